Context: an optimization exercise on an open-source flow, tuned for small area. The choices shown serve that exercise and are no tape-out recipe. Where RTL was checked, it was by simulation tests only, not by an equivalence proof against the original. The runs stand in the order in which they began. Some may have run side by side, so a run need not build on the results above it, and the first need not be the original design. Not every run is shown, and edits may drop behaviour that the tests do not exercise. Function not checked in run 2: the RTL went through the layout flow alone. The clock port is modelled as an ideal driver; clocking choices that lean on that would not hold on a real chip. No activity file was given, so power comes from the tool's default toggle rates.

**flow/config.mk**
```make
export PLATFORM = sky130hd
export DESIGN_NAME = Topmodule
export DESIGN_NICKNAME = Topmodule
export VERILOG_FILES = /design/flow/design.v
export SDC_FILE = /design/flow/constraint.sdc
export NUM_CORES = 4
export LEC_CHECK = 0
export CAP_MARGIN = 20
export CORE_MARGIN = 2
export CORE_UTILIZATION = 40
export SLEW_MARGIN = 20
```
**flow/constraint.sdc**
```tcl
create_clock -name core_clock -period 10.0 [get_ports {clk}]
set_input_delay 2.0000 -clock core_clock [delete_from_list [all_inputs] [get_ports {clk}]]
set_output_delay 2.0000 -clock core_clock [all_outputs]
set_load 0.01 [all_outputs]
```
**flow/design.v**
```verilog
module clock_divider #(parameter DIVISOR = 500_000_000)(
    input clk,
    input reset,
    output reg clk_out,
    output tick              
);
    reg [31:0] count;
    assign tick = (count == DIVISOR - 1) && !clk_out;
    always @(posedge clk or posedge reset) begin
        if (reset) begin
            count <= 0;
            clk_out <= 0;
        end else begin
            if (count == DIVISOR - 1) begin
                count <= 0;
                clk_out <= ~clk_out;
            end else begin
                count <= count + 1;
            end
        end
    end
endmodule
module time_counter (
    input clk,
    input tick_1Hz,     
    input reset,
    output reg [5:0] seconds,
    output reg [5:0] minutes,
    output reg [4:0] hours
);
    always @(posedge clk or posedge reset) begin
        if (reset) begin
            seconds <= 0;
            minutes <= 0;
            hours <= 0;
        end else if (tick_1Hz) begin
            if (seconds == 59) begin
                seconds <= 0;
                if (minutes == 59) begin
                    minutes <= 0;
                    if (hours == 23)
                        hours <= 0;
                    else
                        hours <= hours + 1;
                end else begin
                    minutes <= minutes + 1;
                end
            end else begin
                seconds <= seconds + 1;
            end
        end
    end
endmodule
module debounce (
    input clk,
    input tick,             
    input reset,
    input noisy_btn,
    output reg clean_btn
);
    reg [2:0] shift_reg;
    always @(posedge clk or posedge reset) begin
        if (reset) begin
            shift_reg <= 3'b000;
            clean_btn <= 0;
        end else if (tick) begin
            shift_reg <= {shift_reg[1:0], noisy_btn};
            if (shift_reg == 3'b111)
                clean_btn <= 1;
            else if (shift_reg == 3'b000)
                clean_btn <= 0;
        end
    end
endmodule
module alarm_fsm (
    input clk,
    input tick,              
    input reset,
    input btn_set,
    input btn_mode,
    input [4:0] curr_hour,
    input [5:0] curr_min,
    output reg [4:0] alarm_hour,
    output reg [5:0] alarm_min,
    output reg alarm_on
);
    parameter IDLE = 2'b00,
              SET_HOUR = 2'b01,
              SET_MIN = 2'b10;
    reg [1:0] state;
    always @(posedge clk or posedge reset) begin
        if (reset) begin
            state <= IDLE;
            alarm_hour <= 0;
            alarm_min <= 0;
            alarm_on <= 0;
        end else if (tick) begin
            case (state)
                IDLE: begin
                    if (btn_mode)
                        state <= SET_HOUR;
                    if (curr_hour == alarm_hour && curr_min == alarm_min)
                        alarm_on <= 1;
                    else
                        alarm_on <= 0;
                end
                SET_HOUR: begin
                    if (btn_set) begin
                        if (alarm_hour == 23)
                            alarm_hour <= 0;
                        else
                            alarm_hour <= alarm_hour + 1;
                    end
                    if (btn_mode)
                        state <= SET_MIN;
                end
                SET_MIN: begin
                    if (btn_set) begin
                        if (alarm_min == 59)
                            alarm_min <= 0;
                        else
                            alarm_min <= alarm_min + 1;
                    end
                    if (btn_mode)
                        state <= IDLE;
                end
            endcase
        end
    end
endmodule
module display_controller (
    input clk,
    input tick,              
    input reset,
    input [4:0] hours,
    input [5:0] minutes,
    output reg [6:0] seg,    
    output reg [3:0] an      
);
    reg [3:0] digit;
    reg [1:0] mux_index;
    wire [3:0] bcd_digits[3:0];
    assign bcd_digits[3] = hours / 10;   
    assign bcd_digits[2] = hours % 10;   
    assign bcd_digits[1] = minutes / 10;   
    assign bcd_digits[0] = minutes % 10;   
    always @(*) begin
        case (digit)
            4'd0: seg = 7'b1000000;
            4'd1: seg = 7'b1111001;
            4'd2: seg = 7'b0100100;
            4'd3: seg = 7'b0110000;
            4'd4: seg = 7'b0011001;
            4'd5: seg = 7'b0010010;
            4'd6: seg = 7'b0000010;
            4'd7: seg = 7'b1111000;
            4'd8: seg = 7'b0000000;
            4'd9: seg = 7'b0010000;
            default: seg = 7'b1111111;
        endcase
    end
    always @(posedge clk or posedge reset) begin
        if (reset) begin
            mux_index <= 0;
            an <= 4'b1111;
            digit <= 0;
        end else if (tick) begin
            mux_index <= mux_index + 1;
            case (mux_index)
                2'd0: begin
                    an <= 4'b1110;
                    digit <= bcd_digits[0];  
                end
                2'd1: begin
                    an <= 4'b1101;
                    digit <= bcd_digits[1];  
                end
                2'd2: begin
                    an <= 4'b1011;
                    digit <= bcd_digits[2];  
                end
                2'd3: begin
                    an <= 4'b0111;
                    digit <= bcd_digits[3];  
                end
            endcase
        end
    end
endmodule
module Topmodule (
    input clk,               
    input reset,
    input btn_set,
    input btn_mode,
    output [6:0] seg,
    output [3:0] an,
    output alarm_led         
);
    wire clk_1Hz, clk_1kHz;
    wire tick_1Hz, tick_1kHz;
    clock_divider #(25) clk_div_1Hz (
        .clk(clk),
        .reset(reset),
        .clk_out(clk_1Hz),
        .tick(tick_1Hz)
    );
    clock_divider #(5) clk_div_1kHz (
        .clk(clk),
        .reset(reset),
        .clk_out(clk_1kHz),
        .tick(tick_1kHz)
    );
    wire [5:0] seconds, minutes;
    wire [4:0] hours;
    time_counter time_cnt (
        .clk(clk),
        .tick_1Hz(tick_1Hz),
        .reset(reset),
        .seconds(seconds),
        .minutes(minutes),
        .hours(hours)
    );
    wire btn_set_clean, btn_mode_clean;
    debounce db_set (
        .clk(clk),
        .tick(tick_1kHz),
        .reset(reset),
        .noisy_btn(btn_set),
        .clean_btn(btn_set_clean)
    );
    debounce db_mode (
        .clk(clk),
        .tick(tick_1kHz),
        .reset(reset),
        .noisy_btn(btn_mode),
        .clean_btn(btn_mode_clean)
    );
    wire [5:0] alarm_min;
    wire [4:0] alarm_hour;
    wire alarm_active;
    alarm_fsm alarm (
        .clk(clk),
        .tick(tick_1Hz),
        .reset(reset),
        .btn_set(btn_set_clean),
        .btn_mode(btn_mode_clean),
        .curr_hour(hours),
        .curr_min(minutes),
        .alarm_hour(alarm_hour),
        .alarm_min(alarm_min),
        .alarm_on(alarm_active)
    );
    display_controller display (
        .clk(clk),
        .tick(tick_1kHz),
        .reset(reset),
        .hours(hours),
        .minutes(minutes),
        .seg(seg),
        .an(an)
    );
    assign alarm_led = alarm_active;
endmodule
```
**flow/run.sh**
```bash
#!/bin/bash
# synth_recipe.tcl (not shown) runs the flow's synth.tcl, then flattens the netlist and writes it again
# the make line also repeats each setting of config.mk as NAME=value (left out here)
make -C /OpenROAD-flow-scripts/flow DESIGN_CONFIG=/design/flow/config.mk WORK_HOME=/design/flow/orfs CLKGATE_MAP_FILE= SYNTH_SCRIPT=/design/flow/synth_recipe.tcl finish
```
==> results.yml, run 1 <==
logic_synthesis:
  synth_top_area_share_pct: 44.1
  ys_warn_count: 6
  netlist_instances: 638
  ys_seq_area_share_pct: 45.8
  synth.largest_area_cell: "dfrtp_1"
  yosys-top-cells-area: "dfrtp_1 (44%), xnor2_1 (8.6%), ha_1 (5.2%), nand2_1 (4.7%), nand3_1 (3.1%)"
  ys_ff_latch: 115
  netlist_area_mm2: 0.00630
  synth.net_count: 668
  synth-edff-count: 0
  synth.distinct_cells: 60
  syn_avg_cell_area_um2: 9.87
  synth_ff_type: "dfrtp_1"
  async_flop_share_pct: 100
hold_path:
  min_path_type: "reg2reg"
  worstHoldPathCells: 1
sta:
  rsz0062_at_grt: "no"
  fmax_ghz: 0.237
  min_period_over_period_pct: 42.2
  tightest_slew_ns: 0.901
  finalClockSkew_ns: 0.00761
  min_period_ns: 4.22
  setup_tns_ns: 0
  drv_slew: 0
  setup_viol: 0
  hold_viol: 0
  slew_headroom_pct: 39.9
  hold-worst-slack_ns: 0.472
placement:
  dp_hpwl_um: 8680
  gp_congestion: 0.817
  dp.cells: 844
  port_buffers: 15
final_layout:
  layout.nets: 682
  final.fill_count: 1454
  top_regs: "clk_div_1Hz.count: 32 flops, clk_div_1kHz.count: 32 flops"
  n_antenna_cell: 0
  synthToLayoutAreaGrowth_pct: 14.7
  layoutNonFillerInstCount: 876
  layout_common_cells: "dfrtp_1 (111), nand2_1 (79), xnor2_1 (62), nor2_1 (40), nand3_1 (39)"
  layout_commonest_cell: "dfrtp_1"
  drive_gt1_share_pct: 9.17
global_route:
  antenna_found_initial: 0
  grt_pass1_vias: 4715
  gr-total-overflow: 0
  grt_start_max_net_pins: 74
  grt_util_all_layers_pct: 16.5
  grt_pass1_wl_um: 22100
setup_path:
  ff2ff_path_depth: 10
  worstPathArrival_ns: 2.22
  critPathKind: "reg2out"
  crit_path_start_kind: "flip-flop"
  cpPeakStageDelay_ns: 0.49
  slowest_stage: "clkdlybuf4s50_1"
  cp-end-kind: "output pin"
  crit_required_ns: 8.00
  crit_chain: "inv_1, ha_1, or2_2, a21oi_1, a31oi_1, clkdlybuf4s50_1"
  crit_fanout: 6
  reg2reg_setup_slack_ns: 6.94
die:
  core_mm2: 0.0153
  dieArea_mm2: 0.0168
  die_x_um: 129
  chipHeight_um: 129
  ioPinCount: 16
  initial_utilization_pct: 41.1
  row_count: 45
detailed_routing:
  routed_wl_um: 12500
  drtIter0Drc: 216
  num_vias: 4639
  vias_per_cell: 5.30
  ant_nets: 0
  route.detailed.drc: 0
  wl_per_cell_um: 14.3
  firstDrtPassIters: 4
pwr:
  power_frac_clock_pct: 56.2
  power.density_mw_per_mm2: 152
  switching_share_pct: 19.8
  p_sw_w: 0.000217
  power_frac_seq_pct: 42.8
  leakage_nw: 3.11
  combPwrFrac_pct: 1.1
  peakVddDrop_mv: 0.106
  p_total_w: 0.00110
  p_int_w: 0.000879
cts:
  htree_num_levels: 4
  clkTransAtPathRegs_ns: 0.05
  cts_made_buffers: 17
  cts_root_buffer: "clkbuf_16"
  clk_latency_ns: 0.41
  cts_tree: "built"
  cts.sinks: 115
  clockBufferDepth: 2
  cts.repair.resized: 0
  cts_hold_buf: 0
  cts_setup_buffers: 0
status:
  status: "timing/DRC/antenna clean"
flow_run:
  maxCapViolations: 0
layout make-up:
type | instances | area, um^2 | share of cell area [%]
Clock buffer | 23 | 478 | 6.62
Clock inverter | 9 | 128 | 1.77
Inverter | 23 | 88.8 | 1.23
Multi-Input combinational cell | 479 | 3220 | 44.6
Sequential cell | 115 | 2880 | 39.9
Tap cell | 211 | 264 | 3.66
Timing Repair Buffer | 16 | 158 | 2.18
power by group through the flow:
stage | sequential [W] | combinational (W) | clock (W)
after floorplan | 0.000476 | 0.00000791 | 0
after global placement | 0.000476 | 0.0000120 | 0
after detailed placement | 0.000476 | 0.0000125 | 0
after CTS | 0.000468 | 0.0000125 | 0.000629
after global routing | 0.000468 | 0.0000141 | 0.000653
final | 0.000468 | 0.0000116 | 0.000616
kinds of logic (layout without fill, tap and decap cells):
group / count (synthesis) / in the layout / share of synthesized area [%]
simple gates: 264 / 264 / 22.1
xor+xnor: 76 / 76 / 10.6
compound gates: 87 / 87 / 8.88
mux: 26 / 26 / 4.47
buf+inv: 44 / 71 / 3.04
flops: 115 / 115 / 45.8
fa+ha+maj: 26 / 26 / 5.17
through the flow:
stage	cell area [um^2]	utilization [%]	setup WS, ns
finish	7220	47.2	5.78
CTS	7220	47.2	5.77
global placement	6620	43.2	6.21
global route	7220	47.2	5.61
floorplan	6300	-	4.96
detailed placement	6620	43.2	6.16
synth_stat cells (3+ instances only):
cell / n
clkbuf_1: 14
nand2b_1: 3
xor2_1: 14
nor4_1: 16
nor2_1: 40
nor2b_1: 8
a21oi_1: 6
ha_1: 26
dfrtp_1: 111
o41ai_1: 4
mux2_2: 11
and4_1: 10
nor3_1: 13
inv_1: 22
and2_1: 5
dfstp_2: 4
nand4_1: 17
o211ai_1: 5
o21ai_0: 32
and3_1: 14
buf_2: 3
xnor2_1: 62
a31oi_1: 11
nand2_1: 79
mux2i_1: 12
o31ai_1: 14
nand3_1: 39
final timing paths:
check / start / to
max in group asynchronous: reset / clk_div_1kHz.count[31]$_DFF_PP0_
max: display.digit[1]$_DFFE_PP0P_ / seg[3]
min: clk_div_1Hz.count[31]$_DFF_PP0_ / clk_div_1Hz.count[31]$_DFF_PP0_
min in group asynchronous: reset / clk_div_1kHz.count[29]$_DFF_PP0_
max reg2reg: display.mux_index[0]$_DFFE_PP0P_ / display.digit[3]$_DFFE_PP0P_
min reg2reg: clk_div_1Hz.count[31]$_DFF_PP0_ / clk_div_1Hz.count[31]$_DFF_PP0_
routing by layer:
layer	GRT usage, %	vias up	wire length, um
li1	-	2299	-
met4	7.27	0	229
met5	0	-	0
met3	3.51	18	304
met2	27.0	65	6010
met1	21.1	2257	5940
worst max-delay path, delay by kind of cell (launching register included):
kind / cells / cell delay [ns]
buf+inv: 2 / 0.63
flops: 1 / 0.41
compound gates: 2 / 0.30
simple gates: 1 / 0.27
fa+ha+maj: 1 / 0.20
==> run 2: changes to the inputs <==
==> flow/design.v (replaced) <==
module clock_divider (
    input clk,
    input reset,
    output tick,             
    output tick_sec,         
    output tick_upd,         
    output started           
);
    reg [3:0] cnt;
    reg [2:0] seq;
    assign tick     = cnt[3] & cnt[0];           
    assign tick_sec = tick & ~seq[2] & seq[1];   
    assign tick_upd = tick & seq[2] & seq[0];    
    assign started  = seq[2] | seq[0];
    always @(posedge clk or posedge reset) begin
        if (reset) begin
            cnt <= 4'd5;
            seq <= 3'b000;
        end else begin
            cnt <= tick ? 4'd0 : cnt + 4'd1;
            if (tick)
                seq <= {seq[1:0], ~(seq[2] & seq[1])};
        end
    end
endmodule
module time_counter (
    input clk,
    input reset,
    input tick_upd,
    input [1:0] dsel,
    output reg [3:0] min_o,
    output reg [2:0] min_t,
    output reg [3:0] hr_o,
    output reg [1:0] hr_t
);
    reg [3:0] s15;
    wire min_end = (dsel == 2'b11) && (s15 == 4'b1000);
    wire mo9 = min_o[3] & min_o[0];
    wire mt5 = min_t[2] & min_t[0];
    wire hr23 = hr_t[1] & hr_o[1] & hr_o[0];
    wire ho9 = hr_o[3] & hr_o[0];
    always @(posedge clk or posedge reset) begin
        if (reset) begin
            s15 <= 4'd0;
            min_o <= 4'd0;
            min_t <= 3'd0;
            hr_o <= 4'd0;
            hr_t <= 2'd0;
        end else if (tick_upd) begin
            s15 <= {s15[2:0], ~(s15[3] ^ s15[2])};
            if (min_end) begin
                min_o <= mo9 ? 4'd0 : min_o + 4'd1;
                if (mo9) begin
                    min_t <= mt5 ? 3'd0 : min_t + 3'd1;
                    if (mt5) begin
                        if (hr23) begin
                            hr_o <= 4'd0;
                            hr_t <= 2'd0;
                        end else if (ho9) begin
                            hr_o <= 4'd0;
                            hr_t <= hr_t + 2'd1;
                        end else
                            hr_o <= hr_o + 4'd1;
                    end
                end
            end
        end
    end
endmodule
module debounce (
    input clk,
    input tick,
    input reset,
    input noisy_btn,
    output reg clean_btn
);
    reg [2:0] shift_reg;
    always @(posedge clk or posedge reset) begin
        if (reset) begin
            shift_reg <= 3'b000;
            clean_btn <= 1'b0;
        end else if (tick) begin
            shift_reg <= {shift_reg[1:0], noisy_btn};
            if (shift_reg == 3'b111)
                clean_btn <= 1'b1;
            else if (shift_reg == 3'b000)
                clean_btn <= 1'b0;
        end
    end
endmodule
module alarm_fsm (
    input clk,
    input tick,              
    input reset,
    input btn_set,
    input btn_mode,
    input [3:0] min_o,
    input [2:0] min_t,
    input [3:0] hr_o,
    input [1:0] hr_t,
    output reg alarm_on
);
    localparam IDLE = 2'b00, SET_HOUR = 2'b01, SET_MIN = 2'b10;
    reg [1:0] state;
    reg [3:0] a_mo;
    reg [2:0] a_mt;
    reg [3:0] a_ho;
    reg [1:0] a_ht;
    wire match = (min_o == a_mo) && (min_t == a_mt) && (hr_o == a_ho) && (hr_t == a_ht);
    always @(posedge clk or posedge reset) begin
        if (reset) begin
            state <= IDLE;
            a_mo <= 4'd0;
            a_mt <= 3'd0;
            a_ho <= 4'd0;
            a_ht <= 2'd0;
            alarm_on <= 1'b0;
        end else if (tick) begin
            case (state)
                IDLE: begin
                    if (btn_mode) state <= SET_HOUR;
                    alarm_on <= match;
                end
                SET_HOUR: begin
                    if (btn_set) begin
                        if (a_ht[1] & a_ho[1] & a_ho[0]) begin
                            a_ho <= 4'd0;
                            a_ht <= 2'd0;
                        end else if (a_ho[3] & a_ho[0]) begin
                            a_ho <= 4'd0;
                            a_ht <= a_ht + 2'd1;
                        end else
                            a_ho <= a_ho + 4'd1;
                    end
                    if (btn_mode) state <= SET_MIN;
                end
                default: begin
                    if (btn_set) begin
                        if (a_mo[3] & a_mo[0]) begin
                            a_mo <= 4'd0;
                            a_mt <= (a_mt[2] & a_mt[0]) ? 3'd0 : a_mt + 3'd1;
                        end else
                            a_mo <= a_mo + 4'd1;
                    end
                    if (btn_mode) state <= IDLE;
                end
            endcase
        end
    end
endmodule
module display_controller (
    input clk,
    input tick,
    input reset,
    input started,
    input [3:0] min_o,
    input [2:0] min_t,
    input [3:0] hr_o,
    input [1:0] hr_t,
    output [1:0] dsel,
    output reg [6:0] seg,
    output [3:0] an
);
    reg [1:0] q;
    assign dsel = q;
    always @(posedge clk or posedge reset) begin
        if (reset)
            q <= 2'b00;
        else if (tick)
            q <= {q[0], ~q[1]};
    end
    assign an[0] = ~(started & (q == 2'b01));
    assign an[1] = ~(started & (q == 2'b11));
    assign an[2] = ~(started & (q == 2'b10));
    assign an[3] = ~(started & (q == 2'b00));
    reg [3:0] digit;
    always @(*) begin
        case (q)
            2'b01: digit = min_o;
            2'b11: digit = {1'b0, min_t};
            2'b10: digit = hr_o;
            default: digit = {2'b00, hr_t};
        endcase
    end
    always @(*) begin
        case (digit)
            4'd0: seg = 7'b1000000;
            4'd1: seg = 7'b1111001;
            4'd2: seg = 7'b0100100;
            4'd3: seg = 7'b0110000;
            4'd4: seg = 7'b0011001;
            4'd5: seg = 7'b0010010;
            4'd6: seg = 7'b0000010;
            4'd7: seg = 7'b1111000;
            4'd8: seg = 7'b0000000;
            default: seg = 7'b0010000;
        endcase
    end
endmodule
module Topmodule (
    input clk,               
    input reset,
    input btn_set,
    input btn_mode,
    output [6:0] seg,
    output [3:0] an,
    output alarm_led         
);
    wire tick, tick_sec, tick_upd, started;
    wire [1:0] dsel;
    clock_divider clk_div (
        .clk(clk),
        .reset(reset),
        .tick(tick),
        .tick_sec(tick_sec),
        .tick_upd(tick_upd),
        .started(started)
    );
    wire [3:0] min_o, hr_o;
    wire [2:0] min_t;
    wire [1:0] hr_t;
    time_counter time_cnt (
        .clk(clk),
        .reset(reset),
        .tick_upd(tick_upd),
        .dsel(dsel),
        .min_o(min_o),
        .min_t(min_t),
        .hr_o(hr_o),
        .hr_t(hr_t)
    );
    wire btn_set_clean, btn_mode_clean;
    debounce db_set (
        .clk(clk),
        .tick(tick),
        .reset(reset),
        .noisy_btn(btn_set),
        .clean_btn(btn_set_clean)
    );
    debounce db_mode (
        .clk(clk),
        .tick(tick),
        .reset(reset),
        .noisy_btn(btn_mode),
        .clean_btn(btn_mode_clean)
    );
    alarm_fsm alarm (
        .clk(clk),
        .tick(tick_sec),
        .reset(reset),
        .btn_set(btn_set_clean),
        .btn_mode(btn_mode_clean),
        .min_o(min_o),
        .min_t(min_t),
        .hr_o(hr_o),
        .hr_t(hr_t),
        .alarm_on(alarm_led)
    );
    display_controller display (
        .clk(clk),
        .tick(tick),
        .reset(reset),
        .started(started),
        .min_o(min_o),
        .min_t(min_t),
        .hr_o(hr_o),
        .hr_t(hr_t),
        .dsel(dsel),
        .seg(seg),
        .an(an)
    );
endmodule
==> run 2 against run 1 <==
Non-clock buffer count fell by 1. Flip-flop and latch count fell by 65. Final cell count fell by 57%. Sequential share of layout area is 1.3 points higher. Worst hold slack better by 0.022 ns. Critical path depth unchanged. Global-route usage shrank 1.5 points. Sequential power decreased by 56%. Die area shrank 55%. Setup slack worse by 0.73 ns. Core utilization fell by 2.2 points. Largest cell class unchanged. Largest power group is now sequential cells.
==> results.yml, run 2 <==
logic_synthesis:
  synth_top_area_share_pct: 43.4
  synthMostInstantiatedCell: "nand2_1"
  synth.net_count: 309
  async_flop_share_pct: 100
  synthTopCellsByCount: "nand2_1 (58), dfrtp_1 (48), clkbuf_1 (16), o21ai_0 (16)"
  netlist_area_mm2: 0.00277
  yosys-top-cells-area: "dfrtp_1 (43%), nand2_1 (7.9%), ha_1 (5.9%), xnor2_1 (4.1%), mux2_2 (3.7%)"
  ys_ff_latch: 50
  synth.distinct_cells: 45
  synth-edff-count: 0
  ys_warn_count: 5
  synth_ff_type: "dfrtp_1"
  ys_seq_area_share_pct: 45.3
  syn_avg_cell_area_um2: 9.48
  netlist_instances: 292
  synth.largest_area_cell: "dfrtp_1"
sta:
  worst_slack_ns: 5.05
  hold-worst-slack_ns: 0.495
  rsz0062_at_grt: "no"
  hold_viol: 0
  finalClockSkew_ns: 0.0118
  slew_headroom_pct: 41.3
  fmax_ghz: 0.202
  drv_slew: 0
  tightest_slew_ns: 0.879
  min_period_ns: 4.95
  setup_tns_ns: 0
  min_period_over_period_pct: 49.5
  setup_viol: 0
global_route:
  grt_util_all_layers_pct: 14.9
  grt_start_max_net_pins: 51
  grt_pass1_wl_um: 8970
  gr-total-overflow: 0
  antenna_found_initial: 0
  grt_pass1_vias: 1827
setup_path:
  slowest_stage: "dfrtp_1"
  path_buf_inv: 2
  crit_path_start_kind: "flip-flop"
  critPathKind: "reg2out"
  cpPeakStageDelay_ns: 0.67
  cp-end-kind: "output pin"
  worstPathArrival_ns: 2.95
  crit_chain: "mux4_2, inv_1, ha_1, or2_2, a21oi_1, clkdlybuf4s50_1"
  crit_family: "buffers and inverters"
  crit_fanout: 16
  crit_required_ns: 8.00
detailed_routing:
  vias_per_cell: 5.28
  firstDrtPassIters: 4
  drtIter0Drc: 131
  wl_met3_um: 152
  wl_per_cell_um: 13.5
  ant_nets: 0
  wl_met2_um: 2290
  routed_wl_um: 5110
  highest_layer: "met4"
  route.detailed.drc: 0
  num_vias: 1997
  wl_met1_um: 2620
cts:
  cts_hold_buf: 0
  clk_latency_ns: 0.31
  cts.repair.resized: 0
  cts_made_buffers: 5
  cts_root_buffer: "clkbuf_8"
  clockBufferDepth: 2
  cts_tree: "built"
  clkTransAtPathRegs_ns: 0.10
  cts.sinks: 50
  cts_setup_buffers: 0
  htree_num_levels: 2
die:
  die_x_um: 87.2
  core_mm2: 0.00676
  ioPinCount: 16
  initial_utilization_pct: 41.0
  dieArea_mm2: 0.00760
  row_count: 30
  chipHeight_um: 87.2
final_layout:
  layout.nets: 314
  synthToLayoutAreaGrowth_pct: 9.86
  layout_common_cells: "nand2_1 (58), dfrtp_1 (48), o21ai_0 (16), clkdlybuf4s50_1 (15)"
  drive_gt1_share_pct: 8.72
  final.fill_count: 641
  layout_commonest_cell: "nand2_1"
  n_antenna_cell: 0
  layoutNonFillerInstCount: 378
placement:
  port_buffers: 15
  gp_congestion: 0.780
  dp.cells: 370
  post-place-ws_ns: 5.40
  dp_hpwl_um: 3590
pwr:
  power.density_mw_per_mm2: 109
  leakage_nw: 1.39
  peakVddDrop_mv: 0.0659
status:
  status: "timing/DRC/antenna clean"
flow_run:
  maxCapViolations: 0
hold_path:
  min_path_type: "reg2reg"
## run 2: cell count changes in the layout (fill, tap and decap cells not counted), sizes merged, moves of 14 or more
cell and delta:
dfrtp -63, xnor2 -49, nand3 -31, nor2 -28, nand2 -21, clkbuf -17
inv -14, nor3 -14, o21ai -14
## run 2: worst paths after layout
path                       slack (ns)                     start  depth (start not counted)                      endpoint
max in group asynchronous        7.32                     reset                          2  time_cnt.hr_t[1]$_DFFE_PP0P_
min reg2reg                      0.49  clk_div.cnt[0]$_DFF_PP1_                          1      clk_div.cnt[0]$_DFF_PP1_
min                              0.49  clk_div.cnt[0]$_DFF_PP1_                          1      clk_div.cnt[0]$_DFF_PP1_
min in group asynchronous        2.17                     reset                          2    clk_div.seq[0]$_DFFE_PP0N_
max                              5.05  display.q[1]$_DFFE_PP0N_                          6                        seg[3]
max reg2reg                      7.73  display.q[0]$_DFFE_PP0N_                          4  time_cnt.hr_t[1]$_DFFE_PP0P_
## run 2: kinds of logic (layout without fill, tap and decap cells)
kind of cell | count (synthesis) | after routing | synth area share, %
mux | 14 | 14 | 6.83
flops | 50 | 50 | 45.3
fa+ha+maj | 13 | 13 | 5.88
buf+inv | 26 | 32 | 3.57
compound gates | 51 | 51 | 11.4
xor+xnor | 21 | 21 | 6.65
simple gates | 117 | 117 | 20.4
## run 2: stage by stage
step                      instance area, um^2  util, %  power, W
after floorplan                          2770        -  0.000213
after global placement                   2950     43.7  0.000215
after detailed placement                 2950     43.7  0.000216
after CTS                                3040     45.0  0.000334
after global routing                     3040     45.0  0.000346
final                                    3040     45.0  0.000330
## run 2: layout make-up
class,instances,area [um^2],share of cell area [%]
well taps,80,100,3.29
multi-input cells,216,1420,46.5
clock buffers,6,72.6,2.39
inverters,9,35.0,1.15
flip-flops and latches,50,1250,41.2
clock inverters,2,13.8,0.453
repair buffers,15,150,4.94
## run 2: power by group
| part | leakage, nW | internal [W] | total (W) | switching [W] |
|---|---|---|---|---|
| combinational | 0.687 | 0.00000197 | 0.00000691 | 0.00000494 |
| clock | 0.0452 | 0.0000496 | 0.000119 | 0.0000695 |
| sequential | 0.653 | 0.000203 | 0.000204 | 0.000000988 |
## run 2: layer usage
layer	GRT usage (%)	vias to the layer above
li1	-	1026
met1	21.9	933
met2	22.4	34
met3	3.70	4
met4	3.36	0
met5	0	-
==> run 3: changes to the inputs <==
==> flow/design.v (replaced) <==
module clock_divider (
    input clk,
    input reset,
    output tick,             
    output tick_sec,         
    output tick_upd,         
    output started           
);
    reg [3:0] cnt;
    reg [2:0] seq;
    assign tick     = cnt[3] & cnt[1] & cnt[0];
    assign tick_sec = tick & ~seq[2] & seq[1];   
    assign tick_upd = tick & seq[2] & seq[0];    
    assign started  = seq[2] | seq[0];
    always @(posedge clk or posedge reset) begin
        if (reset) begin
            cnt <= 4'd0;
            seq <= 3'b000;
        end else begin
            cnt <= {cnt[2:0], ~(cnt[3] ^ (~cnt[0] & cnt[2]))};
            if (tick)
                seq <= {seq[1:0], ~(seq[2] & seq[1])};
        end
    end
endmodule
module time_counter (
    input clk,
    input reset,
    input tick_upd,
    input [1:0] dsel,
    output reg [3:0] min_o,
    output reg [2:0] min_t,
    output reg [3:0] hr_o,
    output reg [1:0] hr_t,
    output min_inc,
    output hr_inc
);
    reg [3:0] s15;
    wire e1 = tick_upd & dsel[1] & dsel[0] & s15[3] & ~s15[2] & ~s15[1] & ~s15[0];
    wire e2 = e1 & min_o[3] & min_o[0];          
    wire e3 = e2 & min_t[2] & min_t[0];          
    assign min_inc = e1;
    assign hr_inc = e3;
    wire h23 = hr_t[1] & hr_o[1] & hr_o[0];
    wire ho9 = hr_o[3] & hr_o[0];
    wire [3:0] t_mo;
    assign t_mo[0] = e1;
    assign t_mo[1] = e1 & min_o[0] & ~min_o[3];
    assign t_mo[2] = e1 & min_o[0] & min_o[1];
    assign t_mo[3] = e1 & min_o[0] & (min_o[3] | (min_o[1] & min_o[2]));
    wire [2:0] t_mt;
    assign t_mt[0] = e2;
    assign t_mt[1] = e2 & min_t[0] & ~min_t[2];
    assign t_mt[2] = e2 & min_t[0] & (min_t[1] | min_t[2]);
    wire [3:0] t_ho;
    assign t_ho[0] = e3;
    assign t_ho[1] = e3 & hr_o[0] & ~hr_o[3];
    assign t_ho[2] = e3 & hr_o[0] & hr_o[1] & ~hr_t[1];
    assign t_ho[3] = e3 & hr_o[0] & (hr_o[3] | (hr_o[1] & hr_o[2]));
    wire [1:0] t_ht;
    assign t_ht[0] = e3 & ho9;
    assign t_ht[1] = e3 & ((ho9 & hr_t[0]) | h23);
    always @(posedge clk or posedge reset) begin
        if (reset) begin
            s15 <= 4'd0;
            min_o <= 4'd0;
            min_t <= 3'd0;
            hr_o <= 4'd0;
            hr_t <= 2'd0;
        end else begin
            if (tick_upd)
                s15 <= {s15[2:0], ~(s15[3] ^ s15[2])};
            min_o <= min_o ^ t_mo;
            min_t <= min_t ^ t_mt;
            hr_o <= hr_o ^ t_ho;
            hr_t <= hr_t ^ t_ht;
        end
    end
endmodule
module debounce (
    input clk,
    input tick,
    input reset,
    input noisy_btn,
    output reg clean_btn
);
    reg s0;
    reg [1:0] s21;
    wire all1 = s21[1] & s21[0] & s0;
    wire all0 = ~(s21[1] | s21[0] | s0);
    always @(posedge clk) begin
        if (tick)
            s21 <= {s21[0], s0};
    end
    always @(posedge clk or posedge reset) begin
        if (reset) begin
            s0 <= 1'b0;
            clean_btn <= 1'b0;
        end else if (tick) begin
            s0 <= noisy_btn;
            clean_btn <= all1 | (clean_btn & ~all0);
        end
    end
endmodule
module alarm_fsm (
    input clk,
    input tick,              
    input reset,
    input btn_set,
    input btn_mode,
    input min_inc,
    input hr_inc,
    output reg alarm_on
);
    reg [1:0] state;
    reg [4:0] dh;
    reg [5:0] dm;
    wire idle = ~state[1] & ~state[0];
    wire match = ~|dh & ~|dm;
    wire hu = tick & state[0] & btn_set;         
    wire mu = tick & state[1] & btn_set;         
    wire hd = hr_inc;
    wire md = min_inc;
    wire [4:0] th;
    assign th[0] = hu | hd;
    assign th[1] = (hu & dh[0]) | (hd & ~dh[0]);
    assign th[2] = (hu & dh[0] & dh[1]) | (hd & ~dh[0] & ~dh[1]);
    assign th[3] = ((hu & dh[0] & dh[1] & dh[2]) & ~dh[4]) | ((hd & ~dh[0] & ~dh[1] & ~dh[2]) & (dh[3] | dh[4]));
    assign th[4] = (hu & dh[0] & dh[1] & dh[2] & (dh[3] | dh[4])) | (hd & ~dh[0] & ~dh[1] & ~dh[2] & ~dh[3]);
    wire m59 = dm[5] & dm[4] & dm[3] & dm[1] & dm[0];
    wire mz = ~(dm[5] | dm[4] | dm[3] | dm[2] | dm[1] | dm[0]);
    wire [5:0] tm;
    assign tm[0] = mu | md;
    assign tm[1] = (mu & dm[0]) | (md & ~dm[0]);
    assign tm[2] = (mu & dm[0] & dm[1] & ~m59) | (md & ~dm[0] & ~dm[1] & ~mz);
    assign tm[3] = (mu & ((dm[0] & dm[1] & dm[2]) | m59)) | (md & ~dm[0] & ~dm[1] & ~dm[2]);
    assign tm[4] = (mu & ((dm[0] & dm[1] & dm[2] & dm[3]) | m59)) | (md & ~dm[0] & ~dm[1] & ~dm[2] & ~dm[3]);
    assign tm[5] = (mu & ((dm[0] & dm[1] & dm[2] & dm[3] & dm[4]) | m59)) | (md & ~dm[0] & ~dm[1] & ~dm[2] & ~dm[3] & ~dm[4]);
    always @(posedge clk or posedge reset) begin
        if (reset) begin
            state <= 2'b00;
            dh <= 5'd0;
            dm <= 6'd0;
            alarm_on <= 1'b0;
        end else begin
            if (tick & btn_mode)
                state <= {state[0], idle};
            if (tick & idle)
                alarm_on <= match;
            dh <= dh ^ th;
            dm <= dm ^ tm;
        end
    end
endmodule
module display_controller (
    input clk,
    input tick,
    input reset,
    input started,
    input [3:0] min_o,
    input [2:0] min_t,
    input [3:0] hr_o,
    input [1:0] hr_t,
    output [1:0] dsel,
    output [6:0] seg,
    output [3:0] an
);
    reg [1:0] q;
    assign dsel = q;
    always @(posedge clk or posedge reset) begin
        if (reset)
            q <= 2'b00;
        else if (tick)
            q <= {q[0], ~q[1]};
    end
    assign an[0] = ~(started & ~q[1] & q[0]);
    assign an[1] = ~(started & q[1] & q[0]);
    assign an[2] = ~(started & q[1] & ~q[0]);
    assign an[3] = ~(started & ~q[1] & ~q[0]);
    wire [3:0] d;
    assign d[0] = q[0] ? (q[1] ? min_t[0] : min_o[0]) : (q[1] ? hr_o[0] : hr_t[0]);
    assign d[1] = q[0] ? (q[1] ? min_t[1] : min_o[1]) : (q[1] ? hr_o[1] : hr_t[1]);
    assign d[2] = q[0] ? (q[1] ? min_t[2] : min_o[2]) : (q[1] & hr_o[2]);
    assign d[3] = (q[0] ^ q[1]) & (q[0] ? min_o[3] : hr_o[3]);
    assign seg[0] = (d[2] & ~d[1] & ~d[0]) | (~d[3] & ~d[2] & ~d[1] & d[0]);
    assign seg[1] = d[2] & (d[1] ^ d[0]);
    assign seg[2] = ~d[2] & d[1] & ~d[0];
    assign seg[3] = (d[2] & ~d[1] & ~d[0]) | (d[2] & d[1] & d[0]) | (~d[3] & ~d[2] & ~d[1] & d[0]);
    assign seg[4] = d[0] | (d[2] & ~d[1]);
    assign seg[5] = (~d[2] & d[1]) | (d[1] & d[0]) | (~d[3] & ~d[2] & d[0]);
    assign seg[6] = (d[2] & d[1] & d[0]) | (~d[3] & ~d[2] & ~d[1]);
endmodule
module Topmodule (
    input clk,               
    input reset,
    input btn_set,
    input btn_mode,
    output [6:0] seg,
    output [3:0] an,
    output alarm_led         
);
    wire tick, tick_sec, tick_upd, started;
    wire [1:0] dsel;
    clock_divider clk_div (
        .clk(clk),
        .reset(reset),
        .tick(tick),
        .tick_sec(tick_sec),
        .tick_upd(tick_upd),
        .started(started)
    );
    wire [3:0] min_o, hr_o;
    wire [2:0] min_t;
    wire [1:0] hr_t;
    wire min_inc, hr_inc;
    time_counter time_cnt (
        .clk(clk),
        .reset(reset),
        .tick_upd(tick_upd),
        .dsel(dsel),
        .min_o(min_o),
        .min_t(min_t),
        .hr_o(hr_o),
        .hr_t(hr_t),
        .min_inc(min_inc),
        .hr_inc(hr_inc)
    );
    wire btn_set_clean, btn_mode_clean;
    debounce db_set (
        .clk(clk),
        .tick(tick),
        .reset(reset),
        .noisy_btn(btn_set),
        .clean_btn(btn_set_clean)
    );
    debounce db_mode (
        .clk(clk),
        .tick(tick),
        .reset(reset),
        .noisy_btn(btn_mode),
        .clean_btn(btn_mode_clean)
    );
    alarm_fsm alarm (
        .clk(clk),
        .tick(tick_sec),
        .reset(reset),
        .btn_set(btn_set_clean),
        .btn_mode(btn_mode_clean),
        .min_inc(min_inc),
        .hr_inc(hr_inc),
        .alarm_on(alarm_led)
    );
    display_controller display (
        .clk(clk),
        .tick(tick),
        .reset(reset),
        .started(started),
        .min_o(min_o),
        .min_t(min_t),
        .hr_o(hr_o),
        .hr_t(hr_t),
        .dsel(dsel),
        .seg(seg),
        .an(an)
    );
endmodule
==> flow/flow/run.sh (new file) <==
#!/bin/bash
# Layout flow: the standard flow (standard.sh), with two changes:
#  - synthesis is ORFS's synthesis script run unchanged except that ABC maps
#    the logic with an area-oriented script (flow/abc_area.script); the
#    registers come out of the same Yosys passes as in the standard synthesis,
#    and this script checks that they match it (names and cell types) and
#    falls back to the standard netlist if they do not;
#  - the port buffers are sky130_fd_sc_hd__buf_1.
set -uo pipefail
W=$PWD
F=$W/flow
R=$W/orfs/results/$FLOW_PLATFORM/Topmodule/base
mkdir -p logs_flow

# 1. the standard synthesis, kept for reference
bash standard.sh synth > logs_flow/1_standard_synth.log 2>&1 || exit 1
cp $R/1_2_yosys.v $W/std_1_2_yosys.v

# 2. the same synthesis with the area-oriented ABC script
sed "s#source \$::env(SCRIPTS_DIR)/synth.tcl#source $F/synth_core.tcl#" synth_recipe.tcl > $F/my_synth.tcl
awk -v s="$F/abc_area.script" '{print} /source \$::env\(SCRIPTS_DIR\)\/synth_preamble.tcl/ {print "set abc_args [lreplace $abc_args 1 1 " s "]"}' \
    $FLOW_HOME/scripts/synth.tcl > $F/synth_core.tcl
grep -q "lreplace" $F/synth_core.tcl || echo "abc script not injected" >> logs_flow/notes.txt
rm -f $R/1_2_yosys.v $R/1_synth.odb $R/1_synth.sdc
bash standard.sh SYNTH_SCRIPT=$F/my_synth.tcl synth > logs_flow/2_area_synth.log 2>&1
ok=0
if [[ -f $R/1_2_yosys.v ]]; then
  regs() { grep -oE '^\s*sky130_fd_sc_hd__(df|edf|sdf|dl)[a-z0-9]*_[0-9]+ [^ ]+' "$1" | sed -E 's/_[0-9]+ / /' | sort; }
  if diff <(regs $W/std_1_2_yosys.v) <(regs $R/1_2_yosys.v) > logs_flow/reg_diff.txt; then ok=1; fi
fi
if [[ $ok != 1 ]]; then
  echo "falling back to the standard synthesis" >> logs_flow/notes.txt
  rm -f $R/1_synth.odb $R/1_synth.sdc
  cp $W/std_1_2_yosys.v $R/1_2_yosys.v
  touch $R/1_2_yosys.v
fi

# 3. the rest of the standard flow
EXTRA=()
[[ -f $F/params.sh ]] && source $F/params.sh
bash standard.sh BUFFER_PORTS_ARGS="-buffer_cell sky130_fd_sc_hd__buf_1" "${EXTRA[@]}" finish > logs_flow/3_finish.log 2>&1
==> flow/flow/abc_area.script (new file) <==
strash
 dch -f
 amap
 topo
 dnsize -c
==> flow/flow/params.sh (new file) <==
EXTRA=(CTS_ARGS="-sink_clustering_enable -repair_clock_nets -dont_use_dummy_load")
==> flow/standard.sh (new file) <==
#!/bin/bash
# synth_recipe.tcl (not shown) runs the flow's synth.tcl, then flattens the netlist and writes it again
# the make line also repeats each setting of config.mk as NAME=value (left out here)
make -C /OpenROAD-flow-scripts/flow DESIGN_CONFIG=/design/flow/config.mk WORK_HOME=/design/flow/orfs CLKGATE_MAP_FILE= SYNTH_SCRIPT=/design/flow/synth_recipe.tcl "${@:-finish}"
removed: flow/run.sh
==> run 3 against run 2 <==
Still clean on timing, DRC and antenna. Register-to-register slack worse by 0.90 ns. Setup slack better by 0.65 ns. Power is 7.2% lower. First-iteration DRC count is 41% lower. Largest cell class is now flip-flops and latches.
==> results.yml, run 3 <==
status:
  status: "timing/DRC/antenna clean"
logic_synthesis:
  synth_ff_type: "dfrtp_1"
  netlist_area_mm2: 0.00219
  synth.net_count: 246
  synth-compound-area-share_pct: 17.2
  synth_fa_ha_area_share_pct: 2.28
  netlist_instances: 238
  yosys-top-cells-area: "dfrtp_1 (50%), clkinv_1 (6.2%), edfxtp_1 (5.5%), o21ai_0 (5.0%), o22ai_1 (4.9%)"
  synth-simple-area-share_pct: 17.8
  ys_ff_latch: 48
  async_flop_share_pct: 91.7
  ys_seq_area_share_pct: 55.7
  synth-edff-count: 4
  synthMuxAreaShare_pct: 0
  ys_warn_count: 5
  synthMostInstantiatedCell: "dfrtp_1"
  synth_top_area_share_pct: 50.3
  synthTopCellsByCount: "dfrtp_1 (44), clkinv_1 (36), nor2_1 (24), nand2_1 (22), o21ai_0 (22)"
  synth.distinct_cells: 25
  synthXorXnorAreaFrac_pct: 0.800
  synth_top_family_by_area: "simple AND/OR/NAND/NOR gates"
  synth.largest_area_cell: "dfrtp_1"
  syn_avg_cell_area_um2: 9.21
global_route:
  grt_util_all_layers_pct: 14.8
  grt_start_max_net_pins: 45
  grt_pass1_vias: 1552
  grt_pass1_wl_um: 7060
  gr-total-overflow: 0
  antenna_found_initial: 0
die:
  ioPinCount: 16
  chipHeight_um: 78.0
  core_mm2: 0.00520
  initial_utilization_pct: 42.1
  dieArea_mm2: 0.00608
  row_count: 26
  die_x_um: 78.0
cts:
  cts_setup_buffers: 0
  cts_tree: "built"
  cts_root_buffer: "clkbuf_8"
  cts.sinks: 48
  cts_hold_buf: 0
  clockBufferDepth: 2
  htree_num_levels: 2
  cts_made_buffers: 5
  clk_latency_ns: 0.30
  cts.repair.resized: 0
  clkTransAtPathRegs_ns: 0.09
setup_path:
  path_buf_inv: 2
  slowest_stage: "dfrtp_1"
  crit_path_start_kind: "flip-flop"
  crit_required_ns: 8.00
  critPathKind: "reg2out"
  worstPathArrival_ns: 2.29
  crit_fanout: 12
  crit_chain: "clkinv_1, a22oi_1, o22ai_1, a31oi_1, o21ai_0, nor2_1, o21a_1, or2_0, buf_1"
  cpPeakStageDelay_ns: 0.54
  cp-end-kind: "output pin"
  crit_family: "compound AO/OA/AOI/OAI gates"
sta:
  setup_viol: 0
  min_period_ns: 4.29
  finalClockSkew_ns: 0.0157
  fmax_ghz: 0.233
  setup_tns_ns: 0
  hold-worst-slack_ns: 0.380
  rsz0062_at_grt: "no"
  tightest_slew_ns: 0.552
  worst_slack_ns: 5.71
  hold_viol: 0
  min_period_over_period_pct: 42.9
  slew_headroom_pct: 63.2
  drv_slew: 0
placement:
  gp_congestion: 0.754
  dp_hpwl_um: 2870
  post-place-ws_ns: 6.04
  port_buffers: 15
detailed_routing:
  ant_nets: 0
  route.detailed.drc: 0
  firstDrtPassIters: 6
  num_vias: 1691
  vias_per_cell: 5.14
  drtIter0Drc: 77
  routed_wl_um: 3930
  wl_per_cell_um: 11.9
final_layout:
  layout.nets: 269
  n_antenna_cell: 0
  synthToLayoutAreaGrowth_pct: 10.1
  largest_register_ffs: 6
  drive_gt1_share_pct: 2.32
  layout_commonest_cell: "dfrtp_1"
  top_register: "alarm.dm"
  final.fill_count: 519
  layout_common_cells: "dfrtp_1 (44), clkinv_1 (36), nor2_1 (24), nand2_1 (22), o21ai_0 (22)"
  top_regs: "alarm.dm: 6 flops, alarm.dh: 5 flops"
flow_run:
  maxCapViolations: 0
pwr:
  leakage_nw: 0.993
  power.density_mw_per_mm2: 127
  peakVddDrop_mv: 0.0699
hold_path:
  min_path_type: "reg2reg"
==> run 3: final timing paths <==
kind                                          start                         end  slack (ns)  cells past startpoint
hold / removal             clk_div.cnt[1]$_DFF_PP0_    clk_div.cnt[2]$_DFF_PP0_        0.38                      0
max in group asynchronous                     reset       alarm.dh[0]$_DFF_PP0_        7.81                      3
hold reg to reg            clk_div.cnt[1]$_DFF_PP0_    clk_div.cnt[2]$_DFF_PP0_        0.38                      0
setup reg to reg           clk_div.cnt[0]$_DFF_PP0_  time_cnt.hr_o[2]$_DFF_PP0_        6.83                     12
min in group asynchronous                     reset      db_mode.s0$_DFFE_PP0N_        1.80                      3
setup / recovery           display.q[1]$_DFFE_PP0N_                      seg[3]        5.71                      9
==> run 3: kinds of logic (layout without fill, tap and decap cells) <==
logic type               after synthesis  in the layout
AO/OA/AOI/OAI                         64             64
XOR/XNOR                               2              2
adder cells (fa/ha/maj)                4              4
buffers and inverters                 36             57
flip-flops                            48             48
AND/OR/NAND/NOR                       84             84
==> run 3: per-layer routing <==
metal,vias to the layer above,global-route usage (%),wire (um)
met4,0,5.79,65
met1,786,20.9,1930
met3,6,3.49,121
met5,-,0,0
met2,18,22.2,1820
li1,881,-,-
==> run 3: where the power goes <==
| part | total, W | internal (W) | switching [W] |
|---|---|---|---|
| Sequential | 0.000198 | 0.000197 | 0.000000570 |
| Clock | 0.000104 | 0.0000452 | 0.0000586 |
| Combinational | 0.00000535 | 0.00000116 | 0.00000418 |
| Total | 0.000307 | 0.000243 | 0.0000633 |
==> run 3: per-stage QoR <==
stage               total power, W  util, %  cells  cell area, um^2
global route              0.000321     46.3    329             2410
detailed placement        0.000207     45.0    324             2340
CTS                       0.000311     46.3    329             2410
floorplan                 0.000205        -    238             2190
finish                    0.000307     46.3    329             2410
global placement          0.000207     45.0    324             2340
==> run 3: worst reg2reg max path, stage by stage, from the launching register on <==
cell	delay, ns
dfrtp_1	0.37
nand3_1	0.38
nor3_1	0.51
clkinv_1	0.27
nor2_1	0.19
nand4_1	0.20
nor3_1	0.27
nand3_1	0.16
clkinv_1	0.11
ha_1	0.19
clkinv_1	0.09
nor3_1	0.22
o21ai_0	0.10
==> run 3: final cells by class <==
class	instances	area [um^2]	share of cell area, %
Clock buffer	5	68.8	2.85
Inverter	36	135	5.60
Multi-Input combinational cell	154	835	34.6
Sequential cell	48	1220	50.6
Tap cell	70	87.6	3.63
Timing Repair Buffer	16	63.8	2.65
==> run 4: changes to the inputs <==
--- a/flow/design.v
+++ b/flow/design.v
@@ -113,42 +113,53 @@
     output reg alarm_on
 );
     reg [1:0] state;
-    reg [4:0] dh;
-    reg [5:0] dm;
+    reg [2:0] dh8;
+    reg [1:0] dh3;
+    reg [1:0] dm4;
+    reg [3:0] dm15;
     wire idle = ~state[1] & ~state[0];
-    wire match = ~|dh & ~|dm;
+    wire match = ~|dh8 & ~|dh3 & ~|dm4 & z15;
     wire hu = tick & state[0] & btn_set;         
     wire mu = tick & state[1] & btn_set;         
     wire hd = hr_inc;
     wire md = min_inc;
-    wire [4:0] th;
-    assign th[0] = hu | hd;
-    assign th[1] = (hu & dh[0]) | (hd & ~dh[0]);
-    assign th[2] = (hu & dh[0] & dh[1]) | (hd & ~dh[0] & ~dh[1]);
-    assign th[3] = ((hu & dh[0] & dh[1] & dh[2]) & ~dh[4]) | ((hd & ~dh[0] & ~dh[1] & ~dh[2]) & (dh[3] | dh[4]));
-    assign th[4] = (hu & dh[0] & dh[1] & dh[2] & (dh[3] | dh[4])) | (hd & ~dh[0] & ~dh[1] & ~dh[2] & ~dh[3]);
-    wire m59 = dm[5] & dm[4] & dm[3] & dm[1] & dm[0];
-    wire mz = ~(dm[5] | dm[4] | dm[3] | dm[2] | dm[1] | dm[0]);
-    wire [5:0] tm;
-    assign tm[0] = mu | md;
-    assign tm[1] = (mu & dm[0]) | (md & ~dm[0]);
-    assign tm[2] = (mu & dm[0] & dm[1] & ~m59) | (md & ~dm[0] & ~dm[1] & ~mz);
-    assign tm[3] = (mu & ((dm[0] & dm[1] & dm[2]) | m59)) | (md & ~dm[0] & ~dm[1] & ~dm[2]);
-    assign tm[4] = (mu & ((dm[0] & dm[1] & dm[2] & dm[3]) | m59)) | (md & ~dm[0] & ~dm[1] & ~dm[2] & ~dm[3]);
-    assign tm[5] = (mu & ((dm[0] & dm[1] & dm[2] & dm[3] & dm[4]) | m59)) | (md & ~dm[0] & ~dm[1] & ~dm[2] & ~dm[3] & ~dm[4]);
+    wire he = hu | hd;
+    wire h1 = he & (dh8[0] ^ hd);
+    wire [2:0] th;
+    assign th[0] = he;
+    assign th[1] = h1;
+    assign th[2] = h1 & (dh8[1] ^ hd);
+    wire [1:0] t3;
+    assign t3[0] = (hu & ~dh3[1]) | (hd & (dh3[1] | dh3[0]));
+    assign t3[1] = (hu & (dh3[1] | dh3[0])) | (hd & ~dh3[0]);
+    wire me = mu | md;
+    wire [1:0] t4;
+    assign t4[0] = me;
+    assign t4[1] = me & (dm4[0] ^ md);
+    wire w14 = dm15[3] & dm15[2] & dm15[1];
+    wire z15 = ~dm15[3] & ~dm15[2] & ~dm15[1] & ~dm15[0];
+    wire [3:0] t15;
+    assign t15[0] = (mu & ~w14) | (md & ~z15);
+    assign t15[1] = (mu & (dm15[0] | w14)) | (md & ~dm15[0]);
+    assign t15[2] = (mu & ((dm15[0] & dm15[1]) | w14)) | (md & ~dm15[0] & ~dm15[1]);
+    assign t15[3] = (mu & ((dm15[0] & dm15[1] & dm15[2]) | w14)) | (md & ~dm15[0] & ~dm15[1] & ~dm15[2]);
     always @(posedge clk or posedge reset) begin
         if (reset) begin
             state <= 2'b00;
-            dh <= 5'd0;
-            dm <= 6'd0;
+            dh8 <= 3'd0;
+            dh3 <= 2'd0;
+            dm4 <= 2'd0;
+            dm15 <= 4'd0;
             alarm_on <= 1'b0;
         end else begin
             if (tick & btn_mode)
                 state <= {state[0], idle};
             if (tick & idle)
                 alarm_on <= match;
-            dh <= dh ^ th;
-            dm <= dm ^ tm;
+            dh8 <= dh8 ^ th;
+            dh3 <= dh3 ^ t3;
+            dm4 <= dm4 ^ t4;
+            dm15 <= dm15 ^ t15;
         end
     end
 endmodule
--- a/flow/flow/run.sh
+++ b/flow/flow/run.sh
@@ -1,16 +1,24 @@
 #!/bin/bash
-# Layout flow: the standard flow (standard.sh), with two changes:
+# Layout flow: the standard flow (standard.sh), with these changes:
 #  - synthesis is ORFS's synthesis script run unchanged except that ABC maps
 #    the logic with an area-oriented script (flow/abc_area.script); the
 #    registers come out of the same Yosys passes as in the standard synthesis,
 #    and this script checks that they match it (names and cell types) and
 #    falls back to the standard netlist if they do not;
-#  - the port buffers are sky130_fd_sc_hd__buf_1.
+#  - the port buffers are sky130_fd_sc_hd__buf_1;
+#  - the clock tree is a single level of CTS_K buffers of type CTS_CELL, each
+#    driving an equal share of the registers (flow/clock_buffers.tcl), built
+#    by ORFS's cts.tcl with clock_tree_synthesis replaced by that procedure.
+# Settings are in flow/params.sh. Each tool's output goes to logs_flow/.
 set -uo pipefail
 W=$PWD
 F=$W/flow
 R=$W/orfs/results/$FLOW_PLATFORM/Topmodule/base
 mkdir -p logs_flow
+EXTRA=()
+CTS_K=3
+CTS_CELL=sky130_fd_sc_hd__clkbuf_8
+[[ -f $F/params.sh ]] && source $F/params.sh
 
 # 1. the standard synthesis, kept for reference
 bash standard.sh synth > logs_flow/1_standard_synth.log 2>&1 || exit 1
@@ -35,7 +43,24 @@
   touch $R/1_2_yosys.v
 fi
 
-# 3. the rest of the standard flow
-EXTRA=()
-[[ -f $F/params.sh ]] && source $F/params.sh
-bash standard.sh BUFFER_PORTS_ARGS="-buffer_cell sky130_fd_sc_hd__buf_1" "${EXTRA[@]}" finish > logs_flow/3_finish.log 2>&1
+PORTBUF=(BUFFER_PORTS_ARGS="-buffer_cell sky130_fd_sc_hd__buf_1")
+
+# 3. floorplan and placement as in the standard flow
+bash standard.sh "${PORTBUF[@]}" "${EXTRA[@]}" place > logs_flow/3_place.log 2>&1 || exit 1
+
+# 4. clock buffers
+if [[ $CTS_K -gt 0 ]]; then
+  awk -v f="$F/clock_buffers.tcl" -v k="$CTS_K" -v c="$CTS_CELL" \
+    '/^log_cmd clock_tree_synthesis/ {print "source " f; print "my_clock_buffers " k " " c; next} {print}' \
+    $FLOW_HOME/scripts/cts.tcl > $F/my_cts.tcl
+  if grep -q my_clock_buffers $F/my_cts.tcl; then
+    bash standard.sh "${PORTBUF[@]}" "${EXTRA[@]}" RUN_SCRIPT=$F/my_cts.tcl RUN_LOG_NAME_STEM=4_1_cts_own run > logs_flow/4_cts.log 2>&1
+  fi
+  if [[ ! -f $R/4_1_cts.odb || ! -f $R/4_cts.sdc ]]; then
+    echo "own clock buffering failed; using TritonCTS" >> logs_flow/notes.txt
+    rm -f $R/4_1_cts.odb $R/4_cts.sdc
+  fi
+fi
+
+# 5. the rest of the standard flow
+bash standard.sh "${PORTBUF[@]}" "${EXTRA[@]}" finish > logs_flow/5_finish.log 2>&1
==> flow/flow/clock_buffers.tcl (new file) <==
# Clock buffering used in place of TritonCTS: the clock sinks are split into
# K groups of about equal size by position (capacity-limited k-means), each
# group is driven by one buffer of type CELL at its centroid, and the clock
# port drives the K buffers (all sinks see the same number of buffers).
proc my_clock_buffers { K CELL } {
  set block [ord::get_db_block]
  set dbu [$block getDbUnitsPerMicron]
  set net [$block findNet clk]
  set pts {}
  foreach it [$net getITerms] {
    set inst [$it getInst]
    set box [$inst getBBox]
    lappend pts [list [expr {([$box xMin] + [$box xMax]) / 2.0 / $dbu}] \
                      [expr {([$box yMin] + [$box yMax]) / 2.0 / $dbu}] \
                      "[$inst getName]/[[$it getMTerm] getName]"]
  }
  set n [llength $pts]
  set cap [expr {($n + $K - 1) / $K}]
  set sorted [lsort -real -index 0 $pts]
  set cent {}
  for {set k 0} {$k < $K} {incr k} {
    set p [lindex $sorted [expr {int(($k + 0.5) * $n / $K)}]]
    lappend cent [list [lindex $p 0] [lindex $p 1]]
  }
  for {set iter 0} {$iter < 30} {incr iter} {
    # order sinks by how much they lose if not given their nearest centre
    set order {}
    foreach p $pts {
      set ds {}
      foreach c $cent {
        lappend ds [expr {abs([lindex $p 0] - [lindex $c 0]) + abs([lindex $p 1] - [lindex $c 1])}]
      }
      set s [lsort -real $ds]
      set regret [expr {[llength $s] > 1 ? [lindex $s 1] - [lindex $s 0] : 0}]
      lappend order [list $regret $p $ds]
    }
    set groups {}
    set cnt {}
    for {set k 0} {$k < $K} {incr k} { lappend groups {}; lappend cnt 0 }
    foreach e [lsort -real -decreasing -index 0 $order] {
      set p [lindex $e 1]; set ds [lindex $e 2]
      set best -1; set bd 1e30
      for {set k 0} {$k < $K} {incr k} {
        if {[lindex $cnt $k] >= $cap} continue
        if {[lindex $ds $k] < $bd} { set bd [lindex $ds $k]; set best $k }
      }
      lset groups $best [concat [lindex $groups $best] [list $p]]
      lset cnt $best [expr {[lindex $cnt $best] + 1}]
    }
    set newc {}
    for {set k 0} {$k < $K} {incr k} {
      set g [lindex $groups $k]
      if {[llength $g] == 0} { lappend newc [lindex $cent $k]; continue }
      set sx 0; set sy 0
      foreach p $g { set sx [expr {$sx + [lindex $p 0]}]; set sy [expr {$sy + [lindex $p 1]}] }
      lappend newc [list [expr {$sx / [llength $g]}] [expr {$sy / [llength $g]}]]
    }
    set cent $newc
  }
  for {set k 0} {$k < $K} {incr k} {
    set g [lindex $groups $k]
    if {[llength $g] == 0} continue
    set pins {}
    foreach p $g { lappend pins [get_pins [lindex $p 2]] }
    set c [lindex $cent $k]
    puts "clock buffer $k: [llength $g] sinks at $c"
    insert_buffer -buffer_cell $CELL -net clk -load_pins $pins -buffer_name clkbuf_$k -net_name clknet_$k -location $c
  }
  set_propagated_clock [all_clocks]
}
==> flow/flow/params.sh (replaced) <==
EXTRA=(CTS_ARGS="-sink_clustering_enable -repair_clock_nets -dont_use_dummy_load")
CTS_K=3
CTS_CELL=sky130_fd_sc_hd__clkbuf_8
==> run 4 against run 3 <==
Design area fell by 4.8%. Register-to-register slack improved by 0.12 ns. Wire length fell by 6.9%. Largest cell class unchanged. Synthesized cell count fell by 8.4%. Via count fell by 7.4%. Largest power group unchanged. Clock skew fell by 0.0037 ns. Power fell by 9.7%. Highest routed layer unchanged. Critical path depth did not move. Fmax fell by 2.4%.
==> results.yml, run 4 <==
hold_path:
  worstHoldPathCells: 0
  min_path_type: "reg2reg"
  hp-start: "clk_div.cnt[2]$_DFF_PP0_"
  hold_path_end: "clk_div.cnt[3]$_DFF_PP0_"
global_route:
  gr-total-overflow: 0
  antenna_found_initial: 0
  grt_util_all_layers_pct: 13.3
  grt_pass1_wl_um: 6690
  grt_start_max_net_pins: 45
  grt_pass1_vias: 1534
sta:
  min_period_over_period_pct: 44.0
  tightest_slew_ns: 0.604
  slew_headroom_pct: 59.8
  setup_viol: 0
  hold_viol: 0
  setup_tns_ns: 0
  min_period_ns: 4.40
  rsz0062_at_grt: "no"
  worst_slack_ns: 5.60
  drv_slew: 0
  finalClockSkew_ns: 0.0120
  fmax_ghz: 0.227
logic_synthesis:
  ys_seq_area_share_pct: 58.1
  synth.largest_area_cell: "dfrtp_1"
  ys_ff_latch: 48
  netlist_instances: 218
  synth.distinct_cells: 27
  ys_warn_count: 5
  syn_avg_cell_area_um2: 9.64
  async_flop_share_pct: 91.7
  synthTopCellsByCount: "dfrtp_1 (44), clkinv_1 (27), nor2_1 (26), o21ai_0 (25), nand2_1 (19)"
  synth_top_area_share_pct: 52.4
  yosys-top-cells-area: "dfrtp_1 (52%), o21ai_0 (6.0%), edfxtp_1 (5.7%), clkinv_1 (4.8%), nor2_1 (4.6%)"
  netlist_area_mm2: 0.00210
  synth_ff_type: "dfrtp_1"
  synthMostInstantiatedCell: "dfrtp_1"
  synth-edff-count: 4
  synth.net_count: 226
die:
  chipHeight_um: 76.5
  initial_utilization_pct: 41.4
  die_x_um: 76.5
  ioPinCount: 16
  dieArea_mm2: 0.00585
  core_mm2: 0.00507
  row_count: 26
status:
  status: "timing/DRC/antenna clean"
pwr:
  leakage_nw: 0.949
  power.density_mw_per_mm2: 121
  peakVddDrop_mv: 0.0770
  p_total_w: 0.000277
setup_path:
  crit_path_start_kind: "flip-flop"
  critPathKind: "reg2out"
  crit_fanout: 8
  worstPathArrival_ns: 2.40
  timing.rr.end: "time_cnt.hr_o[2]$_DFF_PP0_"
  cp-end-kind: "output pin"
  r2r_start: "clk_div.cnt[0]$_DFF_PP0_"
  reg2reg_setup_slack_ns: 6.95
  crit_required_ns: 8.00
  ff2ff_path_depth: 11
final_layout:
  n_antenna_cell: 0
  layout_common_cells: "dfrtp_1 (44), clkinv_1 (27), nor2_1 (26), o21ai_0 (25), nand2_1 (19)"
  drive_gt1_share_pct: 1.69
  synthToLayoutAreaGrowth_pct: 9.17
  fin_area_mm2: 0.00229
  final.fill_count: 530
  layout.nets: 247
  layout_commonest_cell: "dfrtp_1"
  layoutNonFillerInstCount: 307
cts:
  clkTransAtPathRegs_ns: 0.10
  clk_latency_ns: 0.16
detailed_routing:
  vias_per_cell: 5.10
  num_vias: 1566
  route.detailed.drc: 0
  drtIter0Drc: 77
  routed_wl_um: 3660
  ant_nets: 0
  firstDrtPassIters: 4
  wl_per_cell_um: 11.9
placement:
  gp_congestion: 0.796
  dp_hpwl_um: 2720
  place_area_mm2: 0.00225
  dp.cells: 304
  post-place-ws_ns: 5.79
  port_buffers: 15
flow_run:
  maxCapViolations: 0
[run 4: final cells by class, clock buffers not listed]
type | instances | area [um^2] | area share [%]
repair buffers | 16 | 63.8 | 2.78
well taps | 70 | 87.6 | 3.82
multi-input cells | 143 | 779 | 34.0
flip-flops and latches | 48 | 1220 | 53.2
inverters | 27 | 101 | 4.42
[run 4: how the worst max path moves through the flow]
stage	from	to	cells past startpoint
after floorplan	display.q[1]$_DFFE_PP0N_	seg[3]	8
after global placement	display.q[1]$_DFFE_PP0N_	seg[3]	9
after detailed placement	display.q[1]$_DFFE_PP0N_	seg[3]	9
after CTS	display.q[1]$_DFFE_PP0N_	seg[3]	9
after global routing	display.q[1]$_DFFE_PP0N_	seg[3]	9
final	display.q[1]$_DFFE_PP0N_	seg[3]	9
[run 4: logic make-up (layout without fill, tap and decap cells)]
logic type	after synthesis	count (layout)	synth area share, %
AND/OR/NAND/NOR	72	72	15.4
flip-flops	48	48	58.1
AO/OA/AOI/OAI	66	66	18.9
buffers and inverters	27	46	4.82
XOR/XNOR	1	1	0.417
adder cells (fa/ha/maj)	4	4	2.38
[run 4: power by group]
part | total, W | internal (W) | switching [W]
clock network | 0.0000743 | 0.0000278 | 0.0000466
registers | 0.000197 | 0.000197 | 0.000000581
logic | 0.00000500 | 0.00000114 | 0.00000386
[run 4: per-layer routing]
layer | part of all wire [%] | GRT usage (%) | vias to the layer above
met5 | 0 | 0 | -
met4 | 1.2 | 1.27 | 0
met3 | 3.3 | 1.30 | 4
met2 | 47 | 23.9 | 20
met1 | 48 | 18.0 | 737
li1 | - | - | 805
[run 4: stage by stage]
step	util, %	hold slack (ns)
2_1_floorplan	-	0.347
3_3_place_gp	44.4	0.366
3_5_place_dp	44.4	0.361
5_1_grt	45.2	0.400
6_report	45.2	0.382
[run 4: worst max-delay path, stage by stage (launching register included)]
cell	delay [ns]
dfrtp_1	0.43
clkinv_1	0.14
nor2_1	0.10
a222oi_1	0.57
clkinv_1	0.18
a221o_1	0.30
nor2_1	0.12
o21a_1	0.14
or2_0	0.10
buf_1	0.15
==> run 5: changes to the inputs <==
--- a/flow/design.v
+++ b/flow/design.v
@@ -2,6 +2,7 @@
     input clk,
     input reset,
     output tick,             
+    output tick_fsm,         
     output tick_sec,         
     output tick_upd,         
     output started           
@@ -9,6 +10,7 @@
     reg [3:0] cnt;
     reg [2:0] seq;
     assign tick     = cnt[3] & cnt[1] & cnt[0];
+    assign tick_fsm = tick & ~seq[1] & seq[0];   
     assign tick_sec = tick & ~seq[2] & seq[1];   
     assign tick_upd = tick & seq[2] & seq[0];    
     assign started  = seq[2] | seq[0];
@@ -37,43 +39,40 @@
 );
     reg [3:0] s15;
     wire e1 = tick_upd & dsel[1] & dsel[0] & s15[3] & ~s15[2] & ~s15[1] & ~s15[0];
-    wire e2 = e1 & min_o[3] & min_o[0];          
-    wire e3 = e2 & min_t[2] & min_t[0];          
+    wire [3:0] t_mo;
+    assign t_mo[0] = e1 & (1'b1);
+    assign t_mo[1] = e1 & ((~min_o[3] & min_o[0]));
+    assign t_mo[2] = e1 & ((min_o[1] & min_o[0]));
+    assign t_mo[3] = e1 & ((min_o[3] & min_o[0]) | (min_o[2] & min_o[1] & min_o[0]));
+    wire e2 = e1 & ((min_o[3] & min_o[0]));           
+    wire [2:0] t_mt;
+    assign t_mt[0] = e2 & (1'b1);
+    assign t_mt[1] = e2 & ((~min_t[2] & min_t[0]));
+    assign t_mt[2] = e2 & (~((~min_t[0]) | (~min_t[2] & ~min_t[1])));
+    wire e3 = e2 & ((min_t[2] & min_t[0]));           
+    wire [5:0] t_h;    
+    assign t_h[0] = e3 & (1'b1);
+    assign t_h[1] = e3 & ((~hr_o[3] & hr_o[0]));
+    assign t_h[2] = e3 & ((~hr_t[1] & hr_o[1] & hr_o[0]));
+    assign t_h[3] = e3 & ((hr_o[3] & hr_o[0]) | (hr_o[2] & hr_o[1] & hr_o[0]));
+    assign t_h[4] = e3 & ((hr_o[3] & hr_o[0]));
+    assign t_h[5] = e3 & ((hr_t[0] & hr_o[3] & hr_o[0]) | (hr_t[1] & hr_o[1] & hr_o[0]));
     assign min_inc = e1;
     assign hr_inc = e3;
-    wire h23 = hr_t[1] & hr_o[1] & hr_o[0];
-    wire ho9 = hr_o[3] & hr_o[0];
-    wire [3:0] t_mo;
-    assign t_mo[0] = e1;
-    assign t_mo[1] = e1 & min_o[0] & ~min_o[3];
-    assign t_mo[2] = e1 & min_o[0] & min_o[1];
-    assign t_mo[3] = e1 & min_o[0] & (min_o[3] | (min_o[1] & min_o[2]));
-    wire [2:0] t_mt;
-    assign t_mt[0] = e2;
-    assign t_mt[1] = e2 & min_t[0] & ~min_t[2];
-    assign t_mt[2] = e2 & min_t[0] & (min_t[1] | min_t[2]);
-    wire [3:0] t_ho;
-    assign t_ho[0] = e3;
-    assign t_ho[1] = e3 & hr_o[0] & ~hr_o[3];
-    assign t_ho[2] = e3 & hr_o[0] & hr_o[1] & ~hr_t[1];
-    assign t_ho[3] = e3 & hr_o[0] & (hr_o[3] | (hr_o[1] & hr_o[2]));
-    wire [1:0] t_ht;
-    assign t_ht[0] = e3 & ho9;
-    assign t_ht[1] = e3 & ((ho9 & hr_t[0]) | h23);
     always @(posedge clk or posedge reset) begin
         if (reset) begin
             s15 <= 4'd0;
-            min_o <= 4'd0;
-            min_t <= 3'd0;
-            hr_o <= 4'd0;
-            hr_t <= 2'd0;
+            min_o <= 4'b0000;
+            min_t <= 3'b000;
+            hr_o <= 4'b0000;
+            hr_t <= 2'b00;
         end else begin
             if (tick_upd)
                 s15 <= {s15[2:0], ~(s15[3] ^ s15[2])};
             min_o <= min_o ^ t_mo;
             min_t <= min_t ^ t_mt;
-            hr_o <= hr_o ^ t_ho;
-            hr_t <= hr_t ^ t_ht;
+            hr_o <= hr_o ^ t_h[3:0];
+            hr_t <= hr_t ^ t_h[5:4];
         end
     end
 endmodule
@@ -82,29 +81,30 @@
     input tick,
     input reset,
     input noisy_btn,
-    output reg clean_btn
-);
-    reg s0;
-    reg [1:0] s21;
-    wire all1 = s21[1] & s21[0] & s0;
-    wire all0 = ~(s21[1] | s21[0] | s0);
+    output reg clean_next
+);
+    reg s0;      
+    reg s1;      
+    wire all1 = s1 & s0 & noisy_btn;
+    wire any1 = s1 | s0 | noisy_btn;
     always @(posedge clk) begin
         if (tick)
-            s21 <= {s21[0], s0};
+            s1 <= s0;
     end
     always @(posedge clk or posedge reset) begin
         if (reset) begin
             s0 <= 1'b0;
-            clean_btn <= 1'b0;
+            clean_next <= 1'b0;
         end else if (tick) begin
             s0 <= noisy_btn;
-            clean_btn <= all1 | (clean_btn & ~all0);
+            clean_next <= all1 | (clean_next & any1);
         end
     end
 endmodule
 module alarm_fsm (
     input clk,
     input tick,              
+    input tick_sec,          
     input reset,
     input btn_set,
     input btn_mode,
@@ -113,6 +113,7 @@
     output reg alarm_on
 );
     reg [1:0] state;
+    reg next_on;
     reg [2:0] dh8;
     reg [1:0] dh3;
     reg [1:0] dm4;
@@ -151,11 +152,14 @@
             dm4 <= 2'd0;
             dm15 <= 4'd0;
             alarm_on <= 1'b0;
+            next_on <= 1'b0;
         end else begin
             if (tick & btn_mode)
                 state <= {state[0], idle};
-            if (tick & idle)
-                alarm_on <= match;
+            if (tick)
+                next_on <= idle ? match : alarm_on;
+            if (tick_sec)
+                alarm_on <= next_on;
             dh8 <= dh8 ^ th;
             dh3 <= dh3 ^ t3;
             dm4 <= dm4 ^ t4;
@@ -194,12 +198,12 @@
     assign d[2] = q[0] ? (q[1] ? min_t[2] : min_o[2]) : (q[1] & hr_o[2]);
     assign d[3] = (q[0] ^ q[1]) & (q[0] ? min_o[3] : hr_o[3]);
     assign seg[0] = (d[2] & ~d[1] & ~d[0]) | (~d[3] & ~d[2] & ~d[1] & d[0]);
-    assign seg[1] = d[2] & (d[1] ^ d[0]);
-    assign seg[2] = ~d[2] & d[1] & ~d[0];
+    assign seg[1] = (d[2] & ~d[1] & d[0]) | (d[2] & d[1] & ~d[0]);
+    assign seg[2] = (~d[2] & d[1] & ~d[0]);
     assign seg[3] = (d[2] & ~d[1] & ~d[0]) | (d[2] & d[1] & d[0]) | (~d[3] & ~d[2] & ~d[1] & d[0]);
-    assign seg[4] = d[0] | (d[2] & ~d[1]);
+    assign seg[4] = (d[0]) | (d[2] & ~d[1]);
     assign seg[5] = (~d[2] & d[1]) | (d[1] & d[0]) | (~d[3] & ~d[2] & d[0]);
-    assign seg[6] = (d[2] & d[1] & d[0]) | (~d[3] & ~d[2] & ~d[1]);
+    assign seg[6] = (~d[3] & ~d[2] & ~d[1]) | (d[2] & d[1] & d[0]);
 endmodule
 module Topmodule (
     input clk,               
@@ -210,12 +214,13 @@
     output [3:0] an,
     output alarm_led         
 );
-    wire tick, tick_sec, tick_upd, started;
+    wire tick, tick_fsm, tick_sec, tick_upd, started;
     wire [1:0] dsel;
     clock_divider clk_div (
         .clk(clk),
         .reset(reset),
         .tick(tick),
+        .tick_fsm(tick_fsm),
         .tick_sec(tick_sec),
         .tick_upd(tick_upd),
         .started(started)
@@ -242,18 +247,19 @@
         .tick(tick),
         .reset(reset),
         .noisy_btn(btn_set),
-        .clean_btn(btn_set_clean)
+        .clean_next(btn_set_clean)
     );
     debounce db_mode (
         .clk(clk),
         .tick(tick),
         .reset(reset),
         .noisy_btn(btn_mode),
-        .clean_btn(btn_mode_clean)
+        .clean_next(btn_mode_clean)
     );
     alarm_fsm alarm (
         .clk(clk),
-        .tick(tick_sec),
+        .tick(tick_fsm),
+        .tick_sec(tick_sec),
         .reset(reset),
         .btn_set(btn_set_clean),
         .btn_mode(btn_mode_clean),
==> flow/flow/run.sh (replaced) <==
#!/bin/bash
# Layout flow: the standard flow (standard.sh), with these changes:
#  - synthesis is ORFS's synthesis script run unchanged except that ABC maps
#    the logic with area-oriented scripts (flow/abc_*.script); each is tried
#    and the netlist with the smallest cell area is kept. The registers come
#    out of the same Yosys passes as in the standard synthesis; a netlist is
#    only used if its registers match the standard synthesis's (names and
#    cell types), else the standard netlist is used;
#  - the port buffers are sky130_fd_sc_hd__buf_1;
#  - the clock tree is a single level of CTS_K buffers of type CTS_CELL, each
#    driving an equal share of the registers (flow/clock_buffers.tcl), built
#    by ORFS's cts.tcl with clock_tree_synthesis replaced by that procedure.
# Settings are in flow/params.sh. Each tool's output goes to logs_flow/.
set -uo pipefail
W=$PWD
F=$W/flow
R=$W/orfs/results/$FLOW_PLATFORM/Topmodule/base
REP=$W/orfs/reports/$FLOW_PLATFORM/Topmodule/base
mkdir -p logs_flow
EXTRA=()
CTS_K=3
CTS_CELL=sky130_fd_sc_hd__clkbuf_8
[[ -f $F/params.sh ]] && source $F/params.sh

regs() { grep -oE '^\s*sky130_fd_sc_hd__(df|edf|sdf|dl)[a-z0-9]*_[0-9]+ [^ ]+' "$1" | sed -E 's/_[0-9]+ / /' | sort; }
area() { grep "Chip area for module" "$1" | tail -1 | awk '{print $NF}'; }

# 1. the standard synthesis, kept for reference
bash standard.sh synth > logs_flow/1_standard_synth.log 2>&1 || exit 1
cp $R/1_2_yosys.v $W/std_1_2_yosys.v
best=$W/std_1_2_yosys.v
best_area=$(area $REP/synth_stat.txt)
echo "standard $best_area" > logs_flow/synth_areas.txt

# 2. the same synthesis with each area-oriented ABC script
sed "s#source \$::env(SCRIPTS_DIR)/synth.tcl#source $F/synth_core.tcl#" synth_recipe.tcl > $F/my_synth.tcl
for s in $F/abc_*.script; do
  n=$(basename $s .script)
  awk -v s="$s" '{print} /source \$::env\(SCRIPTS_DIR\)\/synth_preamble.tcl/ {print "set abc_args [lreplace $abc_args 1 1 " s "]"}' \
      $FLOW_HOME/scripts/synth.tcl > $F/synth_core.tcl
  grep -q "lreplace" $F/synth_core.tcl || continue
  rm -f $R/1_2_yosys.v $R/1_synth.odb $R/1_synth.sdc $REP/synth_stat.txt
  bash standard.sh SYNTH_SCRIPT=$F/my_synth.tcl synth > logs_flow/2_synth_$n.log 2>&1
  [[ -f $R/1_2_yosys.v && -f $REP/synth_stat.txt ]] || continue
  a=$(area $REP/synth_stat.txt)
  same=0
  diff <(regs $W/std_1_2_yosys.v) <(regs $R/1_2_yosys.v) > logs_flow/reg_diff_$n.txt && same=1
  echo "$n $a registers_match=$same" >> logs_flow/synth_areas.txt
  if [[ $same == 1 ]] && awk -v a="$a" -v b="$best_area" 'BEGIN{exit !(a < b)}'; then
    cp $R/1_2_yosys.v $W/best_1_2_yosys.v
    best=$W/best_1_2_yosys.v
    best_area=$a
  fi
done
echo "using $best ($best_area)" >> logs_flow/synth_areas.txt
rm -f $R/1_synth.odb $R/1_synth.sdc
cp $best $R/1_2_yosys.v
touch $R/1_2_yosys.v

PORTBUF=(BUFFER_PORTS_ARGS="-buffer_cell sky130_fd_sc_hd__buf_1")

# 3. floorplan and placement as in the standard flow
bash standard.sh "${PORTBUF[@]}" "${EXTRA[@]}" place > logs_flow/3_place.log 2>&1 || exit 1

# 4. clock buffers
if [[ $CTS_K -gt 0 ]]; then
  awk -v f="$F/clock_buffers.tcl" -v k="$CTS_K" -v c="$CTS_CELL" \
    '/^log_cmd clock_tree_synthesis/ {print "source " f; print "my_clock_buffers " k " " c; next} {print}' \
    $FLOW_HOME/scripts/cts.tcl > $F/my_cts.tcl
  if grep -q my_clock_buffers $F/my_cts.tcl; then
    bash standard.sh "${PORTBUF[@]}" "${EXTRA[@]}" RUN_SCRIPT=$F/my_cts.tcl RUN_LOG_NAME_STEM=4_1_cts_own run > logs_flow/4_cts.log 2>&1
  fi
  if [[ ! -f $R/4_1_cts.odb || ! -f $R/4_cts.sdc ]]; then
    echo "own clock buffering failed; using TritonCTS" >> logs_flow/notes.txt
    rm -f $R/4_1_cts.odb $R/4_cts.sdc
  fi
fi

# 5. the rest of the standard flow
bash standard.sh "${PORTBUF[@]}" "${EXTRA[@]}" finish > logs_flow/5_finish.log 2>&1
==> flow/flow/abc_s12.script (new file) <==
strash
 dch -f
 amap
 topo
 dnsize -c
 strash
 dch -f
 amap
 topo
 dnsize -c
==> flow/flow/abc_s17.script (new file) <==
strash
 dch -f
 amap
 topo
 dnsize -c
 strash
 dch -f
 amap
 topo
 dnsize -c
 strash
 dch -f
 amap
 topo
 dnsize -c
==> flow/flow/abc_s18.script (new file) <==
strash
 dch -f
 amap
 strash
 dch -f
 amap
 strash
 dch -f
 amap
 strash
 dch -f
 amap
 topo
 dnsize -c
==> flow/flow/abc_s20.script (new file) <==
strash
 dch -f
 map -a
 strash
 dch -f
 amap
 topo
 dnsize -c
==> flow/flow/abc_s5.script (new file) <==
strash
 &get -n
 &fraig -x
 &put
 scorr
 dc2
 strash
 &get -n
 &dch -f
 &nf -a
 &put
 topo
 dnsize -c
==> flow/flow/abc_s7.script (new file) <==
strash
 dch -f
 amap
 topo
 dnsize -c
==> flow/flow/params.sh (replaced) <==
EXTRA=()
CTS_K=3
CTS_CELL=sky130_fd_sc_hd__clkbuf_8
removed: flow/flow/abc_area.script
==> run 5 against run 4 <==
First-iteration DRC count is 5.2% higher. Global-route usage hardly changed. Flip-flop and latch count is 1 lower. Critical path type unchanged. Wire length is 0.63% lower. Clock power is 0.7% higher. Design area is 1.4% lower. Synthesized cell count is 2.8% higher. Still clean. Clock skew is 0.0098 ns lower.
==> results.yml, run 5 <==
detailed_routing:
  drtIter0Drc: 81
  num_vias: 1544
  ant_nets: 0
  firstDrtPassIters: 4
  route.detailed.drc: 0
  routed_wl_um: 3630
  vias_per_cell: 4.95
  wl_per_cell_um: 11.6
placement:
  post-place-ws_ns: 5.81
  gp_congestion: 0.783
  port_buffers: 15
  dp_hpwl_um: 2700
  place_area_mm2: 0.00222
setup_path:
  cp_common_cell: "clkinv_1"
  crit_required_ns: 8.00
  crit_chain: "clkinv_1, nor2_1, a222oi_1, clkinv_1, o22ai_1, o21bai_1, buf_1"
  critPathKind: "reg2out"
  slowest_stage: "a222oi_1"
  worstPathArrival_ns: 2.41
  ff2ff_path_depth: 13
  cp-end-kind: "output pin"
  cpPeakStageDelay_ns: 0.78
  timing.rr.end: "time_cnt.hr_o[2]$_DFF_PP0_"
  reg2reg_setup_slack_ns: 6.35
  r2r_start: "clk_div.cnt[3]$_DFF_PP0_"
  crit_fanout: 7
  crit_path_start_kind: "flip-flop"
global_route:
  grt_pass1_wl_um: 6620
  grt_util_all_layers_pct: 13.3
  gr-total-overflow: 0
  antenna_found_initial: 0
  grt_start_max_net_pins: 46
  grt_pass1_vias: 1467
final_layout:
  n_antenna_cell: 0
  fin_area_mm2: 0.00226
  final_core_utilization_pct: 44.6
  layout.nets: 248
  seqCellArea_mm2: 0.00119
  layout_common_cells: "dfrtp_1 (45), clkinv_1 (32), nor2_1 (27), nand2_1 (22), o21ai_0 (19)"
  layout_commonest_cell: "dfrtp_1"
  final.fill_count: 499
  multiInputGateArea_um2: 768
  drive_gt1_share_pct: 1.65
  synthToLayoutAreaGrowth_pct: 8.91
logic_synthesis:
  synth.net_count: 228
  synth.largest_area_cell: "dfrtp_1"
  syn_avg_cell_area_um2: 9.28
  ys_ff_latch: 47
  synth_ff_type: "dfrtp_1"
  ys_seq_area_share_pct: 57.1
  synth-edff-count: 2
  synth_top_area_share_pct: 54.2
  async_flop_share_pct: 95.7
  netlist_instances: 224
  netlist_area_mm2: 0.00208
  ys_warn_count: 5
  yosys-top-cells-area: "dfrtp_1 (54%), clkinv_1 (6.0%), o22ai_1 (5.1%), nor2_1 (4.9%), o21ai_0 (4.6%)"
  synthTopCellsByCount: "dfrtp_1 (45), clkinv_1 (33), nor2_1 (27), nand2_1 (22), o21ai_0 (19)"
  synthMostInstantiatedCell: "dfrtp_1"
  synth.distinct_cells: 30
sta:
  hold_viol: 0
  worst_slack_ns: 5.59
  finalClockSkew_ns: 0.00220
  slew_headroom_pct: 39.0
  rsz0062_at_grt: "no"
  drv_slew: 0
  setup_viol: 0
  fmax_ghz: 0.227
  setup_tns_ns: 0
  hold-worst-slack_ns: 0.385
  min_period_over_period_pct: 44.1
  min_period_ns: 4.41
  tightest_slew_ns: 0.914
hold_path:
  hold_path_end: "clk_div.cnt[2]$_DFF_PP0_"
  hp-start: "clk_div.cnt[1]$_DFF_PP0_"
  min_path_type: "reg2reg"
  worstHoldPathCells: 0
pwr:
  power_frac_seq_pct: 70.4
  peakVddDrop_mv: 0.0875
  p_sw_w: 0.0000526
  combPwrFrac_pct: 2.3
  power.density_mw_per_mm2: 121
  switching_share_pct: 19.2
  power_frac_clock_pct: 27.3
  p_int_w: 0.000222
  leakage_nw: 0.930
die:
  chipHeight_um: 76.1
  die_x_um: 76.1
  dieArea_mm2: 0.00579
  initial_utilization_pct: 41.0
  ioPinCount: 16
  row_count: 26
  core_mm2: 0.00507
status:
  status: "timing/DRC/antenna clean"
cts:
  clk_latency_ns: 0.15
  clkTransAtPathRegs_ns: 0.09
flow_run:
  maxCapViolations: 0
-- run 5: cell count changes after synthesis, moves of 2 or more --
cell	before	now
o22ai_1	11	17
nand4_1	3	0
nand2_1	19	22
or2_0	3	1
clkinv_1	27	33
o21ai_0	25	19
edfxtp_1	4	2
ha_1	4	0
-- run 5: worst max-delay path by stage --
stage | start | end | slack, ns | cells past startpoint
global placement | display.q[1]$_DFFE_PP0N_ | seg[3] | 5.88 | 7
global route | display.q[1]$_DFFE_PP0N_ | seg[3] | 5.36 | 7
CTS | display.q[0]$_DFFE_PP0N_ | seg[3] | 5.63 | 7
finish | display.q[0]$_DFFE_PP0N_ | seg[3] | 5.59 | 7
floorplan | display.q[1]$_DFFE_PP0N_ | seg[3] | 6.03 | 6
detailed placement | display.q[0]$_DFFE_PP0N_ | seg[3] | 5.81 | 7
-- run 5: cell families after synthesis --
kind of cell / count (synthesis) / synth area share [%]
and+or+nand+nor: 75 / 16.0
AOI/OAI and AO/OA: 68 / 20.6
DFF: 47 / 57.1
buffers and inverters: 33 / 5.96
xor gates and xnor gates: 1 / 0.422
-- run 5: worst max-delay path: cells and delay by family (launching register included) --
| family | cells | cell delay [ns] |
|---|---|---|
| flops | 1 | 0.39 |
| compound gates | 3 | 1.17 |
| simple gates | 1 | 0.11 |
| buf+inv | 3 | 0.58 |
-- run 5: power by group through the flow --
stage,combinational (W),clock (W),sequential (W)
2_1_floorplan,0.00000476,0,0.000197
4_1_cts,0.00000682,0.0000795,0.000193
3_5_place_dp,0.00000680,0,0.000197
5_1_grt,0.00000778,0.0000844,0.000193
6_report,0.00000632,0.0000748,0.000193
3_3_place_gp,0.00000683,0,0.000197
-- run 5: layout make-up, clock buffers not listed --
cell class | instances | share of cell area [%]
repair buffers | 15 | 2.49
multi-input cells | 144 | 33.9
flip-flops and latches | 47 | 52.4
well taps | 70 | 3.87
inverters | 33 | 5.47
-- run 5: routing by layer --
| layer | vias to the layer above | part of all wire [%] | track usage, % | wire length, um |
|---|---|---|---|---|
| met3 | 4 | 3.9 | 1.30 | 140 |
| met5 | - | 0 | 0 | 0 |
| met2 | 22 | 45 | 23.0 | 1630 |
| met4 | 0 | 1.4 | 1.45 | 51 |
| li1 | 833 | - | - | - |
| met1 | 685 | 50 | 18.9 | 1820 |
-- run 5: stage by stage --
step           instances  total power (W)
2_1_floorplan        224         0.000202
3_3_place_gp         309         0.000204
3_5_place_dp         309         0.000204
5_1_grt              312         0.000286
6_report             312         0.000274
==> run 6: changes to the inputs <==
--- a/flow/design.v
+++ b/flow/design.v
@@ -119,7 +119,6 @@
     reg [1:0] dm4;
     reg [3:0] dm15;
     wire idle = ~state[1] & ~state[0];
-    wire match = ~|dh8 & ~|dh3 & ~|dm4 & z15;
     wire hu = tick & state[0] & btn_set;         
     wire mu = tick & state[1] & btn_set;         
     wire hd = hr_inc;
@@ -139,6 +138,7 @@
     assign t4[1] = me & (dm4[0] ^ md);
     wire w14 = dm15[3] & dm15[2] & dm15[1];
     wire z15 = ~dm15[3] & ~dm15[2] & ~dm15[1] & ~dm15[0];
+    wire match = ~|dh8 & ~|dh3 & ~|dm4 & z15;
     wire [3:0] t15;
     assign t15[0] = (mu & ~w14) | (md & ~z15);
     assign t15[1] = (mu & (dm15[0] | w14)) | (md & ~dm15[0]);
==> flow/flow/abc_s15.script (new file) <==
strash
 drw
 drf
 dch -f
 amap
 topo
 dnsize -c
==> flow/flow/abc_s19.script (new file) <==
strash
 dch -f
 amap
 strash
 dc2
 dch -f
 amap
 topo
 dnsize -c
==> flow/flow/abc_x1.script (new file) <==
strash
 dch -f
 amap -m
 topo
 dnsize -c
==> flow/flow/abc_x10.script (new file) <==
strash
 irw
 dch -f
 amap
 topo
 dnsize -c
==> flow/flow/abc_x24.script (new file) <==
strash
 iresyn
 dch -f
 amap
 topo
 dnsize -c
removed: flow/flow/abc_s17.script
removed: flow/flow/abc_s20.script
removed: flow/flow/abc_s5.script
==> run 6 against run 5 <==
Critical path type unchanged. Global-route usage unchanged. Register-to-register slack about the same. Via count unchanged.
==> results.yml, run 6 <==
sta:
  rsz0062_at_grt: "no"
  slew_headroom_pct: 39.0
  setup_tns_ns: 0
  fmax_ghz: 0.227
  finalClockSkew_ns: 0.00220
  hold_viol: 0
  min_period_ns: 4.41
  drv_slew: 0
  setup_viol: 0
  tightest_slew_ns: 0.914
  min_period_over_period_pct: 44.1
  hold-worst-slack_ns: 0.385
setup_path:
  worstPathArrival_ns: 2.41
  slowest_stage: "a222oi_1"
  cp_common_cell: "clkinv_1"
  crit_path_start_kind: "flip-flop"
  r2r_start: "clk_div.cnt[3]$_DFF_PP0_"
  cp-startpoint: "display.q[0]$_DFFE_PP0N_"
  timing.rr.end: "time_cnt.hr_o[2]$_DFF_PP0_"
  critPathKind: "reg2out"
  crit_fanout: 7
  crit_chain: "clkinv_1, nor2_1, a222oi_1, clkinv_1, o22ai_1, o21bai_1, buf_1"
  cp-end-kind: "output pin"
  reg2reg_setup_slack_ns: 6.35
  cpPeakStageDelay_ns: 0.78
  crit_required_ns: 8.00
  ff2ff_path_depth: 13
  crit_end: "seg[3]"
cts:
  clk_latency_ns: 0.15
  clkTransAtPathRegs_ns: 0.09
die:
  initial_utilization_pct: 41.0
  die_x_um: 76.1
  core_mm2: 0.00507
  row_count: 26
  ioPinCount: 16
  chipHeight_um: 76.1
  dieArea_mm2: 0.00579
global_route:
  gr-total-overflow: 0
  grt_pass1_wl_um: 6620
  antenna_found_initial: 0
  grt_util_all_layers_pct: 13.3
  grt_pass1_vias: 1467
  grt_start_max_net_pins: 46
flow_run:
  maxCapViolations: 0
hold_path:
  hp-start: "clk_div.cnt[1]$_DFF_PP0_"
  min_path_type: "reg2reg"
detailed_routing:
  ant_nets: 0
  drtIter0Drc: 81
  num_vias: 1544
  wl_per_cell_um: 11.6
  vias_per_cell: 4.95
  route.detailed.drc: 0
  firstDrtPassIters: 4
  routed_wl_um: 3630
final_layout:
  n_antenna_cell: 0
  layout.nets: 248
  drive_gt1_share_pct: 1.65
  layout_common_cells: "dfrtp_1 (45), clkinv_1 (32), nor2_1 (27), nand2_1 (22), o21ai_0 (19)"
  final.fill_count: 499
  layout_commonest_cell: "dfrtp_1"
  synthToLayoutAreaGrowth_pct: 8.91
  seqCellArea_mm2: 0.00119
  multiInputGateArea_um2: 768
logic_synthesis:
  synth.net_count: 228
  syn_avg_cell_area_um2: 9.28
  netlist_instances: 224
  netlist_area_mm2: 0.00208
  ys_warn_count: 5
pwr:
  power.density_mw_per_mm2: 121
  leakage_nw: 0.930
  p_total_w: 0.000274
  peakVddDrop_mv: 0.0875
status:
  status: "timing/DRC/antenna clean"
placement:
  port_buffers: 15
  gp_congestion: 0.783
  dp_hpwl_um: 2700
## run 6: cell counts in the layout (fill, tap and decap cells not counted)
No cell type changed its count.
## run 6: final cells by class, clock buffers not listed
| cell class | count | area share [%] |
|---|---|---|
| Inverter | 33 | 5.47 |
| Multi-Input combinational cell | 144 | 33.9 |
| Tap cell | 70 | 3.87 |
| Sequential cell | 47 | 52.4 |
| Timing Repair Buffer | 15 | 2.49 |
## run 6: through the flow
stage | utilization, % | area [um^2] | setup WS, ns | std cells
after global routing | 44.6 | 2260 | 5.36 | 312
after floorplan | - | 2080 | 6.03 | 224
after detailed placement | 43.8 | 2220 | 5.81 | 309
final | 44.6 | 2260 | 5.59 | 312
after global placement | 43.8 | 2220 | 5.88 | 309
## run 6: metal layers
layer	vias to the layer above	part of all wire, %	track usage (%)
met5	-	0	0
met1	685	50	18.9
met3	4	3.9	1.30
met4	0	1.4	1.45
li1	833	-	-
met2	22	45	23.0
## run 6: worst min path at each step
stage	end	slack, ns	depth (start not counted)
after detailed placement	clk_div.cnt[2]$_DFF_PP0_	0.37	0
after floorplan	clk_div.cnt[3]$_DFF_PP0_	0.35	0
after global routing	clk_div.cnt[3]$_DFF_PP0_	0.40	0
final	clk_div.cnt[2]$_DFF_PP0_	0.38	0
after CTS	clk_div.cnt[2]$_DFF_PP0_	0.39	0
after global placement	clk_div.cnt[2]$_DFF_PP0_	0.36	0
## run 6: worst max-delay path: cells and delay by family, from the launching register on
kind / cells / cell delay (ns)
buffers and inverters: 3 / 0.58
DFF: 1 / 0.39
and+or+nand+nor: 1 / 0.11
AOI/OAI and AO/OA: 3 / 1.17
## run 6: power by group
group / leakage, nW / switching (W) / internal, W
combinational: 0.304 / 0.00000492 / 0.00000140
clock: 0.0216 / 0.0000470 / 0.0000278
sequential: 0.604 / 0.000000738 / 0.000192

re-timing with driven ports:
Ports are ideal in the flow. The routed layouts listed here were re-timed in OpenROAD. Step 1 sets driving cells, clkbuf_16 on the clock port and buf_2 on the other inputs (assumed; they add their load-dependent delay and slew). Step 2 times the ports against the registers' clock, not the clock port: input delays grow and output delays shrink by t, the midpoint of the rising clock arrivals with the driver on. Slacks: ideal / step 1 / step 2; pairs: ideal / step 1.
run	shift t [ns]	setup slack, ns	slew at the worst register clock pin (ns)
run 1	0.451	5.782 / 5.740 / 6.191	0.06 / 0.06
run 2	0.333	5.051 / 5.023 / 5.356	0.10 / 0.10
run 3	0.316	5.705 / 5.678 / 5.994	0.09 / 0.09
run 4	0.196	5.598 / 5.554 / 5.750	0.10 / 0.10
run 5	0.199	5.590 / 5.543 / 5.742	0.10 / 0.10
run 6	0.199	5.590 / 5.543 / 5.742	0.10 / 0.10
After both steps setup and hold are still met in every run listed.
